This is an optimization exercise on Yosys and OpenROAD, whose aim is small area and a short achievable clock period, not a production implementation. RTL that was checked went through simulation tests only; none was proved equivalent to the original. Runs are listed by start time; runs that overlapped did not see each other's results, and the first one shown may already differ from the original design. Some runs may be left out. An edit can pass the tests and still lose a function that they never use. Only the layout flow was run in runs 2 and 3; the RTL was not checked for function there. Power and IR drop assume default switching activity.

**flow/run.sh**
```bash
#!/bin/bash
# synth_recipe.tcl (not shown) runs the flow's synth.tcl, then flattens the netlist and writes it again
# the make line also repeats each setting of config.mk as NAME=value (left out here)
make -C /OpenROAD-flow-scripts/flow DESIGN_CONFIG=/design/flow/config.mk WORK_HOME=/design/flow/orfs CLKGATE_MAP_FILE= SYNTH_SCRIPT=/design/flow/synth_recipe.tcl finish
```
**flow/config.mk**
```make
export PLATFORM = sky130hd
export DESIGN_NAME = PipelineCPU
export DESIGN_NICKNAME = PipelineCPU
export VERILOG_FILES = /design/flow/design.v
export SDC_FILE = /design/flow/constraint.sdc
export NUM_CORES = 4
export LEC_CHECK = 0
export CAP_MARGIN = 20
export CORE_MARGIN = 2
export CORE_UTILIZATION = 30
export PLACE_DENSITY = 0.45
export SLEW_MARGIN = 20
```
**flow/design.v**
```verilog
module ALU(
        input       [3:0]   Aluc,
        input       [31:0]  a, 
        input       [31:0]  b, 
        output  reg [31:0]  out
);
    always @(*) begin
        case (Aluc)
            4'd0: out = a + b;
            4'd1: out = a - b;
            4'd2: out = a & b;
            4'd3: out = a | b;
            4'd4: out = (a < b) ? 1: 0; 
            4'd5: begin  
                if (a < b &&((a[31] == 0 && b[31]==0) ||
                    (a[31] == 1 && b[31]==1))) out = 1;
                else if (a[31] == 0 && b[31]==1) out = 0;
                else if (a[31] == 1 && b[31]==0) out = 1;
                else out = 0;
            end
            4'd6: out = b << a;
            4'd7: out = a ^ b;
            4'd8: out = b >>> a;
            4'd9: out = b >> a;
            4'd10: out = {b,16'd0}; 
            4'd11: out = a - 32'd0;
            default: out = a + b;
        endcase
    end
endmodule
module BranchPredict(
    input  [3:0]  Aluc,
    input  [31:0] in_a,
    input  [31:0] in_b,
    output reg Zero,
    output reg Sign
);
    reg [31:0] out;
    always @(*) begin
        case (Aluc)
            4'd1: out = in_a - in_b;
            4'd11: out = in_a - 32'd0;
            default: out = 1'b1;
        endcase
        if (out == 0) Zero = 1;
        else Zero = 0;
        Sign = out[31];
    end
endmodule
module Conunit(
    input   wire  [5:0] Func,
    input   wire  [5:0] Op,
    input   wire  [4:0] rt, 
    input   wire        Zero, 
    input   wire        Sign,
    output  reg   [3:0] Aluc, 
    output  reg          AluSrcA, 
    output  reg          AluSrcB, 
    output  reg    [1:0] PcSrc, 
    output  reg          Wrback, 
    output  reg          RegDst, 
    output  reg          ExtSe, 
    output  reg          memWr, 
    output  reg          regWr 
);
    always @(*) begin
        case (Op)
            6'b000000: begin
                case(Func)
                    6'b100000: Aluc =4'd0;
                    6'b100001: Aluc =4'd0;
                    6'b100010: Aluc =4'd1;
                    6'b100011: Aluc =4'd1;
                    6'b100100: Aluc =4'd2;
                    6'b100110: Aluc =4'd7;
                    6'b100101: Aluc =4'd3;
                    6'b000000: Aluc =4'd6;
                    6'b000100: Aluc =4'd6;
                    6'b101010: Aluc =4'd5;
                    6'b101011: Aluc =4'd4;
                    6'b000110: Aluc =4'd9;
                    6'b000011,6'b000111: Aluc =4'd8;
                    6'b000010: Aluc =4'd9;
                    default: Aluc = 4'd0;
                endcase
            end
            6'b001000: Aluc = 4'd0;
            6'b001001: Aluc = 4'd0;
            6'b001100: Aluc = 4'd2;
            6'b001101: Aluc = 4'd3;
            6'b001010: Aluc = 4'd5;
            6'b001011: Aluc = 4'd4;
            6'b001110: Aluc = 4'd7; 
            6'b101011: Aluc = 4'd0;
            6'b100011: Aluc = 4'd0;
            6'b101000: Aluc = 4'd0;
            6'b100000: Aluc = 4'd0; 
            6'b000100: Aluc =4'd1;
            6'b000101: Aluc =4'd1;
            6'b000001: Aluc =4'd11;
            6'b000111: Aluc =4'd11;
            6'b000110: Aluc =4'd11;
            6'b000001: Aluc =4'd11; 
            6'b001111: Aluc = 4'd10;
            6'b111111: Aluc = 4'd0;
            default: Aluc = 4'd0;
        endcase
    end
    always @(*) begin
        case({Op,Func})
            {6'b000000,6'b000000},{6'b000000,6'b000011},{6'b000000,6'b000010}: AluSrcA = 1'b1;
            default: AluSrcA = 1'b0;
        endcase
    end
    always @(*) begin
        case(Op)
            6'b001000,6'b001001,6'b001010,6'b001011: AluSrcB = 1'b1;
            6'b001101,6'b001111,6'b001110: AluSrcB = 1'b1;
            6'b101011,6'b100011,6'b101000,6'b100000: AluSrcB = 1'b1;
            6'b111111: AluSrcB = 1'b1;
            default: AluSrcB = 1'b0;
        endcase
    end
    always @(*) begin
        case(Op)
            6'b000011,6'b000010: PcSrc = 2'b01;
            6'b000000: begin
                case (Func)
                    6'b001000: PcSrc = 2'b01; 
                    default: PcSrc = 2'b00;
                endcase
            end
            6'b000100: PcSrc = (Zero == 1) ? 2'b10 : 2'b00;
            6'b000101: PcSrc = (Zero == 0) ? 2'b10 : 2'b00;
            6'b000111: PcSrc = (Sign == 0 && Zero == 0) ? 2'b10 : 2'b00;
            6'b000001: begin 
                case (rt)
                    5'd1: PcSrc = (Sign == 0) ? 2'b10 : 2'b00; 
                    default: PcSrc = (Sign == 1) ? 2'b10 : 2'b00; 
                endcase
            end
            6'b000110: PcSrc = (Sign == 1 || Zero == 0) ? 2'b10 : 2'b00;
            6'b111111: PcSrc = 2'b11;
            default:PcSrc = 2'b00;
        endcase
    end
    always @(*) begin
        case(Op)
            6'b100011,6'b100000: Wrback = 1'b1;
            default: Wrback = 1'b0;
        endcase
    end
    always @(*) begin
        case(Op)
            6'b001001,6'b001010,6'b001011: RegDst = 1'b0;
            6'b111111: RegDst = 1'b0;
            6'b100011,6'b100000: RegDst = 1'b0;
            6'b001000,6'b001101,6'b001100,6'b001110,6'b001111: RegDst = 1'b0;
            default: RegDst = 1'b1;
        endcase
    end
    always @(*) begin
        case(Op)
            6'b001101,6'b001100,6'b001110: ExtSe = 1'b0;
            default: ExtSe = 1'b1;
        endcase
    end
    always @(*) begin
        case(Op)
            6'b101011,6'b101000: memWr = 1;
            default: memWr = 0;
        endcase
    end
    always @(*) begin
        case(Op)
            6'b101011,6'b101000,6'b000100,6'b000101,6'b000111,6'b000001,6'b000001,6'b000110: regWr = 0;
            6'b000010,6'b000011: regWr = 0;
            6'b000000: begin
                case (Func)
                    6'b001000: regWr = 0;
                    default: regWr = 1;
                endcase
            end
            default regWr = 1;
        endcase
    end
endmodule
module EX_MEM(
    input       clk,
    input       rst_n,
    input       memWr_EX,
    input       regWr_EX,
    input       Wrback_EX,
    input [31:0] AluResult_EX,
    input [31:0] WriteMemData_EX,
    input [4:0]  WriteReg_EX,
    output reg        memWr_MEM,           
    output reg        regWr_MEM,
    output reg        Wrback_MEM,
    output reg [31:0] AluResult_MEM,
    output reg [31:0] WriteMemData_MEM,
    output reg [4:0]  WriteReg_MEM  
);
    always @(posedge clk,negedge rst_n) begin
        if(~rst_n)begin
            memWr_MEM           <= 0;        
            regWr_MEM           <= 0;
            Wrback_MEM          <= 0;
            AluResult_MEM       <= 0;
            WriteMemData_MEM    <= 0;
            WriteReg_MEM        <= 0;
        end
        else begin
            memWr_MEM           <= memWr_EX;        
            regWr_MEM           <= regWr_EX;
            Wrback_MEM          <= Wrback_EX;
            AluResult_MEM       <= AluResult_EX;
            WriteMemData_MEM    <= WriteMemData_EX;
            WriteReg_MEM        <= WriteReg_EX;
        end
    end
endmodule
module Extend(
    input   ExtSe,
    input   [15:0] immd16,
    output  [31:0] Extout
);
    wire [31:0] signext;
    wire [31:0] zeroext;
    signExt signExt_instance(
    .im(immd16),
    .extend(signext)
);  
    ZeroExt Zeroext_instance(
    .im(immd16),
    .extend(zeroext)
); 
    assign Extout = (ExtSe) ? signext : zeroext;
endmodule
module Forward(
    input  [4:0] rs_EX,
    input  [4:0] rt_EX,
    input  [4:0] rs_ID,
    input  [4:0] rt_ID,
    input  [4:0] WriteReg_MEM,
    input  [4:0] WriteReg_WB,
    input  regWr_MEM,
    input  regWr_WB,
    output reg [1:0] ForwardAE,
    output reg [1:0] ForwardBE,
    output reg ForwardAD,
    output reg ForwardBD
);
    always @(*) begin
        if((rs_EX != 0) && (rs_EX == WriteReg_MEM) && (regWr_MEM ==1))
            ForwardAE = 2'b01;
        else if((rs_EX != 0) && (rs_EX == WriteReg_WB) && (regWr_WB ==1))
            ForwardAE = 2'b10;
        else ForwardAE = 2'b00;
        if ((rt_EX != 0) && (rt_EX == WriteReg_MEM) && (regWr_MEM ==1))
            ForwardBE = 2'b01;
        else if ((rt_EX != 0) && (rt_EX == WriteReg_WB) && (regWr_WB ==1))
            ForwardBE = 2'b10;
        else ForwardBE = 2'b00;
        if ((rs_ID != 0) && (rs_ID== WriteReg_MEM) && (regWr_MEM ==1))
            ForwardAD = 1'b1;
        else ForwardAD = 1'b0;
        if ((rt_ID != 0) && (rt_ID== WriteReg_MEM) && (regWr_MEM ==1))
            ForwardBD = 1'b1;
        else ForwardBD = 1'b0;
    end
endmodule
module HazardUnit(
    input  [4:0] rs_EX,
    input  [4:0] rt_EX,
    input  [4:0] rs_ID,
    input  [4:0] rt_ID,
    input  [4:0] WriteReg_MEM,
    input  [4:0] WriteReg_WB,
    input  regWr_MEM,
    input  regWr_WB,
    input  [4:0] WriteReg_EX,
    input  Branch_ID,
    input  regWr_EX,
    input  Wrback_EX,
    output [1:0] ForwardAE,
    output [1:0] ForwardBE,
    output ForwardAD,
    output ForwardBD,
    output Stall_IF,
    output Stall_ID,
    output Flush_EX
);
    Forward Forward_instance(
        .rs_EX(rs_EX),
        .rt_EX(rt_EX),
        .rs_ID(rs_ID),
        .rt_ID(rt_ID),
        .WriteReg_MEM(WriteReg_MEM),
        .WriteReg_WB(WriteReg_WB),
        .regWr_MEM(regWr_MEM),
        .regWr_WB(regWr_WB),
        .ForwardAE(ForwardAE),
        .ForwardBE(ForwardBE),
        .ForwardAD(ForwardAD),
        .ForwardBD(ForwardBD)
    );
    Stall Stall_instance(
        .rs_ID(rs_ID),
        .rt_ID(rt_ID),
        .rt_EX(rt_EX),
        .WriteReg_EX(WriteReg_EX),
        .WriteReg_MEM(WriteReg_MEM),
        .Branch_ID(Branch_ID),
        .regWr_EX(regWr_EX),
        .regWr_MEM(regWr_MEM),
        .Wrback_EX(Wrback_EX),
        .Stall_IF(Stall_IF),
        .Stall_ID(Stall_ID),
        .Flush_EX(Flush_EX)
    );
endmodule
module ID_EX(
    input clk,
    input rst_n,
    input Flush_ID,
    input [3:0] Aluc_ID,
    input       AluSrcA_ID,
    input       AluSrcB_ID,
    input       memWr_ID,
    input       Wrback_ID,
    input       RegDst_ID,
    input       regWr_ID,
    input [31:0] RD1_ID,
    input [31:0] RD2_ID,
    input [31:0] ImmSa_ID,
    input [31:0] Imm32_ID,
    input [4:0]  rs_ID,
    input [4:0]  rt_ID,
    input [4:0]  rd_ID,
    output reg [3:0] Aluc_EX,
    output reg       AluSrcA_EX,
    output reg       AluSrcB_EX,
    output reg       memWr_EX,
    output reg       regWr_EX,
    output reg       RegDst_EX,
    output reg       Wrback_EX,
    output reg [31:0] RD1_EX,
    output reg [31:0] RD2_EX,
    output reg [31:0] ImmSa_EX,
    output reg [31:0] Imm32_EX,
    output reg [4:0]  rs_EX,
    output reg [4:0]  rt_EX,
    output reg [4:0]  rd_EX
);
    always @(posedge clk,negedge rst_n) begin
        if(~rst_n)begin
            AluSrcA_EX      <= 0;
            AluSrcB_EX      <= 0;
            Aluc_EX         <= 0;
            memWr_EX        <= 0;
            regWr_EX        <= 0;
            RegDst_EX       <= 0;
            Wrback_EX       <= 0;
            RD1_EX          <= 0;
            RD2_EX          <= 0;
            ImmSa_EX        <= 0;
            Imm32_EX        <= 0;
            rs_EX           <= 0;
            rt_EX           <= 0;
            rd_EX           <= 0;
        end
        else begin
            RD1_EX          <= RD1_ID;
            RD2_EX          <= RD2_ID;
            ImmSa_EX        <= ImmSa_ID;
            Imm32_EX        <= Imm32_ID;
            rs_EX           <= rs_ID;
            rt_EX           <= rt_ID;
            rd_EX           <= rd_ID;
            if(Flush_ID) begin
                AluSrcA_EX      <= 0;
                AluSrcB_EX      <= 0;
                Aluc_EX         <= 0;
                memWr_EX        <= 0;
                regWr_EX        <= 0;
                RegDst_EX       <= 0;
                Wrback_EX       <= 0;
            end else begin
                AluSrcA_EX      <=    AluSrcA_ID;
                AluSrcB_EX      <=    AluSrcB_ID;
                Aluc_EX         <=    Aluc_ID;
                memWr_EX        <=    memWr_ID;
                regWr_EX        <=    regWr_ID;
                RegDst_EX       <=    RegDst_ID;
                Wrback_EX       <=    Wrback_ID;
            end
        end
    end
endmodule
module IF_ID(
    input clk,
    input rst_n,
    input Flush_IF,
    input Stall_ID, 
    input [31:0] PC_IF,
    input [31:0] Instruction_IF,
    output reg[31:0] PC_ID,
    output reg[31:0] Instruction_ID
);
    always @(posedge clk,negedge rst_n) begin
        if(~rst_n) begin
            Instruction_ID <= 32'd0;
            PC_ID <= 32'd0;
        end 
        else if(Flush_IF == 1'b1) begin
            Instruction_ID <= 32'hFC00_0000; 
        end
        else if(Stall_ID == 1'b0) begin
            Instruction_ID <= Instruction_IF;
            PC_ID <= PC_IF;
        end
    end
endmodule
module Jshift(
    input   [25:0] inst,
    input   [31:0] pc_add4,
    output  [31:0] sh
    ); 
    parameter z = 2'b00;
    assign sh = {pc_add4[31:28],inst[25:0],z};
endmodule
module Lshift(
    input   [31:0] in,
    output  [31:0] shift
);
    parameter  z = 2'b00;
    assign shift = {in[29:0], z};
endmodule
module MEM_WB(
    input           clk,
    input           rst_n,
    input           regWr_MEM,
    input           Wrback_MEM,
    input [31:0]    ReadMemData_MEM,
    input [31:0]    AluResult_MEM,
    input [4:0]     WriteReg_MEM,
    output reg      regWr_WB,
    output reg      Wrback_WB,
    output reg [31:0] ReadMemData_WB,
    output reg [31:0] AluResult_WB,
    output reg [4:0]  WriteReg_WB
);
    always @(posedge clk,negedge rst_n) begin
        if(~rst_n)begin
            regWr_WB            <=   0;
            Wrback_WB           <=   0;
            ReadMemData_WB      <=   0;
            AluResult_WB        <=   0;
            WriteReg_WB         <=   0;
        end
        else begin
            regWr_WB            <=   regWr_MEM;
            Wrback_WB           <=   Wrback_MEM;
            ReadMemData_WB      <=   ReadMemData_MEM;
            AluResult_WB        <=   AluResult_MEM;
            WriteReg_WB         <=   WriteReg_MEM;
        end
    end
endmodule
module PC(
    input               clk,
    input               rst_n,
    input               Stall_IF, 
    input       [31:0]  next_pc,
    output  reg [31:0]  pc
);
    always @(posedge clk, negedge rst_n) begin
        if(~rst_n)
            pc <= 32'd0;
        else if(Stall_IF != 1'b1)
            pc <= next_pc;
        else pc <= pc;
    end
endmodule
module PCAdd(
    input       [31:0]  pc,
    output      [31:0]  pc_add4
);
    assign pc_add4 = pc + 32'd4;
endmodule
module PC_branch(
    input   [31:0] immd_pc,
    input   [31:0] pc_add4,
    output  [31:0] pc_branch
);
    assign pc_branch = immd_pc + pc_add4;
endmodule
module RegFile(
    input clk,
    input rst_n,
    input regWr,
    input [4:0] RdReg1,
    input [4:0] RdReg2,
    input [4:0] WrReg,
    input [31:0] WriteData, 
    output [31:0] RD1,
    output [31:0] RD2
);
    reg [31:0] regfile [0:31];
    integer i;
    assign RD1 = (RdReg1 == 0) ? 0 : regfile[RdReg1];
    assign RD2 = (RdReg2 == 0) ? 0 : regfile[RdReg2];
    always @(posedge clk, negedge rst_n) begin
        if(~rst_n)
            for (i = 0; i<32; i=i+1) begin
                regfile[i] <= 32'd0;
            end
        else if(regWr == 1 && WrReg != 0)
            regfile[WrReg] <= WriteData;
    end
endmodule
module signExt(
    input   [15:0] im,
    output  [31:0] extend
);
    assign extend = {{16{im[15]}},im};
endmodule
module Stall(
    input  [4:0] rs_ID,
    input  [4:0] rt_ID,
    input  [4:0] rt_EX,
    input  [4:0] WriteReg_EX,
    input  [4:0] WriteReg_MEM,
    input  Branch_ID,
    input  regWr_EX,
    input  regWr_MEM,
    input  Wrback_EX,
    output reg Stall_IF,
    output reg Stall_ID,
    output reg Flush_EX
);
    wire lwstall;
    wire branchstall;
    assign lwstall = ((rs_ID == rt_EX) | (rt_ID == rt_EX)) & ( Wrback_EX == 1);
    assign branchstall = ((Branch_ID ==1) & (regWr_EX == 1) & ((WriteReg_EX == rs_ID) | (WriteReg_EX == rt_ID)))
                        || ((Branch_ID ==1) & (regWr_MEM == 1) & ((WriteReg_MEM == rs_ID) | (WriteReg_MEM == rt_ID)));
    always @(*) begin
        if((lwstall == 1'b1) | (branchstall == 1'b1))begin
            Stall_IF = 1'b1;
            Stall_ID = 1'b1;
            Flush_EX = 1'b1;
        end
        else begin
            Stall_IF = 1'b0;
            Stall_ID = 1'b0;
            Flush_EX = 1'b0;
        end
    end
endmodule
module ZeroExt(
    input   [15:0] im,
    output  [31:0]extend
);
    assign extend = {{16{1'b0}},im};
endmodule
module decoder(
    input [31:0] ins,
    output [5:0] op,
    output [5:0] func,
    output [4:0] sa,
    output [4:0] rs,
    output [4:0] rt,
    output [4:0] rd,
    output [15:0] immd16,
    output [25:0] immd26
    );
    assign op = ins[31:26];
    assign func = ins[5:0];
    assign sa = ins[10:6];
    assign rs = ins[25:21];
    assign rt = ins[20:16];
    assign rd = ins[15:11];
    assign immd16 = ins[15:0];
    assign immd26 = ins[25:0];
endmodule
module mux2(
    input   [4:0] rd, 
    input   [4:0] rt, 
    input         sel,
    output  reg [4:0] result
);
    always @(*) begin
        case (sel)
            1'b0: result = rt;
            1'b1: result = rd; 
            default: result = rd;
        endcase
    end
endmodule
module mux2Forward(
    input  [31:0] RD,
    input  [31:0] forward_ALU,
    input    selet,
    output reg [31:0] data_out
);
    always @(*) begin
        case(selet)
            1'b0: data_out = RD;
            1'b1: data_out = forward_ALU;
            default: data_out = RD;
        endcase
    end
endmodule
module mux2x32(
    input   wire [31:0] Qb, 
    input   wire [31:0] im, 
    input   wire        sel,
    output  reg [31:0]  result
);
    always @(*) begin
        case (sel)
            1'b0: result = Qb;
            1'b1: result = im;
            default: result = Qb;
        endcase
    end
endmodule
module mux3Forward(
    input  [31:0] RD,
    input  [31:0] forward_MEM,
    input  [31:0] forward_WB,
    input  [1:0]  selet,
    output reg [31:0] data_out
);
    always @(*) begin
        case(selet)
            2'b00: data_out = RD;
            2'b01: data_out = forward_MEM;
            2'b10:  data_out = forward_WB;
            default: data_out = RD;
        endcase
    end
endmodule
module mux4(
    input   [31:0] pc_add4,
    input   [31:0] NOOP,
    input   [31:0] branch,
    input   [31:0] pc_jump,
    input   [1:0]  sel,
    output  reg [31:0] result
);
    always @(*) begin
        case (sel)
            2'b00: result = pc_add4;
            2'b01: result = pc_jump;
            2'b10: result = branch;
            2'b11: result = NOOP;
            default: result = pc_add4;
        endcase
    end
endmodule
module noop_reg(
    input clk,
    input [31:0] noop_in,
    output reg [31:0] noop_out
);
    always @(posedge clk) begin
        noop_out <= noop_in;
    end
endmodule
module PipelineCPU(
    input wire clk,
    input wire rst_n,
    output wire [31:0] imem_addr,
    input  wire [31:0] imem_rdata,
    output wire [31:0] dmem_addr,
    output wire [31:0] dmem_wdata,
    output wire        dmem_we,
    input  wire [31:0] dmem_rdata,
    output wire        wb_en,
    output wire [4:0]  wb_reg,
    output wire [31:0] wb_data
);
    wire [31:0] pc;
    wire [31:0] next_pc;
    wire [31:0] pc_branch;
    wire [31:0] pc_jump;
    wire [1:0]  PcSrc;
    wire Stall_IF;
    wire Flush_IF;
    assign Flush_IF = (PcSrc == 2'b01 || PcSrc == 2'b10) ? 1'b1 : 1'b0; 
    wire [31:0] PC_IF;
    wire [31:0] Instruction_IF;
    wire [31:0] PC_ID;
    wire [31:0] Instruction_ID;
    wire Stall_ID;
    wire Flush_ID; 
    wire [3:0] Aluc_ID;
    wire AluSrcA_ID;
    wire AluSrcB_ID;
    wire memWr_ID;
    wire Wrback_ID;
    wire RegDst_ID;
    wire regWr_ID;
    wire [31:0] RD1_ID;
    wire [31:0] RD2_ID;
    wire [31:0] ImmSa_ID;
    wire  [31:0] Imm32_ID;
    wire Branch_ID;
    assign Branch_ID = (PcSrc == 2'b01 || PcSrc == 2'b10) ? 1'b1 : 1'b0; 
    wire ForwardAD;
    wire ForwardBD;
    wire [3:0] Aluc_EX;
    wire       AluSrcA_EX;
    wire       AluSrcB_EX;
    wire       memWr_EX;
    wire       regWr_EX;
    wire       RegDst_EX;
    wire       Wrback_EX;
    wire [31:0] RD1_EX;
    wire [31:0] RD2_EX;
    wire [31:0] ImmSa_EX;
    wire [31:0] Imm32_EX;
    wire [4:0]  rs_EX;
    wire [4:0]  rt_EX;
    wire [4:0]  rd_EX;
    wire [31:0] Alu_out_EX;
    wire [31:0] WriteMemData_EX;
    wire [4:0] WriteReg_EX;
    wire Flush_EX;
    assign Flush_ID = Flush_EX; 
    wire [1:0] ForwardAE;
    wire [1:0] ForwardBE;
    wire memWr_MEM;     
    wire regWr_MEM;
    wire Wrback_MEM;
    wire [31:0] Alu_out_MEM;
    wire [31:0] WriteMemData_MEM;
    wire  [4:0] WriteReg_MEM;
    wire  [31:0] data_mem_out_MEM;
    wire regWr_WB;
    wire Wrback_WB;
    wire  [31:0] data_mem_out_WB;
    wire [31:0] Alu_out_WB;
    wire [4:0] WriteReg_WB;
    wire [31:0] WriteData_WB;
    wire [5:0] op;
    wire [5:0] func;
    wire [4:0] sa;
    wire [4:0] rs_ID;
    wire [4:0] rt_ID;
    wire [4:0] rd_ID;
    wire [15:0] immd16;
    wire [25:0] immd26;
    wire  Zero; 
    wire  Sign;
    wire  ExtSe; 
    wire  [31:0] immd_pc;
    wire  [31:0] alu_in_a;
    wire  [31:0] alu_in_b;
    PC pc_instance(
        .clk(clk),
        .rst_n(rst_n),
        .Stall_IF(Stall_IF),
        .next_pc(next_pc),
        .pc(pc)
    );
    PCAdd pc_add4_instance(
        .pc(pc),
        .pc_add4(PC_IF)
    );
    assign imem_addr = pc;
    assign Instruction_IF = imem_rdata;
    wire [31:0] NOOP;
    noop_reg noop_reg_instance(
        .clk(clk),
        .noop_in(next_pc),
        .noop_out(NOOP)
    );
    mux4 mux4(
        .pc_add4(PC_IF),
        .NOOP(NOOP),
        .branch(pc_branch),
        .pc_jump(pc_jump),
        .sel(PcSrc),
        .result(next_pc)
    );
    wire [31:0] pc_jr;
    wire [31:0] pc_j_jal;
    assign pc_jump = (func == 6'b001000)? pc_jr : pc_j_jal; 
    IF_ID IF_ID_instance(
        .clk(clk),
        .rst_n(rst_n),
        .Flush_IF(Flush_IF),
        .Stall_ID(Stall_ID),
        .PC_IF(PC_IF),
        .Instruction_IF(Instruction_IF),
        .PC_ID(PC_ID),
        .Instruction_ID(Instruction_ID)
    );
    decoder decoder_instance(
        .ins(Instruction_ID),
        .op(op),
        .func(func),
        .sa(sa),
        .rs(rs_ID),
        .rt(rt_ID),
        .rd(rd_ID),
        .immd16(immd16),
        .immd26(immd26)
    );
    RegFile RegFile_instance(
        .clk(clk),
        .rst_n(rst_n),
        .regWr(regWr_WB),
        .RdReg1(rs_ID),
        .RdReg2(rt_ID),
        .WrReg(WriteReg_WB),
        .WriteData(WriteData_WB), 
        .RD1(RD1_ID),
        .RD2(RD2_ID)
    );
    assign pc_jr = RD1_ID; 
    mux2 mux2_instance(
        .rd(rd_EX), 
        .rt(rt_EX), 
        .sel(RegDst_EX),
        .result(WriteReg_EX)
    );
    Extend Extend_instance(
        .ExtSe(ExtSe),
        .immd16(immd16),
        .Extout(Imm32_ID)
    );
    Lshift Lshift_instance(
        .in(Imm32_ID),
        .shift(immd_pc)
    );
    PC_branch PC_branch_instance(
        .immd_pc(immd_pc),
        .pc_add4(PC_ID),
        .pc_branch(pc_branch)
    );
    Jshift Jshift_instance(
        .inst(immd26),
        .pc_add4(PC_ID),
        .sh(pc_j_jal)
    );
    Conunit Conunit_instance(
        .Func(func),
        .Op(op),
        .rt(rt_ID), 
        .Zero(Zero), 
        .Sign(Sign),
        .Aluc(Aluc_ID), 
        .AluSrcA(AluSrcA_ID), 
        .AluSrcB(AluSrcB_ID), 
        .PcSrc(PcSrc), 
        .Wrback(Wrback_ID), 
        .RegDst(RegDst_ID), 
        .ExtSe(ExtSe), 
        .memWr(memWr_ID), 
        .regWr(regWr_ID) 
    );
    wire [31:0] branch_in_a;
    wire [31:0] branch_in_b;
    mux2Forward mux2Forward_instance_1(
        .RD(RD1_ID),
        .forward_ALU(Alu_out_MEM),
        .selet(ForwardAD),
        .data_out(branch_in_a)
    );
    mux2Forward mux2Forward_instance_2(
        .RD(RD2_ID),
        .forward_ALU(Alu_out_MEM),
        .selet(ForwardBD),
        .data_out(branch_in_b)
    );
    BranchPredict BranchPredict_instance(
        .Aluc(Aluc_ID),
        .in_a(branch_in_a),
        .in_b(branch_in_b),
        .Zero(Zero),
        .Sign(Sign)
    );
    ID_EX ID_EX_instance(
        .clk(clk),
        .rst_n(rst_n),
        .Flush_ID(Flush_ID),
        .Aluc_ID(Aluc_ID),
        .AluSrcA_ID(AluSrcA_ID),
        .AluSrcB_ID(AluSrcB_ID),
        .memWr_ID(memWr_ID),
        .Wrback_ID(Wrback_ID),
        .RegDst_ID(RegDst_ID),
        .regWr_ID(regWr_ID),
        .RD1_ID(RD1_ID),
        .RD2_ID(RD2_ID),
        .ImmSa_ID(ImmSa_ID),
        .Imm32_ID(Imm32_ID),
        .rs_ID(rs_ID),
        .rt_ID(rt_ID),
        .rd_ID(rd_ID),
        .Aluc_EX(Aluc_EX),
        .AluSrcA_EX(AluSrcA_EX),
        .AluSrcB_EX(AluSrcB_EX),
        .memWr_EX(memWr_EX),
        .regWr_EX(regWr_EX),
        .RegDst_EX(RegDst_EX),
        .Wrback_EX(Wrback_EX),
        .RD1_EX(RD1_EX),
        .RD2_EX(RD2_EX),
        .ImmSa_EX(ImmSa_EX),
        .Imm32_EX(Imm32_EX),
        .rs_EX(rs_EX),
        .rt_EX(rt_EX),
        .rd_EX(rd_EX)
    );
    assign WriteMemData_EX = RD2_EX;
    ALU ALU_instance(
        .Aluc(Aluc_EX),
        .a(alu_in_a), 
        .b(alu_in_b), 
        .out(Alu_out_EX)
    );
    wire [31:0] forward_MEM;
    wire [31:0] forward_WB;
    assign forward_MEM = Alu_out_MEM;
    assign forward_WB  = WriteData_WB;
    wire [31:0] mux_in_a;
    wire [31:0] mux_in_b;
    mux3Forward mux3Forward_instance_1(
        .RD(RD1_EX),
        .forward_MEM(forward_MEM),
        .forward_WB(forward_WB),
        .selet(ForwardAE),
        .data_out(mux_in_a)
    );
    wire [15:0] SA;
    assign SA = {{11{1'b0}},sa};
    ZeroExt Zeroext_instance_1(
        .im(SA),
        .extend(ImmSa_ID)
    );
    mux2x32 mux2x32_instance_1(
        .Qb(mux_in_a),
        .im(ImmSa_EX),
        .sel(AluSrcA_EX),
        .result(alu_in_a)
    );
    mux3Forward mux3Forward_instance_2(
        .RD(RD2_EX),
        .forward_MEM(forward_MEM),
        .forward_WB(forward_WB),
        .selet(ForwardBE),
        .data_out(mux_in_b)
    );
    mux2x32 mux2x32_instance_2(
        .Qb(mux_in_b), 
        .im(Imm32_EX), 
        .sel(AluSrcB_EX),
        .result(alu_in_b)
    );
    EX_MEM EX_MEM_instance(
        .clk(clk),
        .rst_n(rst_n),
        .memWr_EX(memWr_EX),
        .regWr_EX(regWr_EX),
        .Wrback_EX(Wrback_EX),
        .AluResult_EX(Alu_out_EX),
        .WriteMemData_EX(WriteMemData_EX),
        .WriteReg_EX(WriteReg_EX),
        .memWr_MEM(memWr_MEM),           
        .regWr_MEM(regWr_MEM),
        .Wrback_MEM(Wrback_MEM),
        .AluResult_MEM(Alu_out_MEM),
        .WriteMemData_MEM(WriteMemData_MEM),
        .WriteReg_MEM(WriteReg_MEM)
    );
    assign dmem_addr = Alu_out_MEM;
    assign dmem_wdata = WriteMemData_MEM;
    assign dmem_we = memWr_MEM;
    assign data_mem_out_MEM = dmem_rdata;
    MEM_WB MEM_WB_instance(
        .clk(clk),
        .rst_n(rst_n),
        .regWr_MEM(regWr_MEM),
        .Wrback_MEM(Wrback_MEM),
        .ReadMemData_MEM(data_mem_out_MEM),
        .AluResult_MEM(Alu_out_MEM),
        .WriteReg_MEM(WriteReg_MEM),
        .regWr_WB(regWr_WB),
        .Wrback_WB(Wrback_WB),
        .ReadMemData_WB(data_mem_out_WB),
        .AluResult_WB(Alu_out_WB),
        .WriteReg_WB(WriteReg_WB)
    );
    mux2x32 mux2x32_instance_3(
        .Qb(Alu_out_WB),
        .im(data_mem_out_WB),
        .sel(Wrback_WB),
        .result(WriteData_WB)
    );
    assign wb_en = regWr_WB;
    assign wb_reg = WriteReg_WB;
    assign wb_data = WriteData_WB;
    HazardUnit HazardUnit_instance(
        .rs_EX(rs_EX),
        .rt_EX(rt_EX),
        .rs_ID(rs_ID),
        .rt_ID(rt_ID),
        .WriteReg_MEM(WriteReg_MEM),
        .WriteReg_WB(WriteReg_WB),
        .regWr_MEM(regWr_MEM),
        .regWr_WB(regWr_WB),
        .WriteReg_EX(WriteReg_EX),
        .Branch_ID(Branch_ID), 
        .regWr_EX(regWr_EX),
        .Wrback_EX(Wrback_EX),
        .ForwardAE(ForwardAE),
        .ForwardBE(ForwardBE),
        .ForwardAD(ForwardAD),
        .ForwardBD(ForwardBD),
        .Stall_IF(Stall_IF),
        .Stall_ID(Stall_ID),
        .Flush_EX(Flush_EX)
    );
endmodule
```
**flow/constraint.sdc**
```tcl
create_clock -name core_clock -period 10.0 [get_ports {clk}]
set_input_delay 2.0000 -clock core_clock [delete_from_list [all_inputs] [get_ports {clk}]]
set_output_delay 2.0000 -clock core_clock [all_outputs]
set_load 0.01 [all_outputs]
```
==> results of run 1 <==
==> layout make-up <==
type,instances,area [µm²],share of cell area [%]
inverter,195,737,0.822
timing repair buffer,609,5360,5.98
sequential,1364,34000,37.9
clock inverter,55,638,0.712
antenna,14,35.0,0.0391
clock buffer,247,4760,5.31
multi-input combinational,6539,39900,44.5
tap,3366,4210,4.70
==> stage by stage <==
stage,hold WS [ps],cell area [µm²]
after floorplan,331,76700
after global placement,335,84200
after detailed placement,357,84200
after CTS,370,89600
after global routing,381,89600
final,367,89700
==> worst max path at each step <==
stage | startpoint | endpoint | slack, ps | cells past startpoint
after detailed placement | IF_ID_instance.Instruction_ID[18]$_DFFE_PN0P_ | IF_ID_instance.PC_ID[12]$_DFFE_PN0P_ | 1100 | 30
final | IF_ID_instance.Instruction_ID[18]$_DFFE_PN0P_ | IF_ID_instance.PC_ID[26]$_DFFE_PN0P_ | 650 | 30
after global placement | IF_ID_instance.Instruction_ID[18]$_DFFE_PN0P_ | pc_instance.pc[12]$_DFFE_PN0N_ | 1170 | 30
after floorplan | IF_ID_instance.Instruction_ID[21]$_DFFE_PN0P_ | pc_instance.pc[10]$_DFFE_PN0N_ | 2760 | 29
after CTS | IF_ID_instance.Instruction_ID[18]$_DFFE_PN0P_ | IF_ID_instance.PC_ID[26]$_DFFE_PN0P_ | 1040 | 30
after global routing | IF_ID_instance.Instruction_ID[18]$_DFFE_PN0P_ | IF_ID_instance.PC_ID[25]$_DFFE_PN0P_ | 420 | 30
==> layout by cell type (no fill, tap or decap), types with 25 or more instances in the layout <==
| cell type | Yosys | layout |
|---|---|---|
| a2111oi_0 | 35 | 34 |
| a211oi_1 | 57 | 57 |
| a21o_1 | 53 | 53 |
| a21oi_1 | 971 | 969 |
| a221o_1 | 25 | 25 |
| a221oi_1 | 147 | 147 |
| a222oi_1 | 63 | 63 |
| a22o_1 | 168 | 168 |
| a22oi_1 | 334 | 334 |
| a31oi_1 | 56 | 52 |
| and2_1 | 40 | 40 |
| and3_1 | 88 | 86 |
| buf_4 | 6 | 388 |
| clkbuf_1 | 718 | 51 |
| clkbuf_16 | 0 | 166 |
| clkbuf_8 | 0 | 30 |
| clkdlybuf4s50_1 | 0 | 199 |
| dfrtp_1 | 1332 | 1325 |
| dfxtp_1 | 32 | 32 |
| ha_1 | 170 | 169 |
| inv_1 | 187 | 187 |
| mux2_2 | 57 | 57 |
| mux2i_1 | 124 | 92 |
| mux2i_4 | 0 | 32 |
| nand2_1 | 703 | 691 |
| nand2b_1 | 43 | 42 |
| nand3_1 | 718 | 717 |
| nand4_1 | 221 | 221 |
| nor2_1 | 924 | 879 |
| nor2_4 | 0 | 44 |
| nor2b_1 | 57 | 53 |
| nor3_1 | 133 | 124 |
| nor4_1 | 99 | 95 |
| o211ai_1 | 69 | 69 |
| o21ai_0 | 626 | 626 |
| o41ai_1 | 35 | 35 |
| xnor2_1 | 76 | 76 |
| xor2_1 | 57 | 57 |
==> cells by family (layout without fill, tap and decap cells) <==
family / Yosys count / count (layout) / synth area share [%]
and+or+nand+nor: 3148 / 3148 / 19.2
muxes: 190 / 190 / 2.72
xor gates and xnor gates: 134 / 134 / 1.55
DFF: 1364 / 1364 / 44.3
buffers and inverters: 1016 / 1106 / 5.12
other: 0 / 14 / 0
AOI/OAI and AO/OA: 2893 / 2893 / 24.2
adders and majority gates: 174 / 174 / 2.88
==> layer usage <==
metal | global-route usage [%] | vias up
met3 | 10.3 | 1507
met2 | 49.8 | 6064
met4 | 19.6 | 22
li1 | - | 32700
met1 | 49.0 | 40400
met5 | 0.530 | -
==> power by group through the flow <==
stage          Clock, W  Sequential, W  Combinational (W)
6_report        0.00620         0.0112             0.0158
5_1_grt         0.00647         0.0114             0.0166
4_1_cts         0.00624         0.0111             0.0152
3_5_place_dp          0         0.0111             0.0152
3_3_place_gp          0         0.0112             0.0151
2_1_floorplan         0        0.00960            0.00889
==> metrics.yaml, run 1 <==
clock_tree:
  clock_path_buffers: 3
  clock_sink_count: 1364
  cts_made_buffers: 165
  postCtsSetupBuffers: 0
  cts.htree.levels: 4
  cts.clk_slew.worst_paths_ps: 70
  cts-resized-gates: 0
  cts_tree: "built"
  clk-insertion-delay-late_ps: 870
  cts_root_buf: "clkbuf_16"
  ctsHoldBuffers: 0
layout:
  finish.utilization_pct: 35.3
  area_growth_pct: 16.8
  fin_nets: 9114
  fillers: 26100
  fin_cells: 12400
  largest_register_ffs: 992
  drive_gt1_share_pct: 10.3
  largest_register: "RegFile_instance.regfile"
setup_path:
  slowest_stage: "nor2_4"
  crit_arrival_ps: 10070
  crit_path_frequent_cell: "buf_4"
  path_max_fanout: 34
  r2r_setup_slack_ps: 650
  start_kind: "flip-flop"
  r2r-start: "IF_ID_instance.Instruction_ID[18]$_DFFE_PN0P_"
  path_class: "reg2reg"
  r2r_end: "IF_ID_instance.PC_ID[26]$_DFFE_PN0P_"
  cp-end-kind: "flip-flop"
  cpPeakStageDelay_ps: 1050
  worst-r2r-cell-count: 30
  critPathTopFamily: "simple AND/OR/NAND/NOR gates"
  required_ps: 10720
  critPathBufInv: 4
sta:
  max_slew_margin_pct: 18.1
  final_hold_viol_count: 0
  max_freq_mhz: 107
  post-route-period-util_pct: 93.5
  finalSetupViolCount: 0
  worst_pin_slew_ps: 1230
  tns_ps: 0
  maxSlewViolCount: 0
  clock_skew_ps: 40.7
  layout_min_cycle_time_ps: 9350
  rsz0062_at_grt: "no"
  post-route-worst-setup-slack_ps: 646
logic_synthesis:
  synth_top_cell_by_area: "dfrtp_1"
  synth-seq-cells: 1364
  yosysWarnings: 18
  syn_avg_cell_area_um2: 8.60
  ys_types: 98
  netlist_area_um2: 76700
  synth_edf_count: 0
  synth_fp_nets: 9159
  yosys-top-cells-area: "dfrtp_1, a21oi_1, nand3_1, nor2_1, o21ai_0"
  synth.most_common_cell: "dfrtp_1"
  async_reset_ff_share_pct: 97.7
  synth_cells: 8919
  synth.top_cells.by_count: "dfrtp_1, a21oi_1, nor2_1"
  synth_top_area_share_pct: 43.4
  seq_area_frac_synth_pct: 44.3
  synth_ff_type: "dfrtp_1"
power:
  pwr-share-seq_pct: 33.8
  report.power.total_w: 0.0332
  p_int_w: 0.0166
  p_leak_nw: 37.3
  p_sw_w: 0.0166
  switching_share_pct: 49.9
  combPwrFrac_pct: 47.5
  ir_worst_vdd_v: 0.000203
  p_per_area_nw_per_um2: 370
  clkPwrFrac_pct: 18.7
drt:
  vias: 80600
  drt-initial-drc-count: 13100
  dr.pass1.iters: 12
  drc: 0
  wl_met3_um: 55200
  wl_met2_um: 192000
  drt-wirelength-per-cell_um: 38.5
  vias_per_cell: 6.51
  routed.top_layer: "met5"
  wirelength_um: 477000
  detail-route-antenna-nets: 0
  wirelength_met1_um: 197000
placement:
  placed_cells: 12100
  io_buffers: 200
  dp.final_hpwl_um: 328000
  pre_cts_slack_ps: 1100
  gp_congestion: 1.01
floorplanning:
  rows: 185
  core_region_area_um2: 254000
  io-pin-count: 201
  die_h_um: 510
  dieWidth_um: 510
  start_util_pct: 30.2
  dieArea_um2: 260000
min_path:
  hold_class: "reg2reg"
  worstHoldStart: "EX_MEM_instance.Wrback_MEM$_DFF_PN0_"
  holdPathStages: 0
  worstHoldEndpoint: "MEM_WB_instance.Wrback_WB$_DFF_PN0_"
global_route:
  grt_usage_pct: 35.6
  grt_overflow: 0
  grt_pass1_vias: 74900
  antenna_found_initial: 34
  grt_max_degree: 172
  grt_pass1_wl_um: 647000
job:
  drv_cap: 0
outcome:
  status: "finished clean"
==> run 2: changes to the inputs <==
==> flow/design.v (replaced) <==
module PipelineCPU(
    input wire clk,
    input wire rst_n,
    output wire [31:0] imem_addr,
    input  wire [31:0] imem_rdata,
    output wire [31:0] dmem_addr,
    output wire [31:0] dmem_wdata,
    output wire        dmem_we,
    input  wire [31:0] dmem_rdata,
    output wire        wb_en,
    output wire [4:0]  wb_reg,
    output wire [31:0] wb_data
);
    localparam [3:0] A_ADD = 4'd0, A_SUB = 4'd1, A_AND = 4'd2, A_OR = 4'd3,
                     A_LTU = 4'd4, A_LT = 4'd5, A_SLL = 4'd6, A_XOR = 4'd7,
                     A_SRL = 4'd9, A_LUI = 4'd10, A_PASS = 4'd11;
    reg  [31:0] pc;
    reg  [31:0] noop_pc;             
    reg  [31:0] pc_id;               
    reg  [31:0] ins_id;
    reg  [3:0]  aluc_ex;
    reg         srca_ex, srcb_ex, memwr_ex, regwr_ex, regdst_ex, wrback_ex;
    reg  [31:0] rd1_ex, rd2_ex;
    reg  [15:0] imm_ex;              
    reg         immx_ex;             
    reg  [4:0]  rs_ex, rt_ex;
    reg         memwr_mem, regwr_mem, wrback_mem;
    reg  [31:0] alu_mem, wdata_mem;
    reg  [4:0]  wreg_mem;
    reg         regwr_wb;
    reg  [4:0]  wreg_wb;
    reg  [31:0] wdata_wb;
    reg  [31:0] rf [1:31];
    reg  [31:1] rf_valid;
    wire        rf_we = regwr_wb & (wreg_wb != 5'd0);
    genvar g;
    generate
        for (g = 1; g < 32; g = g + 1) begin : regs
            always @(posedge clk)
                if (rf_we && wreg_wb == g) rf[g] <= wdata_wb;
        end
    endgenerate
    always @(posedge clk or negedge rst_n)
        if (!rst_n) rf_valid <= 31'd0;
        else if (rf_we) rf_valid[wreg_wb] <= 1'b1;
    wire [5:0]  op   = ins_id[31:26];
    wire [4:0]  rs   = ins_id[25:21];
    wire [4:0]  rt   = ins_id[20:16];
    wire [5:0]  func = ins_id[5:0];
    wire [15:0] imm  = ins_id[15:0];
    wire [31:0] sel1, sel2;
    wire [31:0] rf_v = {rf_valid, 1'b0};
    generate
        for (g = 0; g < 32; g = g + 1) begin : dec
            assign sel1[g] = (rs == g) & rf_v[g];
            assign sel2[g] = (rt == g) & rf_v[g];
        end
    endgenerate
    reg [31:0] rd1, rd2;
    integer k;
    always @(*) begin
        rd1 = 32'd0;
        rd2 = 32'd0;
        for (k = 1; k < 32; k = k + 1) begin
            rd1 = rd1 | ({32{sel1[k]}} & rf[k]);
            rd2 = rd2 | ({32{sel2[k]}} & rf[k]);
        end
    end
    wire op_r    = (op == 6'b000000);
    wire op_beq  = (op == 6'b000100);
    wire op_bne  = (op == 6'b000101);
    wire op_bz   = (op == 6'b000001);    
    wire op_bgtz = (op == 6'b000111);
    wire op_blez = (op == 6'b000110);
    wire op_j    = (op == 6'b000010) | (op == 6'b000011);
    wire op_noop = (op == 6'b111111);
    wire f_jr    = (func == 6'b001000);
    reg [3:0] aluc;
    always @(*) begin
        case (op)
            6'b000000:
                case (func)
                    6'b100010, 6'b100011: aluc = A_SUB;
                    6'b100100: aluc = A_AND;
                    6'b100110: aluc = A_XOR;
                    6'b100101: aluc = A_OR;
                    6'b000000, 6'b000100: aluc = A_SLL;
                    6'b101010: aluc = A_LT;
                    6'b101011: aluc = A_LTU;
                    6'b000110, 6'b000011, 6'b000111, 6'b000010: aluc = A_SRL;
                    default: aluc = A_ADD;
                endcase
            6'b001100: aluc = A_AND;
            6'b001101: aluc = A_OR;
            6'b001010: aluc = A_LT;
            6'b001011: aluc = A_LTU;
            6'b001110: aluc = A_XOR;
            6'b000100, 6'b000101: aluc = A_SUB;
            6'b000001, 6'b000111, 6'b000110: aluc = A_PASS;
            6'b001111: aluc = A_LUI;
            default: aluc = A_ADD;
        endcase
    end
    wire srca = op_r & (func == 6'b000000 || func == 6'b000011 || func == 6'b000010);
    reg srcb, regdst, exts, memwr, regwr;
    always @(*) begin
        case (op)
            6'b001000, 6'b001001, 6'b001010, 6'b001011, 6'b001101, 6'b001111,
            6'b001110, 6'b101011, 6'b100011, 6'b101000, 6'b100000, 6'b111111:
                srcb = 1'b1;
            default: srcb = 1'b0;
        endcase
        case (op)
            6'b001001, 6'b001010, 6'b001011, 6'b111111, 6'b100011, 6'b100000,
            6'b001000, 6'b001101, 6'b001100, 6'b001110, 6'b001111:
                regdst = 1'b0;
            default: regdst = 1'b1;
        endcase
        case (op)
            6'b001101, 6'b001100, 6'b001110: exts = 1'b0;
            default: exts = 1'b1;
        endcase
        memwr = (op == 6'b101011) | (op == 6'b101000);
        case (op)
            6'b101011, 6'b101000, 6'b000100, 6'b000101, 6'b000111, 6'b000001,
            6'b000110, 6'b000010, 6'b000011: regwr = 1'b0;
            6'b000000: regwr = ~f_jr;
            default: regwr = 1'b1;
        endcase
    end
    wire wrback = (op == 6'b100011) | (op == 6'b100000);
    wire fwd_ad = (rs != 5'd0) & (rs == wreg_mem) & regwr_mem;
    wire fwd_bd = (rt != 5'd0) & (rt == wreg_mem) & regwr_mem;
    wire [31:0] ba = fwd_ad ? alu_mem : rd1;
    wire [31:0] bb = fwd_bd ? alu_mem : rd2;
    wire eq   = (ba == bb);
    wire az   = (ba == 32'd0);
    wire sgn  = ba[31];
    reg taken;
    always @(*) begin
        taken = 1'b0;
        if (op_beq)  taken = eq;
        if (op_bne)  taken = ~eq;
        if (op_bgtz) taken = ~sgn & ~az;
        if (op_bz)   taken = (rt == 5'd1) ? ~sgn : sgn;
        if (op_blez) taken = sgn | ~az;
    end
    wire is_jump   = op_j | (op_r & f_jr);
    wire branch_id = is_jump | taken;      
    wire [4:0] wreg_ex = regdst_ex ? imm_ex[15:11] : rt_ex;
    wire lwstall = ((rs == rt_ex) | (rt == rt_ex)) & wrback_ex;
    wire bhaz = (regwr_ex & ((wreg_ex == rs) | (wreg_ex == rt))) |
                (regwr_mem & ((wreg_mem == rs) | (wreg_mem == rt)));
    wire stall = lwstall | (branch_id & bhaz);
    wire [31:0] pc4     = pc + 32'd4;
    wire [31:0] ext     = {{16{exts & imm[15]}}, imm};
    wire [31:0] pc_br   = pc_id + {ext[29:0], 2'b00};
    wire [31:0] pc_jump = f_jr ? rd1 : {pc_id[31:28], ins_id[25:0], 2'b00};
    wire [31:0] next_pc = is_jump ? pc_jump :
                          taken   ? pc_br :
                          op_noop ? noop_pc : pc4;
    always @(posedge clk) noop_pc <= next_pc;
    always @(posedge clk or negedge rst_n)
        if (!rst_n) pc <= 32'd0;
        else if (!stall) pc <= next_pc;
    always @(posedge clk or negedge rst_n)
        if (!rst_n) begin
            ins_id <= 32'd0;
            pc_id  <= 32'd0;
        end else if (branch_id) begin
            ins_id <= 32'hFC00_0000;
        end else if (!stall) begin
            ins_id <= imem_rdata;
            pc_id  <= pc4;
        end
    always @(posedge clk or negedge rst_n)
        if (!rst_n) begin
            aluc_ex <= 4'd0; srca_ex <= 1'b0; srcb_ex <= 1'b0; memwr_ex <= 1'b0;
            regwr_ex <= 1'b0; regdst_ex <= 1'b0; wrback_ex <= 1'b0;
            rd1_ex <= 32'd0; rd2_ex <= 32'd0; imm_ex <= 16'd0; immx_ex <= 1'b0;
            rs_ex <= 5'd0; rt_ex <= 5'd0;
        end else begin
            rd1_ex <= rd1; rd2_ex <= rd2; imm_ex <= imm; immx_ex <= exts & imm[15];
            rs_ex <= rs; rt_ex <= rt;
            if (stall) begin
                aluc_ex <= 4'd0; srca_ex <= 1'b0; srcb_ex <= 1'b0; memwr_ex <= 1'b0;
                regwr_ex <= 1'b0; regdst_ex <= 1'b0; wrback_ex <= 1'b0;
            end else begin
                aluc_ex <= aluc; srca_ex <= srca; srcb_ex <= srcb; memwr_ex <= memwr;
                regwr_ex <= regwr; regdst_ex <= regdst; wrback_ex <= wrback;
            end
        end
    wire fa_mem = (rs_ex != 5'd0) & (rs_ex == wreg_mem) & regwr_mem;
    wire fa_wb  = (rs_ex != 5'd0) & (rs_ex == wreg_wb)  & regwr_wb;
    wire fb_mem = (rt_ex != 5'd0) & (rt_ex == wreg_mem) & regwr_mem;
    wire fb_wb  = (rt_ex != 5'd0) & (rt_ex == wreg_wb)  & regwr_wb;
    wire [31:0] fwa = fa_mem ? alu_mem : fa_wb ? wdata_wb : rd1_ex;
    wire [31:0] fwb = fb_mem ? alu_mem : fb_wb ? wdata_wb : rd2_ex;
    wire [31:0] a = srca_ex ? {27'd0, imm_ex[10:6]} : fwa;
    wire [31:0] b = srcb_ex ? {{16{immx_ex}}, imm_ex} : fwb;
    wire        sub  = (aluc_ex == A_SUB) | (aluc_ex == A_LT) | (aluc_ex == A_LTU);
    wire [32:0] sum  = {1'b0, a} + {1'b0, b ^ {32{sub}}} + {32'd0, sub};
    wire        ltu  = ~sum[32];
    wire        lt   = (a[31] ^ b[31]) ? a[31] : sum[31];
    wire        big  = |a[31:5];
    wire [31:0] shl  = big ? 32'd0 : (b << a[4:0]);
    wire [31:0] shr  = big ? 32'd0 : (b >> a[4:0]);
    reg [31:0] alu_out;
    always @(*) begin
        case (aluc_ex)
            A_AND:  alu_out = a & b;
            A_OR:   alu_out = a | b;
            A_LTU:  alu_out = {31'd0, ltu};
            A_LT:   alu_out = {31'd0, lt};
            A_SLL:  alu_out = shl;
            A_XOR:  alu_out = a ^ b;
            A_SRL:  alu_out = shr;
            A_LUI:  alu_out = {b[15:0], 16'd0};
            A_PASS: alu_out = a;
            default: alu_out = sum[31:0];
        endcase
    end
    always @(posedge clk or negedge rst_n)
        if (!rst_n) begin
            memwr_mem <= 1'b0; regwr_mem <= 1'b0; wrback_mem <= 1'b0;
            alu_mem <= 32'd0; wdata_mem <= 32'd0; wreg_mem <= 5'd0;
        end else begin
            memwr_mem <= memwr_ex; regwr_mem <= regwr_ex; wrback_mem <= wrback_ex;
            alu_mem <= alu_out; wdata_mem <= rd2_ex; wreg_mem <= wreg_ex;
        end
    always @(posedge clk or negedge rst_n)
        if (!rst_n) begin
            regwr_wb <= 1'b0; wreg_wb <= 5'd0; wdata_wb <= 32'd0;
        end else begin
            regwr_wb <= regwr_mem; wreg_wb <= wreg_mem;
            wdata_wb <= wrback_mem ? dmem_rdata : alu_mem;
        end
    assign imem_addr  = pc;
    assign dmem_addr  = alu_mem;
    assign dmem_wdata = wdata_mem;
    assign dmem_we    = memwr_mem;
    assign wb_en      = regwr_wb;
    assign wb_reg     = wreg_wb;
    assign wb_data    = wdata_wb;
endmodule
==> run 2 against run 1 <==
- still clean on timing, DRC and antenna
- routed wire length grew 12%
- flip-flop and latch count shrank 2
- clock-buffer cell count shrank 39
- sequential share of layout area grew 6.7 points
- register-to-register slack gained 560 ps
- clock power is essentially flat
- highest routed layer unchanged
==> metrics.yaml, run 2 <==
power:
  p_int_w: 0.0137  # -18%
  clkPwrFrac_pct: 24.0  # +5.3 points
  combPwrFrac_pct: 42.4  # -5.1 points
  pwr-share-seq_pct: 33.6  # -0.2 points
  ir_worst_vdd_v: 0.000207  # +2.2%
  report.power.total_w: 0.0257  # -23%
  switching_share_pct: 46.7  # -3.2 points
  p_sw_w: 0.0120  # -28%
  p_leak_nw: 31.5  # -16%
  p_per_area_nw_per_um2: 295  # -20%
sta:
  finalSetupViolCount: 0  # unchanged
  final_hold_viol_count: 0  # unchanged
  worst_pin_slew_ps: 1360  # +128 ps
  maxSlewViolCount: 0  # unchanged
  clock_skew_ps: 91.1  # +50.4 ps
  tns_ps: 0  # unchanged
  max_freq_mhz: 114  # +6.3%
  post-route-period-util_pct: 88.0  # -5.6 points
  max_slew_margin_pct: 9.55  # -8.5 points
  rsz0062_at_grt: "no"
  layout_min_cycle_time_ps: 8800  # -556 ps
logic_synthesis:
  yosysWarnings: 2  # -16
  synth_edf_count: 992  # +992
  seq_area_frac_synth_pct: 52.8  # +8.5 points
  synth.most_common_cell: "edfxtp_1"
  synth.top_cells.by_count: "edfxtp_1, nand2_1, nand3_1"
  synth_ff_type: "edfxtp_1"
  synth_top_cell_by_area: "edfxtp_1"
  yosys-top-cells-area: "edfxtp_1, dfrtp_1, nand2_1, o22ai_1, mux2i_1"
  synth_top_area_share_pct: 40.4  # -3.0 points
  async_reset_ff_share_pct: 24.8  # -73 points
  synth-seq-cells: 1362  # -0.15%
  ys_types: 94  # -4.1%
  syn_avg_cell_area_um2: 10.3  # +19%
  synth_fp_nets: 7383  # -19%
  netlist_area_um2: 73700  # -4.0%
  synth_cells: 7173  # -20%
layout:
  mostFrequentLayoutCells: "edfxtp_1, nand2_1, nand3_1, o22ai_1, buf_4"
  fin_nets: 7637  # -16%
  area_growth_pct: 18.3
  multi_input_area_um2: 32600  # -18%
  register_area_um2: 38900  # +15%
  fillers: 24400  # -6.6%
  final_common_cell: "edfxtp_1"
  largest_register_ffs: 992  # unchanged
  largest_register: "rf"
  drive_gt1_share_pct: 13.5  # +3.2 points
clock_tree:
  clk-insertion-delay-late_ps: 930  # +60 ps
  cts_tree: "built"
  cts.htree.levels: 4  # unchanged
  ctsHoldBuffers: 0  # unchanged
  clock_sink_count: 1362  # -0.15%
  cts.clk_slew.worst_paths_ps: 60  # about the same
  cts_root_buf: "clkbuf_16"
  cts_made_buffers: 165  # unchanged
  clock_path_buffers: 3  # unchanged
  postCtsSetupBuffers: 0  # unchanged
  cts-resized-gates: 0  # unchanged
global_route:
  grt_max_degree: 151  # -12%
  grt_overflow: 0  # unchanged
  antenna_found_initial: 60  # +76%
  grt_usage_pct: 41.1  # +5.5 points
  grt_pass1_vias: 68600  # -8.4%
  grt_pass1_wl_um: 684000  # +5.8%
setup_path:
  crit_path_frequent_cell: "buf_4"
  crit_arrival_ps: 9530  # -540 ps
  r2r-start: "ins_id[24]$_DFFE_PN0P_"
  cp-end-kind: "flip-flop"
  cpPeakStageDelay_ps: 1050  # about the same
  path_max_fanout: 32  # -5.9%
  r2r_setup_slack_ps: 1200  # +560 ps
  start_kind: "flip-flop"
  slowest_stage: "dfrtp_1"
  r2r_end: "pc[4]$_DFFE_PN0N_"
  required_ps: 10740  # +20 ps
  path_class: "reg2reg"
  worst-r2r-cell-count: 18  # -40%
  crit_chain: "nor3b_2 > buf_4 > nand2_1 > buf_4 > o22ai_1 > or4_1 > or4_1 > nor4_4 > nand4_1 > nor4_1 > nand3_1 > a211oi_4 > buf_4 > o21a_1 > nand3_1 > o2bb2ai_4 > nand2_1 > o221a_2"
drt:
  vias: 75000  # -7.0%
  drc: 0  # unchanged
  vias_per_cell: 6.95  # +6.8%
  drt-initial-drc-count: 14300  # +8.8%
  detail-route-antenna-nets: 0  # unchanged
  drt-wirelength-per-cell_um: 49.4  # +28%
  dr.pass1.iters: 7  # -5
  wirelength_um: 533000  # +12%
floorplanning:
  die_h_um: 500  # -2.0%
  dieArea_um2: 250000  # -3.9%
  rows: 181  # -2.2%
  dieWidth_um: 500  # -2.0%
  core_region_area_um2: 244000  # -4.1%
  start_util_pct: 30.2  # +0.049 points
  io-pin-count: 201  # unchanged
job:
  drv_cap: 0  # unchanged
min_path:
  worstHoldStart: "rd2_ex[14]$_DFF_PN0_"
  hold_class: "reg2reg"
  worstHoldEndpoint: "wdata_mem[14]$_DFF_PN0_"
  holdPathStages: 0  # unchanged
placement:
  io_buffers: 200  # unchanged
  gp_congestion: 1.10  # +8.3%
  dp.final_hpwl_um: 365000  # +11%
outcome:
  status: "finished clean"
==> run 2: changes by cell type after synthesis, sizes merged, moves of 261 or more <==
cell | previous run | this run
clkbuf | 718 | 422
edfxtp | 0 | 992
o21ai | 634 | 169
o22ai | 22 | 445
a21oi | 971 | 213
nand3 | 718 | 457
dfrtp | 1332 | 338
nor2 | 925 | 410
a22oi | 334 | 57
==> run 2: power groups by stage <==
| stage | sequential, W | clock [W] | combinational [W] |
|---|---|---|---|
| floorplan | 0.00821 | 0 | 0.00477 |
| finish | 0.00864 | 0.00617 | 0.0109 |
| global placement | 0.00865 | 0 | 0.0104 |
| global route | 0.00860 | 0.00638 | 0.0110 |
| CTS | 0.00853 | 0.00619 | 0.0104 |
| detailed placement | 0.00864 | 0 | 0.0103 |
==> run 2: worst max-delay path by stage <==
stage	from	end	slack [ps]
detailed placement	ins_id[24]$_DFFE_PN0P_	pc[4]$_DFFE_PN0N_	1610
global route	ins_id[23]$_DFFE_PN0P_	memwr_ex$_DFF_PN0_	1240
global placement	ins_id[24]$_DFFE_PN0P_	pc[4]$_DFFE_PN0N_	1690
finish	ins_id[24]$_DFFE_PN0P_	pc[4]$_DFFE_PN0N_	1200
CTS	ins_id[24]$_DFFE_PN0P_	pc[4]$_DFFE_PN0N_	1540
floorplan	rs_ex[1]$_DFF_PN0_	alu_mem[28]$_DFF_PN0_	3740
==> run 2: worst max-delay path: cells and delay by family (launching register included) <==
family	cells	cell delay (ps)
AND/OR/NAND/NOR	10	4260
buffers and inverters	3	1250
AO/OA/AOI/OAI	5	2020
flip-flops	1	1050
==> run 2: per-stage QoR <==
stage	hold slack [ps]	setup slack [ps]	cell area (µm²)	std cells	utilization, %
after CTS	376	1540	87000	10800	35.7
after global placement	369	1690	81500	10400	33.4
after floorplan	331	3740	73700	7173	-
final	381	1200	87200	10800	35.8
after detailed placement	371	1610	81600	10500	33.5
after global routing	385	1240	87100	10800	35.8
==> run 2: layer usage <==
layer,global-route usage (%),up-vias,share of wire [%]
li1,-,28100,-
met1,52.3,37900,38
met4,26.4,36,7.8
met2,57.4,7037,40
met5,0.0579,-,0.077
met3,16.7,1937,14
==> run 2: logic make-up (layout without fill, tap and decap cells) <==
family | Yosys count | after routing | share of synthesized area (%)
buffers and inverters | 743 | 1125 | 3.95
flip-flops | 1362 | 1362 | 52.8
other | 0 | 31 | 0
AND/OR/NAND/NOR | 2796 | 2796 | 18.8
adder cells (fa/ha/maj) | 144 | 144 | 2.47
XOR/XNOR | 198 | 198 | 2.35
multiplexers | 341 | 341 | 4.81
AO/OA/AOI/OAI | 1589 | 1589 | 14.9
==> run 2: final cells by class <==
| cell class | count | share of cell area (%) |
|---|---|---|
| repair buffers | 648 | 6.36 |
| flip-flops and latches | 1362 | 44.6 |
| inverters | 182 | 0.783 |
| diodes | 31 | 0.0890 |
| multi-input cells | 5068 | 37.4 |
| clock buffers | 208 | 5.07 |
| clock inverters | 87 | 1.09 |
| well taps | 3202 | 4.59 |
==> run 3: changes to the inputs <==
--- a/flow/design.v
+++ b/flow/design.v
@@ -19,11 +19,14 @@
     reg  [31:0] pc_id;               
     reg  [31:0] ins_id;
     reg  [3:0]  aluc_ex;
-    reg         srca_ex, srcb_ex, memwr_ex, regwr_ex, regdst_ex, wrback_ex;
+    reg         memwr_ex, regwr_ex, regdst_ex, wrback_ex;
+    reg         sub_ex, shr_ex;          
+    reg         am_ex, aw_ex;            
+    reg         bi_ex, bm_ex, bw_ex;     
     reg  [31:0] rd1_ex, rd2_ex;
     reg  [15:0] imm_ex;              
     reg         immx_ex;             
-    reg  [4:0]  rs_ex, rt_ex;
+    reg  [4:0]  rt_ex;
     reg         memwr_mem, regwr_mem, wrback_mem;
     reg  [31:0] alu_mem, wdata_mem;
     reg  [4:0]  wreg_mem;
@@ -32,6 +35,7 @@
     reg  [31:0] wdata_wb;
     reg  [31:0] rf [1:31];
     reg  [31:1] rf_valid;
+    integer     k;
     wire        rf_we = regwr_wb & (wreg_wb != 5'd0);
     genvar g;
     generate
@@ -48,16 +52,10 @@
     wire [4:0]  rt   = ins_id[20:16];
     wire [5:0]  func = ins_id[5:0];
     wire [15:0] imm  = ins_id[15:0];
-    wire [31:0] sel1, sel2;
-    wire [31:0] rf_v = {rf_valid, 1'b0};
-    generate
-        for (g = 0; g < 32; g = g + 1) begin : dec
-            assign sel1[g] = (rs == g) & rf_v[g];
-            assign sel2[g] = (rt == g) & rf_v[g];
-        end
-    endgenerate
+    reg  [31:1] sel1_q, sel2_q;
+    wire [31:0] sel1 = {sel1_q, 1'b0};
+    wire [31:0] sel2 = {sel2_q, 1'b0};
     reg [31:0] rd1, rd2;
-    integer k;
     always @(*) begin
         rd1 = 32'd0;
         rd2 = 32'd0;
@@ -146,65 +144,102 @@
         if (op_blez) taken = sgn | ~az;
     end
     wire is_jump   = op_j | (op_r & f_jr);
-    wire branch_id = is_jump | taken;      
     wire [4:0] wreg_ex = regdst_ex ? imm_ex[15:11] : rt_ex;
     wire lwstall = ((rs == rt_ex) | (rt == rt_ex)) & wrback_ex;
     wire bhaz = (regwr_ex & ((wreg_ex == rs) | (wreg_ex == rt))) |
                 (regwr_mem & ((wreg_mem == rs) | (wreg_mem == rt)));
-    wire stall = lwstall | (branch_id & bhaz);
+    wire stall_t = lwstall | bhaz;                  
+    wire stall_n = lwstall | (is_jump & bhaz);      
     wire [31:0] pc4     = pc + 32'd4;
     wire [31:0] ext     = {{16{exts & imm[15]}}, imm};
     wire [31:0] pc_br   = pc_id + {ext[29:0], 2'b00};
     wire [31:0] pc_jump = f_jr ? rd1 : {pc_id[31:28], ins_id[25:0], 2'b00};
-    wire [31:0] next_pc = is_jump ? pc_jump :
-                          taken   ? pc_br :
-                          op_noop ? noop_pc : pc4;
+    wire [31:0] next_n  = is_jump ? pc_jump : op_noop ? noop_pc : pc4;
+    wire [31:0] next_pc = taken ? pc_br : next_n;
+    wire [31:0] pc_t    = stall_t ? pc : pc_br;
+    wire [31:0] pc_n    = stall_n ? pc : next_n;
     always @(posedge clk) noop_pc <= next_pc;
     always @(posedge clk or negedge rst_n)
         if (!rst_n) pc <= 32'd0;
-        else if (!stall) pc <= next_pc;
-    always @(posedge clk or negedge rst_n)
-        if (!rst_n) begin
-            ins_id <= 32'd0;
-            pc_id  <= 32'd0;
-        end else if (branch_id) begin
-            ins_id <= 32'hFC00_0000;
-        end else if (!stall) begin
-            ins_id <= imem_rdata;
-            pc_id  <= pc4;
-        end
-    always @(posedge clk or negedge rst_n)
-        if (!rst_n) begin
-            aluc_ex <= 4'd0; srca_ex <= 1'b0; srcb_ex <= 1'b0; memwr_ex <= 1'b0;
+        else pc <= taken ? pc_t : pc_n;
+    wire [31:0] ins_n = is_jump ? 32'hFC00_0000 : stall_n ? ins_id : imem_rdata;
+    wire [4:0]  rs_n  = stall_n ? rs : imem_rdata[25:21];
+    wire [4:0]  rt_n  = stall_n ? rt : imem_rdata[20:16];
+    wire        sel_ok = ~is_jump;
+    reg  [31:1] sel1_n, sel2_n;
+    always @(*)
+        for (k = 1; k < 32; k = k + 1) begin
+            sel1_n[k] = sel_ok & (rs_n == k) & (rf_valid[k] | (rf_we & (wreg_wb == k)));
+            sel2_n[k] = sel_ok & (rt_n == k) & (rf_valid[k] | (rf_we & (wreg_wb == k)));
+        end
+    always @(posedge clk or negedge rst_n)
+        if (!rst_n) begin
+            sel1_q <= 31'd0;
+            sel2_q <= 31'd0;
+        end else begin
+            sel1_q <= taken ? 31'd0 : sel1_n;
+            sel2_q <= taken ? 31'd0 : sel2_n;
+        end
+    always @(posedge clk or negedge rst_n)
+        if (!rst_n) ins_id <= 32'd0;
+        else ins_id <= taken ? 32'hFC00_0000 : ins_n;
+    always @(posedge clk) if (!stall_n) pc_id <= pc4;
+    always @(posedge clk) begin
+        imm_ex <= imm; immx_ex <= exts & imm[15];
+    end
+    wire ctl_t = ~stall_t;
+    wire ctl_n = ~stall_n;
+    wire ctl_ok = taken ? ctl_t : ctl_n;
+    wire srca_k = srca & ctl_n;              
+    wire srcb_k = srcb & ctl_n;
+    wire fam = (rs != 5'd0) & (rs == wreg_ex)  & regwr_ex;
+    wire faw = (rs != 5'd0) & (rs == wreg_mem) & regwr_mem;
+    wire fbm = (rt != 5'd0) & (rt == wreg_ex)  & regwr_ex;
+    wire fbw = (rt != 5'd0) & (rt == wreg_mem) & regwr_mem;
+    wire [3:0] aluc_k = ctl_ok ? aluc : 4'd0;
+    always @(posedge clk or negedge rst_n)
+        if (!rst_n) begin
+            aluc_ex <= 4'd0; memwr_ex <= 1'b0; sub_ex <= 1'b0; shr_ex <= 1'b0;
             regwr_ex <= 1'b0; regdst_ex <= 1'b0; wrback_ex <= 1'b0;
-            rd1_ex <= 32'd0; rd2_ex <= 32'd0; imm_ex <= 16'd0; immx_ex <= 1'b0;
-            rs_ex <= 5'd0; rt_ex <= 5'd0;
-        end else begin
-            rd1_ex <= rd1; rd2_ex <= rd2; imm_ex <= imm; immx_ex <= exts & imm[15];
-            rs_ex <= rs; rt_ex <= rt;
-            if (stall) begin
-                aluc_ex <= 4'd0; srca_ex <= 1'b0; srcb_ex <= 1'b0; memwr_ex <= 1'b0;
-                regwr_ex <= 1'b0; regdst_ex <= 1'b0; wrback_ex <= 1'b0;
-            end else begin
-                aluc_ex <= aluc; srca_ex <= srca; srcb_ex <= srcb; memwr_ex <= memwr;
-                regwr_ex <= regwr; regdst_ex <= regdst; wrback_ex <= wrback;
-            end
-        end
-    wire fa_mem = (rs_ex != 5'd0) & (rs_ex == wreg_mem) & regwr_mem;
-    wire fa_wb  = (rs_ex != 5'd0) & (rs_ex == wreg_wb)  & regwr_wb;
-    wire fb_mem = (rt_ex != 5'd0) & (rt_ex == wreg_mem) & regwr_mem;
-    wire fb_wb  = (rt_ex != 5'd0) & (rt_ex == wreg_wb)  & regwr_wb;
-    wire [31:0] fwa = fa_mem ? alu_mem : fa_wb ? wdata_wb : rd1_ex;
-    wire [31:0] fwb = fb_mem ? alu_mem : fb_wb ? wdata_wb : rd2_ex;
-    wire [31:0] a = srca_ex ? {27'd0, imm_ex[10:6]} : fwa;
-    wire [31:0] b = srcb_ex ? {{16{immx_ex}}, imm_ex} : fwb;
-    wire        sub  = (aluc_ex == A_SUB) | (aluc_ex == A_LT) | (aluc_ex == A_LTU);
+            am_ex <= 1'b0; aw_ex <= 1'b0; bi_ex <= 1'b0; bm_ex <= 1'b0; bw_ex <= 1'b0;
+            rd1_ex <= 32'd0; rd2_ex <= 32'd0; rt_ex <= 5'd0;
+        end else begin
+            rd1_ex <= srca_k ? {27'd0, imm[10:6]} : rd1;
+            rd2_ex <= rd2; rt_ex <= rt;
+            am_ex <= ~srca_k & fam;
+            aw_ex <= ~srca_k & ~fam & faw;
+            bi_ex <= srcb_k;
+            bm_ex <= ~srcb_k & fbm;
+            bw_ex <= ~srcb_k & ~fbm & fbw;
+            aluc_ex  <= aluc_k;
+            sub_ex   <= (aluc_k == A_SUB) | (aluc_k == A_LT) | (aluc_k == A_LTU);
+            shr_ex   <= (aluc_k == A_SRL);
+            memwr_ex <= ctl_ok & memwr;
+            regwr_ex <= ctl_ok & regwr;
+            regdst_ex <= ctl_ok & regdst;
+            wrback_ex <= ctl_ok & wrback;
+        end
+    wire ar_ex = ~(am_ex | aw_ex);
+    wire br_ex = ~(bi_ex | bm_ex | bw_ex);
+    wire [31:0] a = ({32{am_ex}} & alu_mem) | ({32{aw_ex}} & wdata_wb) |
+                    ({32{ar_ex}} & rd1_ex);
+    wire [31:0] b = ({32{bi_ex}} & {{16{immx_ex}}, imm_ex}) | ({32{bm_ex}} & alu_mem) |
+                    ({32{bw_ex}} & wdata_wb) | ({32{br_ex}} & rd2_ex);
+    wire        sub  = sub_ex;
     wire [32:0] sum  = {1'b0, a} + {1'b0, b ^ {32{sub}}} + {32'd0, sub};
     wire        ltu  = ~sum[32];
     wire        lt   = (a[31] ^ b[31]) ? a[31] : sum[31];
     wire        big  = |a[31:5];
-    wire [31:0] shl  = big ? 32'd0 : (b << a[4:0]);
-    wire [31:0] shr  = big ? 32'd0 : (b >> a[4:0]);
+    wire        shr_op = shr_ex;
+    reg  [31:0] b_rev, sh_rev;
+    wire [31:0] sh_in  = shr_op ? b_rev : b;
+    wire [31:0] sh_l   = sh_in << a[4:0];
+    always @(*)
+        for (k = 0; k < 32; k = k + 1) begin
+            b_rev[k]  = b[31-k];
+            sh_rev[k] = sh_l[31-k];
+        end
+    wire [31:0] sh_res = big ? 32'd0 : (shr_op ? sh_rev : sh_l);
     reg [31:0] alu_out;
     always @(*) begin
         case (aluc_ex)
@@ -212,9 +247,9 @@
             A_OR:   alu_out = a | b;
             A_LTU:  alu_out = {31'd0, ltu};
             A_LT:   alu_out = {31'd0, lt};
-            A_SLL:  alu_out = shl;
+            A_SLL:  alu_out = sh_res;
             A_XOR:  alu_out = a ^ b;
-            A_SRL:  alu_out = shr;
+            A_SRL:  alu_out = sh_res;
             A_LUI:  alu_out = {b[15:0], 16'd0};
             A_PASS: alu_out = a;
             default: alu_out = sum[31:0];
--- a/flow/config.mk
+++ b/flow/config.mk
@@ -7,6 +7,9 @@
 export LEC_CHECK = 0
 export CAP_MARGIN = 20
 export CORE_MARGIN = 2
-export CORE_UTILIZATION = 30
-export PLACE_DENSITY = 0.45
+export CORE_UTILIZATION = 50
+export CTS_CLUSTER_DIAMETER = 60
+export CTS_CLUSTER_SIZE = 30
+export PLACE_DENSITY = 0.65
+export SETUP_SLACK_MARGIN = 5
 export SLEW_MARGIN = 20
==> run 3 against run 2 <==
- worst setup slack better by 3700 ps
- critical endpoint is now pc[6]$_DFFE_PN0P_
- synthesized area fell by 7.4%
- critical path depth decreased by 2
- largest cell class unchanged
- via count shrank 21%
- still clean
- sequential power hardly changed
- highest routed layer unchanged
- routed wire length is 41% lower
- sequential share of layout area increased by 7.5 points
- non-clock buffer count is 227 lower
==> metrics.yaml, run 3 <==
setup_path:
  crit_arrival_ps: 5710  # -3820 ps
  cp-end-kind: "flip-flop"
  slowest_stage: "or4_4"
  crit_path_frequent_cell: "or4_4"
  cpPeakStageDelay_ps: 660  # -390 ps
  path_max_fanout: 20  # -38%
  path_class: "reg2reg"
  start_kind: "flip-flop"
  required_ps: 10620  # -120 ps
  crit_chain: "buf_4 > buf_12 > a22o_1 > a221oi_2 > nand3_1 > or4_4 > o22ai_2 > nor2_1 > o21ai_1 > nand4_1 > or4_1 > or4_4 > mux2_4 > o31ai_4 > buf_6 > o221ai_1"
logic_synthesis:
  ys_types: 86  # -8.5%
  synth_top_cell_by_area: "edfxtp_1"
  async_reset_ff_share_pct: 24.6  # -0.17 points
  netlist_area_um2: 68200  # -7.4%
  yosys-top-cells-area: "edfxtp_1, dfrtp_1, a22oi_1, ha_1, a22o_1"
  synth-seq-cells: 1424  # +4.6%
  synth_top_area_share_pct: 45.1  # +4.6 points
  seq_area_frac_synth_pct: 59.4  # +6.6 points
  syn_avg_cell_area_um2: 12.4  # +21%
  synth_ff_type: "edfxtp_1"
  synth_fp_nets: 5703  # -23%
  synth.top_cells.by_count: "edfxtp_1, a22oi_1, dfrtp_1"
  yosysWarnings: 2  # unchanged
  synth.most_common_cell: "edfxtp_1"
  synth_edf_count: 1024  # +3.2%
  synth_cells: 5494  # -23%
layout:
  area_growth_pct: 14.2
  multi_input_area_um2: 26100  # -20%
  largest_register_ffs: 992  # unchanged
  final_common_cell: "edfxtp_1"
  drive_gt1_share_pct: 13.9  # +0.45 points
  mostFrequentLayoutCells: "edfxtp_1, a22oi_1, dfrtp_1, nand2_1, clkdlybuf4s50_1"
  fillers: 11000  # -55%
  register_area_um2: 40600  # +4.4%
  largest_register: "rf"
  finish.utilization_pct: 57.5  # +22 points
  fin_nets: 5800  # -24%
power:
  p_sw_w: 0.00794  # -34%
  p_int_w: 0.0127  # -7.6%
  combPwrFrac_pct: 32.9  # -9.5 points
  p_leak_nw: 27.8  # -12%
  clkPwrFrac_pct: 25.1  # +1.1 points
  ir_worst_vdd_v: 0.000163  # -22%
  p_per_area_nw_per_um2: 264  # -10%
  report.power.total_w: 0.0206  # -20%
  switching_share_pct: 38.5  # -8.2 points
  pwr-share-seq_pct: 42.0  # +8.4 points
drt:
  drc: 0  # unchanged
  vias: 58900  # -21%
  detail-route-antenna-nets: 0  # unchanged
  wirelength_um: 316000  # -41%
  drt-initial-drc-count: 13900  # -2.2%
  drt-wirelength-per-cell_um: 42.2  # -15%
  dr.pass1.iters: 11  # +4
  vias_per_cell: 7.88  # +13%
global_route:
  grt_util_met1_pct: 58.3  # +6.1 points
  antenna_found_initial: 11  # -82%
  grt_max_degree: 138  # -8.6%
  grt_overflow: 0  # unchanged
  grt_usage_pct: 43.6  # +2.5 points
  use_met2_pct: 57.4  # about the same
  grt_pass1_wl_um: 427000  # -38%
  met3_usage_pct: 19.5  # +2.8 points
  grt_pass1_vias: 54500  # -21%
  busiest_layer: "met1"
clock_tree:
  clock_path_buffers: 3  # unchanged
  clk-insertion-delay-late_ps: 800  # -130 ps
  cts.clk_slew.worst_paths_ps: 80  # +20 ps
  cts_made_buffers: 116  # -30%
  cts.htree.levels: 3  # -1
  cts_tree: "built"
  clock_sink_count: 1424  # +4.6%
  cts_root_buf: "clkbuf_16"
job:
  drv_cap: 0  # unchanged
placement:
  gp_congestion: 1.01  # -8.1%
  io_buffers: 200  # unchanged
  dp.final_hpwl_um: 177000  # -52%
  pre_cts_slack_ps: 3410  # +1800 ps
sta:
  final_hold_viol_count: 0  # unchanged
  tns_ps: 0  # unchanged
  post-route-worst-setup-slack_ps: 4910  # +3700 ps
  worst_pin_slew_ps: 1240  # -118 ps
  rsz0062_at_grt: "yes"
  layout_min_cycle_time_ps: 5090  # -3700 ps
  maxSlewViolCount: 0  # unchanged
  clock_skew_ps: 85.8  # -5.34 ps
  finalSetupViolCount: 0  # unchanged
  post-route-period-util_pct: 50.9  # -37 points
  max_freq_mhz: 196  # +73%
  holdWs_ps: 398  # +17.4 ps
  max_slew_margin_pct: 17.0  # +7.5 points
floorplanning:
  dieWidth_um: 373  # -25%
  core_region_area_um2: 135000  # -44%
  rows: 135  # -25%
  io-pin-count: 201  # unchanged
  dieArea_um2: 139000  # -44%
  start_util_pct: 50.4  # +20 points
  die_h_um: 373  # -25%
outcome:
  status: "finished clean"
min_path:
  hold_class: "reg2reg"
run 3: changes by cell type in the layout (fill, tap and decap cells not counted), moves of 68 or more:
| cell | delta |
|---|---|
| nand3_1 | -270 |
| a222oi_1 | +79 |
| and3_1 | -68 |
| a22o_1 | +156 |
| or3_1 | -134 |
| nand4_1 | -125 |
| o22ai_1 | -408 |
| a22oi_1 | +681 |
| mux2i_1 | -133 |
| a221oi_1 | +104 |
| nand2_1 | -672 |
| nor2_1 | -173 |
| buf_4 | -287 |
| o2111ai_1 | -117 |
run 3: timing repair:
action,CTS,global route
gates resized for setup,105,99
gates cloned,3,1
setup buffers,19,30
setup endpoints to repair,180,180
pin swaps,6,18
hold buffers,0,0
run 3: final cells by class:
type / instances / area share (%)
Timing Repair Buffer: 421 / 5.32
Clock inverter: 97 / 1.71
Timing Repair inverter: 1 / 0.00963
Multi-Input combinational cell: 3505 / 33.5
Clock buffer: 123 / 3.84
Sequential cell: 1424 / 52.1
Inverter: 122 / 0.592
Tap cell: 1781 / 2.86
Antenna cell: 8 / 0.0257
run 3: kinds of logic after synthesis:
family,synth area share [%]
xor+xnor,2.41
mux,3.59
flops,59.4
fa+ha+maj,2.64
buf+inv,3.31
compound gates,19.5
simple gates,9.20
run 3: metrics by stage:
| step | std cells | area, µm² |
|---|---|---|
| global route | 7475 | 77900 |
| finish | 7482 | 77900 |
| CTS | 7443 | 77300 |
| global placement | 7201 | 72300 |
| detailed placement | 7201 | 72300 |
| floorplan | 5494 | 68200 |
run 3: power by group through the flow:
stage | Sequential [W] | Combinational [W] | Clock (W)
after floorplan | 0.00860 | 0.00346 | 0
after global placement | 0.00869 | 0.00627 | 0
after detailed placement | 0.00869 | 0.00634 | 0
after CTS | 0.00857 | 0.00644 | 0.00516
after global routing | 0.00866 | 0.00711 | 0.00538
final | 0.00865 | 0.00679 | 0.00517
run 3: path summary, 6_finish.rpt:
| kind | from | to | slack [ps] | cells past startpoint |
|---|---|---|---|---|
| hold reg to reg | wrback_ex$_DFF_PN0_ | wrback_mem$_DFF_PN0_ | 400 | 0 |
| setup reg to reg | sel1_q[13]$_DFF_PN0_ | pc[6]$_DFFE_PN0P_ | 4910 | 16 |
| min in group asynchronous | rst_n | wdata_mem[6]$_DFF_PN0_ | 1340 | 1 |
| hold / removal | wrback_ex$_DFF_PN0_ | wrback_mem$_DFF_PN0_ | 400 | 0 |
| max in group asynchronous | rst_n | ins_id[22]$_DFFE_PN0P_ | 6840 | 3 |
| setup / recovery | sel1_q[13]$_DFF_PN0_ | pc[6]$_DFFE_PN0P_ | 4910 | 16 |
run 3: worst max-delay path: cells and delay by family (launching register included):
| kind | cells | cell delay (ps) |
|---|---|---|
| mux | 1 | 460 |
| simple gates | 6 | 2100 |
| flops | 1 | 590 |
| compound gates | 6 | 1170 |
| buf+inv | 3 | 560 |
run 3: per-layer routing:
| metal | vias up | wire (µm) |
|---|---|---|
| met5 | - | 93 |
| met1 | 28400 | 110000 |
| met4 | 10 | 25900 |
| met3 | 1668 | 59000 |
| li1 | 22300 | - |
| met2 | 6534 | 121000 |
==> run 4: changes to the inputs <==
--- a/flow/design.v
+++ b/flow/design.v
@@ -17,12 +17,15 @@
     reg  [31:0] pc;
     reg  [31:0] noop_pc;             
     reg  [31:0] pc_id;               
-    reg  [31:0] ins_id;
-    reg  [3:0]  aluc_ex;
+    reg  [31:0] ins_raw;             
+    reg         bub_q;               
+    wire [31:0] ins_id = bub_q ? 32'hFC00_0000 : ins_raw;
+    reg         r_sum, r_and, r_or, r_xor, r_ltu, r_lt, r_sh, r_lui, r_pass;
     reg         memwr_ex, regwr_ex, regdst_ex, wrback_ex;
     reg         sub_ex, shr_ex;          
-    reg         am_ex, aw_ex;            
-    reg         bi_ex, bm_ex, bw_ex;     
+    reg  [4:0]  shamt_ex;                
+    reg         am_ex, aw_ex, ar_ex;     
+    reg         bi_ex, bm_ex, bw_ex, br_ex;  
     reg  [31:0] rd1_ex, rd2_ex;
     reg  [15:0] imm_ex;              
     reg         immx_ex;             
@@ -100,6 +103,8 @@
         endcase
     end
     wire srca = op_r & (func == 6'b000000 || func == 6'b000011 || func == 6'b000010);
+    wire is_shift = op_r & (func == 6'b000000 || func == 6'b000100 || func == 6'b000110 ||
+                            func == 6'b000011 || func == 6'b000111 || func == 6'b000010);
     reg srcb, regdst, exts, memwr, regwr;
     always @(*) begin
         case (op)
@@ -129,11 +134,12 @@
     wire wrback = (op == 6'b100011) | (op == 6'b100000);
     wire fwd_ad = (rs != 5'd0) & (rs == wreg_mem) & regwr_mem;
     wire fwd_bd = (rt != 5'd0) & (rt == wreg_mem) & regwr_mem;
-    wire [31:0] ba = fwd_ad ? alu_mem : rd1;
-    wire [31:0] bb = fwd_bd ? alu_mem : rd2;
-    wire eq   = (ba == bb);
-    wire az   = (ba == 32'd0);
-    wire sgn  = ba[31];
+    wire e_rr = (rd1 == rd2);
+    wire e_mr = (alu_mem == rd2);
+    wire e_rm = (rd1 == alu_mem);
+    wire eq   = fwd_ad ? (fwd_bd | e_mr) : (fwd_bd ? e_rm : e_rr);
+    wire az   = fwd_ad ? (alu_mem == 32'd0) : (rd1 == 32'd0);
+    wire sgn  = fwd_ad ? alu_mem[31] : rd1[31];
     reg taken;
     always @(*) begin
         taken = 1'b0;
@@ -162,7 +168,6 @@
     always @(posedge clk or negedge rst_n)
         if (!rst_n) pc <= 32'd0;
         else pc <= taken ? pc_t : pc_n;
-    wire [31:0] ins_n = is_jump ? 32'hFC00_0000 : stall_n ? ins_id : imem_rdata;
     wire [4:0]  rs_n  = stall_n ? rs : imem_rdata[25:21];
     wire [4:0]  rt_n  = stall_n ? rt : imem_rdata[20:16];
     wire        sel_ok = ~is_jump;
@@ -177,12 +182,17 @@
             sel1_q <= 31'd0;
             sel2_q <= 31'd0;
         end else begin
-            sel1_q <= taken ? 31'd0 : sel1_n;
-            sel2_q <= taken ? 31'd0 : sel2_n;
-        end
-    always @(posedge clk or negedge rst_n)
-        if (!rst_n) ins_id <= 32'd0;
-        else ins_id <= taken ? 32'hFC00_0000 : ins_n;
+            sel1_q <= sel1_n;
+            sel2_q <= sel2_n;
+        end
+    always @(posedge clk or negedge rst_n)
+        if (!rst_n) begin
+            ins_raw <= 32'd0;
+            bub_q   <= 1'b0;
+        end else begin
+            if (!stall_n) ins_raw <= imem_rdata;
+            bub_q <= taken | is_jump | (stall_n & bub_q);
+        end
     always @(posedge clk) if (!stall_n) pc_id <= pc4;
     always @(posedge clk) begin
         imm_ex <= imm; immx_ex <= exts & imm[15];
@@ -199,19 +209,34 @@
     wire [3:0] aluc_k = ctl_ok ? aluc : 4'd0;
     always @(posedge clk or negedge rst_n)
         if (!rst_n) begin
-            aluc_ex <= 4'd0; memwr_ex <= 1'b0; sub_ex <= 1'b0; shr_ex <= 1'b0;
+            r_sum <= 1'b1; r_and <= 1'b0; r_or <= 1'b0; r_xor <= 1'b0; r_ltu <= 1'b0;
+            r_lt <= 1'b0; r_sh <= 1'b0; r_lui <= 1'b0; r_pass <= 1'b0;
+            ar_ex <= 1'b1; br_ex <= 1'b1;
+            memwr_ex <= 1'b0; sub_ex <= 1'b0; shr_ex <= 1'b0;
             regwr_ex <= 1'b0; regdst_ex <= 1'b0; wrback_ex <= 1'b0;
             am_ex <= 1'b0; aw_ex <= 1'b0; bi_ex <= 1'b0; bm_ex <= 1'b0; bw_ex <= 1'b0;
-            rd1_ex <= 32'd0; rd2_ex <= 32'd0; rt_ex <= 5'd0;
-        end else begin
-            rd1_ex <= srca_k ? {27'd0, imm[10:6]} : rd1;
-            rd2_ex <= rd2; rt_ex <= rt;
+            rd1_ex <= 32'd0; rd2_ex <= 32'd0; rt_ex <= 5'd0; shamt_ex <= 5'd0;
+        end else begin
+            rd1_ex <= bub_q ? 32'd0 : srca_k ? {27'd0, imm[10:6]} : rd1;
+            rd2_ex <= bub_q ? 32'd0 : rd2;
+            shamt_ex <= ~is_shift ? 5'd0 : srca_k ? imm[10:6] : rd1[4:0];
+            rt_ex <= rt;
             am_ex <= ~srca_k & fam;
             aw_ex <= ~srca_k & ~fam & faw;
+            ar_ex <= srca_k | (~fam & ~faw);
             bi_ex <= srcb_k;
             bm_ex <= ~srcb_k & fbm;
             bw_ex <= ~srcb_k & ~fbm & fbw;
-            aluc_ex  <= aluc_k;
+            br_ex <= ~srcb_k & ~fbm & ~fbw;
+            r_and  <= (aluc_k == A_AND);
+            r_or   <= (aluc_k == A_OR);
+            r_xor  <= (aluc_k == A_XOR);
+            r_ltu  <= (aluc_k == A_LTU);
+            r_lt   <= (aluc_k == A_LT);
+            r_sh   <= (aluc_k == A_SLL) | (aluc_k == A_SRL);
+            r_lui  <= (aluc_k == A_LUI);
+            r_pass <= (aluc_k == A_PASS);
+            r_sum  <= (aluc_k == A_ADD) | (aluc_k == A_SUB);
             sub_ex   <= (aluc_k == A_SUB) | (aluc_k == A_LT) | (aluc_k == A_LTU);
             shr_ex   <= (aluc_k == A_SRL);
             memwr_ex <= ctl_ok & memwr;
@@ -219,8 +244,6 @@
             regdst_ex <= ctl_ok & regdst;
             wrback_ex <= ctl_ok & wrback;
         end
-    wire ar_ex = ~(am_ex | aw_ex);
-    wire br_ex = ~(bi_ex | bm_ex | bw_ex);
     wire [31:0] a = ({32{am_ex}} & alu_mem) | ({32{aw_ex}} & wdata_wb) |
                     ({32{ar_ex}} & rd1_ex);
     wire [31:0] b = ({32{bi_ex}} & {{16{immx_ex}}, imm_ex}) | ({32{bm_ex}} & alu_mem) |
@@ -233,28 +256,19 @@
     wire        shr_op = shr_ex;
     reg  [31:0] b_rev, sh_rev;
     wire [31:0] sh_in  = shr_op ? b_rev : b;
-    wire [31:0] sh_l   = sh_in << a[4:0];
+    wire [4:0]  sh_amt = am_ex ? alu_mem[4:0] : aw_ex ? wdata_wb[4:0] : shamt_ex;
+    wire [31:0] sh_l   = sh_in << sh_amt;
     always @(*)
         for (k = 0; k < 32; k = k + 1) begin
             b_rev[k]  = b[31-k];
             sh_rev[k] = sh_l[31-k];
         end
     wire [31:0] sh_res = big ? 32'd0 : (shr_op ? sh_rev : sh_l);
-    reg [31:0] alu_out;
-    always @(*) begin
-        case (aluc_ex)
-            A_AND:  alu_out = a & b;
-            A_OR:   alu_out = a | b;
-            A_LTU:  alu_out = {31'd0, ltu};
-            A_LT:   alu_out = {31'd0, lt};
-            A_SLL:  alu_out = sh_res;
-            A_XOR:  alu_out = a ^ b;
-            A_SRL:  alu_out = sh_res;
-            A_LUI:  alu_out = {b[15:0], 16'd0};
-            A_PASS: alu_out = a;
-            default: alu_out = sum[31:0];
-        endcase
-    end
+    wire [31:0] alu_out = ({32{r_sum}} & sum[31:0]) | ({32{r_and}} & (a & b)) |
+                          ({32{r_or}} & (a | b)) | ({32{r_xor}} & (a ^ b)) |
+                          {31'd0, (r_ltu & ltu) | (r_lt & lt)} |
+                          ({32{r_sh}} & sh_res) | ({32{r_lui}} & {b[15:0], 16'd0}) |
+                          ({32{r_pass}} & a);
     always @(posedge clk or negedge rst_n)
         if (!rst_n) begin
             memwr_mem <= 1'b0; regwr_mem <= 1'b0; wrback_mem <= 1'b0;
==> flow/flow/run.sh (new file) <==
#!/bin/bash
set -euo pipefail
bash standard.sh SETUP_SLACK_MARGIN=5.5 \
    "BUFFER_PORTS_ARGS=-buffer_cell sky130_fd_sc_hd__buf_1" finish > flow_make.log 2>&1
==> flow/standard.sh (new file) <==
#!/bin/bash
# synth_recipe.tcl (not shown) runs the flow's synth.tcl, then flattens the netlist and writes it again
# the make line also repeats each setting of config.mk as NAME=value (left out here)
make -C /OpenROAD-flow-scripts/flow DESIGN_CONFIG=/design/flow/config.mk WORK_HOME=/design/flow/orfs CLKGATE_MAP_FILE= SYNTH_SCRIPT=/design/flow/synth_recipe.tcl "${@:-finish}"
--- a/flow/config.mk
+++ b/flow/config.mk
@@ -7,9 +7,8 @@
 export LEC_CHECK = 0
 export CAP_MARGIN = 20
 export CORE_MARGIN = 2
-export CORE_UTILIZATION = 50
+export CORE_UTILIZATION = 60
 export CTS_CLUSTER_DIAMETER = 60
 export CTS_CLUSTER_SIZE = 30
-export PLACE_DENSITY = 0.65
-export SETUP_SLACK_MARGIN = 5
+export PLACE_DENSITY = 0.72
 export SLEW_MARGIN = 20
removed: flow/run.sh
==> run 4 against run 3 <==
- maximum frequency shrank 0.33%
- clock power shrank 5.0%
- clock skew shrank 25 ps
- worst hold slack lost 10 ps
- first-iteration DRC count grew 14%
- worst setup slack lost 17 ps
- synthesized area shrank 0.58%
- flip-flop and latch count grew 13
- sequential share of layout area grew 0.71 points
- power shrank 7.1%
- critical path depth grew 3
- critical endpoint is now pc[12]$_DFFE_PN0P_
- largest power group unchanged
==> metrics.yaml, run 4 <==
outcome:
  status: "finished clean"
setup_path:
  crit_arrival_ps: 5750  # +40 ps
  required_ps: 10640  # +20 ps
  cp-end-kind: "flip-flop"
  start_kind: "flip-flop"
  path_class: "reg2reg"
  path_max_fanout: 8  # -60%
floorplanning:
  die_h_um: 340  # -8.9%
  dieArea_um2: 116000  # -17%
  start_util_pct: 60.4  # +10 points
  core_region_area_um2: 112000  # -17%
  io-pin-count: 201  # unchanged
  dieWidth_um: 340  # -8.9%
  rows: 123  # -8.9%
global_route:
  grt_pass1_vias: 54400  # -0.18%
  antenna_found_initial: 10  # -1
  grt_max_degree: 148  # +7.2%
  grt_usage_pct: 51.0  # +7.4 points
  grt_overflow: 0  # unchanged
  grt_pass1_wl_um: 413000  # -3.4%
logic_synthesis:
  ys_types: 81  # -5.8%
  yosysWarnings: 2  # unchanged
  synth_ff_type: "edfxtp_1"
  async_reset_ff_share_pct: 25.3  # +0.68 points
  synth_cells: 5406  # -1.6%
  synth.top_cells.by_count: "edfxtp_1, a22oi_1, dfrtp_1"
  synth-seq-cells: 1437  # +0.91%
  synth_edf_count: 1024  # unchanged
  syn_avg_cell_area_um2: 12.6  # +1.0%
  seq_area_frac_synth_pct: 60.2  # +0.83 points
  synth_top_area_share_pct: 45.3  # +0.26 points
  synth_top_cell_by_area: "edfxtp_1"
  netlist_area_um2: 67800  # -0.58%
  synth.most_common_cell: "edfxtp_1"
  yosys-top-cells-area: "edfxtp_1, dfrtp_1, a22oi_1, ha_1, mux2i_1"
  synth_fp_nets: 5615  # -1.5%
drt:
  drt-initial-drc-count: 15900  # +14%
  wirelength_met1_um: 98900  # -9.8%
  drt-wirelength-per-cell_um: 42.5  # +0.79%
  vias_per_cell: 8.24  # +4.6%
  wl_met3_um: 62600  # +6.0%
  detail-route-antenna-nets: 0  # unchanged
  wl_met2_um: 115000  # -5.1%
  drc: 0  # unchanged
  dr.pass1.iters: 15  # +4
  vias: 59700  # +1.2%
  wirelength_um: 308000  # -2.4%
  routed.top_layer: "met5"
sta:
  max_slew_margin_pct: 22.3  # +5.3 points
  worst_pin_slew_ps: 1160  # -81.8 ps
  maxSlewViolCount: 0  # unchanged
  holdWs_ps: 388  # -10.3 ps
  max_freq_mhz: 196  # -0.33%
  post-route-period-util_pct: 51.1  # +0.17 points
  final_hold_viol_count: 0  # unchanged
  clock_skew_ps: 60.6  # -25.2 ps
  finalSetupViolCount: 0  # unchanged
  layout_min_cycle_time_ps: 5110  # +17.1 ps
  rsz0062_at_grt: "yes"
  tns_ps: 0  # unchanged
clock_tree:
  cts.clk_slew.worst_paths_ps: 100  # +20 ps
  clock_sink_count: 1437  # +0.91%
  clk-insertion-delay-late_ps: 790  # about the same
  cts_made_buffers: 106  # -8.6%
  cts_tree: "built"
  clock_path_buffers: 3  # unchanged
  cts.htree.levels: 3  # unchanged
  ctsHoldBuffers: 0  # unchanged
  cts_root_buf: "clkbuf_16"
layout:
  largest_register: "rf"
  drive_gt1_share_pct: 15.2  # +1.2 points
  mostFrequentLayoutCells: "edfxtp_1, a22oi_1, nand2_1, dfrtp_1, buf_1"
  fin_nets: 5841  # +0.71%
  largest_register_ffs: 992  # unchanged
  area_growth_pct: 14.3  # about the same
  final_common_cell: "edfxtp_1"
power:
  p_leak_nw: 28.3  # +1.8%
  ir_worst_vdd_v: 0.000211  # +30%
  p_per_area_nw_per_um2: 247  # -6.6%
min_path:
  hold_class: "reg2reg"
placement:
  io_buffers: 200  # unchanged
  gp_congestion: 1.03  # +2.3%
  dp.final_hpwl_um: 170000  # -4.2%
job:
  drv_cap: 0  # unchanged
-- run 4: timing repair --
| action | in CTS | in global routing |
|---|---|---|
| setup buffers | 38 | 41 |
| pin swaps | 30 | 34 |
| setup endpoints to repair | 237 | 193 |
| gates resized for setup | 156 | 193 |
| cloned | 15 | 5 |
-- run 4: area by class of cell --
type / instances / area, µm²
Timing Repair Buffer: 470 / 3770
Tap cell: 1500 / 1880
Antenna cell: 17 / 42.5
Sequential cell: 1437 / 41000
Clock buffer: 109 / 2690
Fill cell: 7909 / 34800
Inverter: 125 / 473
Multi-Input combinational cell: 3492 / 26400
Clock inverter: 92 / 1350
-- run 4: layer usage --
| layer | up-vias | GRT usage [%] |
|---|---|---|
| li1 | 22100 | - |
| met1 | 28200 | 65.5 |
| met2 | 7134 | 66.1 |
| met3 | 2229 | 27.4 |
| met4 | 37 | 33.5 |
| met5 | - | 1.47 |
-- run 4: cell families after synthesis --
family | after synthesis | share of synthesized area, %
buffers and inverters | 480 | 2.72
adder cells (fa/ha/maj) | 143 | 2.66
multiplexers | 284 | 4.95
XOR/XNOR | 192 | 2.48
AND/OR/NAND/NOR | 1229 | 9.04
AO/OA/AOI/OAI | 1641 | 18.0
flip-flops | 1437 | 60.2
-- run 4: path summary, 6_finish.rpt --
check                      slack (ps)                 start                       to  cells after the start
min                               390  rd2_ex[18]$_DFF_PN0_  wdata_mem[18]$_DFF_PN0_                      0
max reg2reg                      4890   sel1_q[1]$_DFF_PN0_       pc[12]$_DFFE_PN0P_                     19
max in group asynchronous        6560                 rst_n          bub_q$_DFF_PN0_                      3
min in group asynchronous        1310                 rst_n  wdata_mem[23]$_DFF_PN0_                      1
min reg2reg                       390  rd2_ex[18]$_DFF_PN0_  wdata_mem[18]$_DFF_PN0_                      0
max                              4890   sel1_q[1]$_DFF_PN0_       pc[12]$_DFFE_PN0P_                     19
-- run 4: power breakdown --
group	internal [W]	switching (W)	leakage, nW
logic	0.00192	0.00379	12.1
registers	0.00766	0.000871	14.4
clock network	0.00226	0.00265	1.93
total	0.0118	0.00731	28.3
-- run 4: worst max-delay path, cell delays in order (launching register included) --
cell and delay, ps:
dfrtp_2 440, buf_8 160, buf_8 150, a22o_1 260, a221oi_2 220, nand3_1 100
or4_4 700, a222oi_1 360, nand4_1 210, a211oi_2 300, nand4_1 300, nor4_4 360
or3_4 200, a41oi_4 150, buf_6 160, buf_6 110, buf_12 140, buf_16 170
mux2i_4 190, mux2_4 290
-- run 4: stage by stage --
stage	setup slack, ps	utilization, %	total power [W]	cells	cell area [µm²]
after global routing	4830	69.0	0.0196	7226	77500
after CTS	5050	67.8	0.0184	7178	76200
after global placement	3850	63.0	0.0135	6924	70800
after floorplan	5510	-	0.0113	5406	67900
after detailed placement	3810	63.0	0.0135	6924	70800
final	4890	69.0	0.0191	7242	77500
==> run 5: changes to the inputs <==
==> flow/run.sh (new file) <==
#!/bin/bash
# synth_recipe.tcl (not shown) runs the flow's synth.tcl, then flattens the netlist and writes it again
# the make line also repeats each setting of config.mk as NAME=value (left out here)
make -C /OpenROAD-flow-scripts/flow DESIGN_CONFIG=/design/flow/config.mk WORK_HOME=/design/flow/orfs CLKGATE_MAP_FILE= SYNTH_SCRIPT=/design/flow/synth_recipe.tcl finish
--- a/flow/config.mk
+++ b/flow/config.mk
@@ -7,8 +7,9 @@
 export LEC_CHECK = 0
 export CAP_MARGIN = 20
 export CORE_MARGIN = 2
-export CORE_UTILIZATION = 60
+export CORE_UTILIZATION = 50
 export CTS_CLUSTER_DIAMETER = 60
 export CTS_CLUSTER_SIZE = 30
-export PLACE_DENSITY = 0.72
+export PLACE_DENSITY = 0.65
+export SETUP_SLACK_MARGIN = 5
 export SLEW_MARGIN = 20
removed: flow/flow/run.sh
removed: flow/standard.sh
==> run 5 against run 4 <==
- global-route usage decreased by 6.8 points
- clock power about the same
- core utilization down 11 points
- clock skew is 27 ps higher
- via count decreased by 2.4%
- worst hold slack better by 7.4 ps
- non-clock buffer count down 17
- clock-buffer cell count increased by 7
==> metrics.yaml, run 5 <==
clock_tree:
  cts_tree: "built"
  ctsHoldBuffers: 0  # unchanged
  cts.htree.levels: 3  # unchanged
  cts.clk_slew.worst_paths_ps: 80  # -20 ps
  cts_root_buf: "clkbuf_16"
  clk-insertion-delay-late_ps: 800  # about the same
  clock_path_buffers: 3  # unchanged
  cts_made_buffers: 109  # +2.8%
  clock_sink_count: 1437  # unchanged
power:
  p_per_area_nw_per_um2: 246  # -0.25%
  p_leak_nw: 28.7  # +1.3%
  report.power.total_w: 0.0193  # +0.65%
  ir_worst_vdd_v: 0.000197  # -6.6%
logic_synthesis:
  synth_ff_type: "edfxtp_1"
  synth-seq-cells: 1437  # unchanged
  synth_cells: 5406  # unchanged
  synth_edf_count: 1024  # unchanged
  synthAdderAreaFrac_pct: 2.66  # unchanged
  synth_fp_nets: 5615  # unchanged
  async_reset_ff_share_pct: 25.3  # unchanged
  netlist_area_um2: 67800  # unchanged
  synthXorXnorAreaFrac_pct: 2.48  # unchanged
  synth_mux_area_share_pct: 4.95  # unchanged
  synth_top_family_by_area: "compound AO/OA/AOI/OAI gates"
  seq_area_frac_synth_pct: 60.2  # unchanged
  syn_avg_cell_area_um2: 12.6  # unchanged
  synth-simple-area-share_pct: 9.04  # unchanged
  synth_top_cell_by_area: "edfxtp_1"
  synth.top_cells.by_count: "edfxtp_1, a22oi_1, dfrtp_1"
  synth_top_area_share_pct: 45.3  # unchanged
  ys_types: 81  # unchanged
  yosys-top-cells-area: "edfxtp_1, dfrtp_1, a22oi_1, ha_1, mux2i_1"
  yosysWarnings: 2  # unchanged
  synth.most_common_cell: "edfxtp_1"
  synth-compound-area-share_pct: 18.0  # unchanged
layout:
  largest_register_ffs: 992  # unchanged
  area_growth_pct: 15.3
  fin_cells: 7504  # +3.6%
  fin_nets: 5826  # -0.26%
  drive_gt1_share_pct: 13.9  # -1.3 points
  finish.utilization_pct: 57.9  # -11 points
  largest_register: "rf"
  mostFrequentLayoutCells: "edfxtp_1, a22oi_1, nand2_1, dfrtp_1, clkdlybuf4s50_1"
  final_common_cell: "edfxtp_1"
sta:
  max_slew_margin_pct: 22.4  # +0.038 points
  finalSetupViolCount: 0  # unchanged
  max_freq_mhz: 189  # -3.7%
  post-route-period-util_pct: 53.0  # +1.9 points
  layout_min_cycle_time_ps: 5300  # +194 ps
  post-route-worst-setup-slack_ps: 4700  # -194 ps
  tns_ps: 0  # unchanged
  rsz0062_at_grt: "yes"
  maxSlewViolCount: 0  # unchanged
  final_hold_viol_count: 0  # unchanged
  clock_skew_ps: 87.5  # +26.9 ps
  worst_pin_slew_ps: 1160  # -0.565 ps
floorplanning:
  io-pin-count: 201  # unchanged
  die_h_um: 372  # +9.4%
  core_region_area_um2: 135000  # +20%
  start_util_pct: 50.2  # -10 points
  dieArea_um2: 139000  # +20%
  dieWidth_um: 372  # +9.4%
  rows: 135  # +9.8%
drt:
  vias_per_cell: 7.76  # -5.8%
  drt-initial-drc-count: 14300  # -9.8%
  detail-route-antenna-nets: 0  # unchanged
  wirelength_um: 315000  # +2.3%
  vias: 58300  # -2.4%
  drc: 0  # unchanged
  drt-wirelength-per-cell_um: 42.0  # -1.3%
  dr.pass1.iters: 13  # -2
setup_path:
  path_class: "reg2reg"
  crit_arrival_ps: 5950  # +200 ps
  critPathBufInv: 4  # -2
  crit_chain: "buf_4 > a22oi_1 > nand4_1 > or4_4 > a222oi_1 > nand4_1 > a211oi_2 > nand4_1 > nor4_4 > or3_4 > a41oi_4 > buf_12 > a21oi_4 > buf_12 > clkbuf_16 > mux2_4"
  cp-end-kind: "flip-flop"
  crit_path_frequent_cell: "nand4_1"
  critPathTopFamily: "simple AND/OR/NAND/NOR gates"
  slowest_stage: "or4_4"
  start_kind: "flip-flop"
  required_ps: 10650  # about the same
  cpPeakStageDelay_ps: 670  # -30 ps
  path_max_fanout: 32  # +24
  r2r_setup_slack_ps: 4700  # -190 ps
min_path:
  hold_class: "reg2reg"
placement:
  placed_cells: 7208  # +4.1%
  io_buffers: 200  # unchanged
  pre_cts_slack_ps: 3500  # -311 ps
  gp_congestion: 0.997  # -3.3%
  dp.final_hpwl_um: 178000  # +5.0%
global_route:
  grt_usage_pct: 44.2  # -6.8 points
  grt_max_degree: 155  # +4.7%
  grt_pass1_vias: 54100  # -0.53%
  antenna_found_initial: 9  # -1
  grt_pass1_wl_um: 424000  # +2.7%
  grt_overflow: 0  # unchanged
outcome:
  status: "finished clean"
job:
  drv_cap: 0  # unchanged
run 5: cell type report:
class,count,area (µm²)
Sequential cell,1437,41000
Multi-Input combinational cell,3491,26000
Fill cell,10900,56900
Inverter,125,473
Clock inverter,92,1230
Clock buffer,116,2820
Antenna cell,9,22.5
Tap cell,1781,2230
Timing Repair Buffer,453,4540
run 5: stage by stage:
stage	hold slack (ps)	cell area (µm²)
6_report	395	78200
5_1_grt	405	78200
4_1_cts	394	77500
3_5_place_dp	372	72400
3_3_place_gp	368	72400
2_1_floorplan	331	67800
run 5: kinds of logic after synthesis:
| kind of cell | after synthesis |
|---|---|
| AOI/OAI and AO/OA | 1641 |
| DFF | 1437 |
| and+or+nand+nor | 1229 |
| buffers and inverters | 480 |
| muxes | 284 |
| xor gates and xnor gates | 192 |
| adders and majority gates | 143 |
run 5: what timing repair did:
action | 4_1_cts | 5_1_grt
endpoints found under the setup margin | 135 | 115
gates resized for setup | 103 | 111
gates cloned | 7 | 5
pin swaps | 13 | 30
buffers inserted | 47 | 19
run 5: path summary, 6_finish.rpt:
kind,startpoint,to,depth (start not counted)
max in group asynchronous,rst_n,wreg_wb[0]$_DFF_PN0_,2
setup / recovery,sel1_q[19]$_DFF_PN0_,pc[9]$_DFFE_PN0P_,16
setup reg to reg,sel1_q[19]$_DFF_PN0_,pc[9]$_DFFE_PN0P_,16
min in group asynchronous,rst_n,rd1_ex[19]$_DFF_PN0_,1
hold / removal,rd2_ex[26]$_DFF_PN0_,wdata_mem[26]$_DFF_PN0_,0
hold reg to reg,rd2_ex[26]$_DFF_PN0_,wdata_mem[26]$_DFF_PN0_,0
run 5: report_power, final:
| group | switching (W) | internal, W | leakage [nW] |
|---|---|---|---|
| registers | 0.000798 | 0.00766 | 14.4 |
| clock network | 0.00259 | 0.00233 | 1.95 |
| logic | 0.00378 | 0.00212 | 12.4 |
run 5: metal layers:
layer	vias to the layer above	global-route usage [%]	wire length (µm)
met5	-	0.140	141
met4	16	26.7	26300
met3	1687	21.2	58500
met2	6320	58.3	120000
met1	28200	58.4	110000
li1	22000	-	-
run 5: worst register-to-register path: stages (launching register included):
cell       delay (ps)
dfrtp_2           390
buf_4             390
a22oi_1           450
nand4_1           170
or4_4             670
a222oi_1          550
nand4_1           190
a211oi_2          280
nand4_1           310
nor4_4            370
or3_4             200
a41oi_4           140
buf_12            190
a21oi_4           190
buf_12            180
clkbuf_16         190
mux2_4            300

==> re-timing with driven ports <==
The results above use ideal ports. As a check the final layouts listed here were re-extracted and re-timed, cells and wires unchanged.
Step 1, drivers: a clkbuf_16 drives clk and a buf_2 each remaining input, both assumed.
Step 2 adds t to the input delays and takes it off the output delays; t is the mean of the earliest and latest rising clock arrival at the registers after step 1. Input paths then give back, and output paths get back, about the clock's delay inside the block.
Slacks: ideal / step 1 / step 2; pairs: ideal / step 1.
| run | t, ns | setup WS [ns] | worst slew at a driven data input, ns |
|---|---|---|---|
| run 1 | 0.957 | 0.646 / 0.646 / 0.646 | 0.12 |
| run 2 | 0.979 | 1.202 / 1.202 / 1.202 | 0.14 |
| run 3 | 0.848 | 4.906 / 4.906 / 4.906 | 0.07 |
| run 4 | 0.845 | 4.889 / 4.889 / 4.889 | 0.07 |
| run 5 | 0.843 | 4.695 / 4.695 / 4.695 | 0.07 |
After both steps setup and hold are still met in every run listed.
